Background: an optimization exercise with open tools, aiming at small area. Do not read the settings as production practice.
RTL that was checked went through simulation tests only; none was proved equivalent to the original.
Order is by start time. A run may have started before the one above it ended, and the first run may already hold edits.
The series may have gaps, and a smaller design here may also do less where the tests do not look.
The RTL of runs 2 and 3 was laid out without a check of its function.
Power and IR drop assume default switching activity.

===== flow/config.mk =====
export PLATFORM = sky130hd
export DESIGN_NAME = mycpu
export DESIGN_NICKNAME = mycpu
export VERILOG_FILES = /design/flow/design.v
export SDC_FILE = /design/flow/constraint.sdc
export NUM_CORES = 8
export LEC_CHECK = 0
export CAP_MARGIN = 20
export CORE_MARGIN = 2
export CORE_UTILIZATION = 40
export PLACE_DENSITY = 0.55
export SETUP_SLACK_MARGIN = 0.3
export SLEW_MARGIN = 20

===== flow/constraint.sdc =====
create_clock -name core_clock -period 13.0 [get_ports {clk}]
set_input_delay 2.6000 -clock core_clock [delete_from_list [all_inputs] [get_ports {clk}]]
set_output_delay 2.6000 -clock core_clock [all_outputs]
set_load 0.01 [all_outputs]

===== flow/design.v =====
`timescale 1ns / 1ps
module pc(
    input           clk,
    input           rst,
    input           pc_jmp,
    input           pc_br,       
    input   [15:0]  pc_off,      
    input   [25:0]  pc_tgt,      
    output  [31:0]  pc_val       
    );
    reg [31:0] pc_reg;
    wire [31:0] pc_ds;   
    assign pc_ds = pc_reg + 32'h4;       
    always @(posedge clk or negedge rst) begin       
        if (!rst) pc_reg <= 32'hbfc00000;            
        else if (pc_jmp) pc_reg <= {pc_ds[31:28], pc_tgt[25:0], 2'b00};
        else if (pc_br) pc_reg <= pc_ds + (pc_off << 2);    
        else pc_reg <= pc_ds;
    end
    assign pc_val = pc_reg;
endmodule
`timescale 1ns / 1ps
module regfile(
    input  wire       clk,
    input  wire       rst,
    input  wire       reg_we,
    input  wire[4:0]  reg_ra1,
    input  wire[4:0]  reg_ra2,
    input  wire[4:0]  reg_wa,
    input  wire[31:0] reg_wd,
    output wire[31:0] reg_rd1,
    output wire[31:0] reg_rd2
    );
    (*mark_debug = "true"*)reg [31:0] regs[31:0];
   assign reg_rd1 = regs[reg_ra1];
    assign reg_rd2 = regs[reg_ra2];
    integer i;
    always @(posedge clk or negedge rst) begin
        if (!rst) begin
            for (i = 0; i <= 31; i = i + 1) regs[i] <= 32'b0;
        end
        else if (reg_we == 1'b1) regs[reg_wa] <= reg_wd;
    end
endmodule
`timescale 1ns / 1ps
module alu(
    input  wire [3:0]  alu_op,
    input  wire [31:0] alu_in1,
    input  wire [31:0] alu_in2,
    output wire [31:0] alu_out,
    output wire        alu_zero
    );
    reg err;
    reg zero;
    wire [31:0] in1   = alu_in1;
    wire [31:0] in2   = alu_in2;
    wire [31:0] in2_u = {16'b0, alu_in2[15:0]};
    wire [4:0]  sa    = alu_in1[10:6];
    wire [31:0] o_or  = in1 | in2_u;
    wire [31:0] o_lui = {alu_in2[15:0], 16'b0};
    wire [31:0] o_nor = ~(o_or);
    wire [32:0] in1_e = {alu_in1[31], alu_in1};
    wire [32:0] in2_e = {alu_in2[31], alu_in2};
    wire [32:0] o_add = in1_e + in2_e;
    wire [32:0] o_addiu = in1_e + in2_e;     
    wire [32:0] o_sub = in1_e - in2_e;
    assign alu_out = (alu_op == 0) ? o_add[31:0] :
                     (alu_op == 1) ? o_sub[31:0] :
                     (alu_op == 3 ) ? o_or  :
                     (alu_op == 6) ? o_lui : 
                     (alu_op == 9) ? o_addiu:
                     (alu_op == 8) ? o_nor : 32'b0;
    assign alu_zero = (alu_out == 32'b0) ? 1 : 0;
endmodule
`timescale 1ns / 1ps
module control(
    input   [5:0]   opcode,
    input   [5:0]   func,
    output          cu_c1,   
    output          cu_c2,   
    output          cu_c3,   
    output          cu_c4,   
    output  [3:0]   cu_cA,   
    output          cu_jmp,
    output          cu_br,
    output          d_we,    
    output          reg_we
    );
    wire [3:0] inst_id = get_inst_id(opcode, func);
    function [3:0] get_inst_id(input [5:0] opcode, input [5:0] func);
    begin
        case (opcode)
            6'b001111   : get_inst_id = 4;
            6'b001101   : get_inst_id = 5;
            6'b101011    : get_inst_id = 0;
            6'b100011    : get_inst_id = 1;
            6'b000100   : get_inst_id = 2;
            6'b000010     : get_inst_id = 3;
            6'b000101   : get_inst_id = 8;   
            6'b000000  : begin
                case (func)
                    6'b100000   : get_inst_id = 6;
                    default     : get_inst_id = 7;
                endcase
            end
            default     : get_inst_id = 7;
        endcase
    end
    endfunction
    wire [15:0] mask_c1 = 16'b0000000100110011;
    assign cu_c1  = mask_c1[inst_id];
    wire [15:0] mask_c2 = 16'b0000000001000000;
    assign cu_c2  = mask_c2[inst_id];
    assign cu_c3  = 1'b0;
    assign cu_c4  = (inst_id == 1 ) ? 1 : 0;
    assign cu_cA  = get_alu_op(inst_id);
    function [3:0] get_alu_op(input [3:0] inst_id);
    begin
        case (inst_id)
            0, 1, 6 : get_alu_op = 0;
            4                 : get_alu_op = 6;
            2                 : get_alu_op = 1;
            5                 : get_alu_op = 3;
            8                 : get_alu_op = 8;   
            default                 : get_alu_op = 7;
        endcase
    end
    endfunction
    assign cu_br  = (inst_id == 2) ? 1 : 0;
    assign cu_jmp = (inst_id == 3  ) ? 1 : 0;
    assign d_we   = (inst_id == 0 ) ? 1 : 0;
    wire [15:0] mask_regwe = 16'b0000000101110010;
    assign reg_we = mask_regwe[inst_id];
endmodule
`timescale 1ns / 1ps
module mycpu (
    input         rstn,
    input         clk,
    output [31:0] inst_rom_addr,     
    input  [31:0] inst_rom_rdata,    
    output [31:0] data_ram_addr,     
    output [31:0] data_ram_wdata,    
    output        data_ram_wen,      
    input  [31:0] data_ram_rdata     
    );
    wire        pc_jmp;      
    wire        pc_br;       
    wire [15:0] pc_off;      
    wire [25:0] pc_tgt;      
    wire [31:0] pc_val;      
    pc _pc(
        .clk(clk),
        .rst(rstn),
        .pc_jmp(pc_jmp),
        .pc_br(pc_br),
        .pc_off(pc_off),
        .pc_tgt(pc_tgt),
        .pc_val(pc_val)
    );
    wire        reg_we;      
    wire [4:0]  reg_ra1;     
    wire [4:0]  reg_ra2;     
    wire [4:0]  reg_wa;      
    wire [31:0] reg_wd;      
    wire [31:0] reg_rd1;     
    wire [31:0] reg_rd2;     
    regfile _regfile(
        .clk(clk),
        .rst(rstn),
        .reg_we(reg_we),
        .reg_ra1(reg_ra1),
        .reg_ra2(reg_ra2),
        .reg_wa(reg_wa),
        .reg_wd(reg_wd),
        .reg_rd1(reg_rd1),
        .reg_rd2(reg_rd2)
    );
    wire [3:0]  alu_op;      
    wire [31:0] alu_in1;     
    wire [31:0] alu_in2;     
    wire [31:0] alu_out;     
    wire        alu_zero;    
    alu _alu(
        .alu_op(alu_op),
        .alu_in1(alu_in1),
        .alu_in2(alu_in2),
        .alu_out(alu_out),
        .alu_zero(alu_zero)
    );
    wire [31:0] instr;       
    assign inst_rom_addr = pc_val;
    assign instr = inst_rom_rdata;
    wire        d_we;        
    wire [31:0] d_rdata;     
    assign data_ram_addr  = alu_out;
    assign data_ram_wdata = reg_rd2;
    assign data_ram_wen   = d_we;
    assign d_rdata        = data_ram_rdata;
    wire [5:0]  opcode;      
    wire [5:0]  func;        
    wire        cu_c1;       
    wire        cu_c2;       
    wire        cu_c3;       
    wire        cu_c4;       
    wire        cu_br;       
    control _cu(
        .opcode(opcode),
        .func(func),
        .cu_c1(cu_c1),
        .cu_c2(cu_c2),
        .cu_c3(cu_c3),
        .cu_c4(cu_c4),
        .cu_cA(alu_op),
        .cu_jmp(pc_jmp),
        .cu_br(cu_br),
        .d_we(d_we),
        .reg_we(reg_we)
    );
    wire [31:0] imm_e;       
    assign opcode   = instr[31:26];
    assign func     = instr[5:0];
    assign imm_e    = {{16{instr[15]}}, instr[15:0]};
    assign pc_tgt   = instr[25:0];
    assign pc_off   = instr[15:0];
    assign pc_br    = (cu_br == 1'b1) && (reg_rd1 == reg_rd2);
    assign reg_ra1  = instr[25:21];
    assign reg_ra2  = instr[20:16];
    assign reg_wa   = (cu_c2 == 1) ? instr[15:11] : instr[20:16];
    assign reg_wd   = (cu_c4 == 1) ? d_rdata : alu_out;      
    assign alu_in1  = (cu_c3 == 1) ? imm_e : reg_rd1;
    assign alu_in2  = (cu_c1 == 1) ? imm_e : reg_rd2;
endmodule

===== flow/run.sh =====
#!/bin/bash
# synth_recipe.tcl (not shown) runs the flow's synth.tcl, then flattens the netlist and writes it again
# the make line also repeats each setting of config.mk as NAME=value (left out here)
make -C /OpenROAD-flow-scripts/flow DESIGN_CONFIG=/design/flow/config.mk WORK_HOME=/design/flow/orfs CLKGATE_MAP_FILE= SYNTH_SCRIPT=/design/flow/synth_recipe.tcl finish

==> results of run 1 <==
==> final timing paths <==
kind                                    endpoint  cells past startpoint  slack, ns
max                            data_ram_addr[22]                     22       0.52
min                         _regfile.regs[6][28]                      2       0.50
max reg2reg                _regfile.regs[15][30]                     22       6.14
min reg2reg                 _regfile.regs[6][28]                      2       0.50
max in group asynchronous   _regfile.regs[2][19]                      3       8.55
min in group asynchronous          _pc.pc_reg[2]                      1       1.81
==> layout by cell type, fill, tap and decap left out, types with 59 or more instances in the layout <==
cell / count
clkbuf_16: 120
nor3_1: 59
and3_1: 174
a21oi_1: 207
buf_4: 355
nand2_1: 1163
clkdlybuf4s50_1: 148
nor2_1: 248
ha_1: 95
inv_1: 108
dfrtp_1: 1045
xnor2_1: 68
nor4_1: 65
nand4_1: 248
o21ai_0: 1042
nand3_1: 726
a22oi_1: 421
==> cell usage after synthesis (14+ instances only) <==
cell | count | area, sq um
nand2_1 | 1199 | 4500
nand2b_1 | 34 | 213
inv_1 | 108 | 405
and2_1 | 22 | 138
a211oi_1 | 21 | 158
dfrtp_1 | 1045 | 26200
nor2_1 | 291 | 1090
o21ai_0 | 1042 | 5220
a31oi_1 | 48 | 300
o22ai_1 | 14 | 87.6
a21oi_1 | 209 | 1050
nand3_1 | 726 | 3630
o21bai_1 | 21 | 158
a21o_1 | 20 | 150
and4_1 | 18 | 158
a2111oi_0 | 48 | 420
buf_1 | 42 | 158
or4_1 | 15 | 113
or3_1 | 19 | 119
nand4_1 | 248 | 1550
xor2_1 | 37 | 324
xnor2_1 | 68 | 596
and3_1 | 176 | 1100
a221o_1 | 25 | 250
buf_2 | 142 | 711
a22oi_1 | 421 | 3160
clkbuf_1 | 445 | 1670
a222oi_1 | 26 | 260
ha_1 | 95 | 1190
nor2b_1 | 22 | 138
a22o_1 | 42 | 368
buf_4 | 28 | 210
o221ai_1 | 15 | 131
nor4_1 | 66 | 413
nor3_1 | 60 | 300
mux2i_1 | 73 | 731
a221oi_1 | 21 | 184
==> timing repair <==
item	in CTS	in global routing
gates resized for setup	0	1
endpoints found under the setup margin	0	7
setup buffers	0	0
==> critical path, stage by stage <==
cell and delay [ns]:
buf_2 0.58, nor3b_2 1.10, buf_4 0.42, nand3_1 0.14, nand4_1 0.18, nor4_1 0.08
a31oi_1 0.85, inv_1 0.19, ha_1 0.32, fa_1 0.46, nand2b_1 0.16, a21oi_1 0.17
o21ai_0 0.14, a21oi_1 0.31, o21ai_1 0.15, a21oi_1 0.17, buf_4 0.15, nor4b_1 0.08
or2_2 0.33, a221o_1 0.32, a21oi_1 0.33, clkdlybuf4s50_1 0.62
==> kinds of logic after synthesis <==
logic type      share of synthesized area [%]
fa+ha+maj                                2.09
simple gates                             23.9
flops                                    44.1
other cells                           0.00627
mux                                      1.32
compound gates                           21.4
buf+inv                                  5.53
xor+xnor                                 1.54
==> final cells by class <==
cell class | count | area (sq um) | share of cell area, %
multi-input combinational | 5360 | 30800 | 44.8
sequential | 1054 | 26400 | 38.4
timing repair buffer | 534 | 4600 | 6.69
clock buffer | 166 | 3440 | 5.00
tap | 1930 | 2410 | 3.51
clock inverter | 52 | 687 | 0.999
inverter | 109 | 409 | 0.595
antenna | 16 | 40.0 | 0.0582
==> stage by stage <==
stage	hold slack [ns]	instance area (sq um)
global placement	0.473	64500
floorplan	0.455	59800
CTS	0.496	68700
global route	0.513	68700
finish	0.498	68800
detailed placement	0.483	64600
==> per-layer routing <==
metal / track usage [%] / up-vias / part of all wire [%]
met5: 0.797 / - / 0.10
li1: - / 26100 / -
met3: 16.5 / 1536 / 14
met2: 66.2 / 5209 / 40
met1: 60.3 / 31400 / 38
met4: 30.3 / 26 / 8.2
==> power by group through the flow <==
stage / clock, mW / combinational, mW / sequential (mW)
after floorplan: 0 / 0.592 / 3.49
after global placement: 0 / 1.13 / 3.52
after detailed placement: 0 / 1.14 / 3.52
after CTS: 3.65 / 1.14 / 3.46
after global routing: 3.77 / 1.24 / 3.47
final: 3.64 / 1.18 / 3.46
==> results.sh, run 1 <==
export IMPL_worst_pin_slew_ns=1.29
export IMPL_dp_hpwl_mm=239
export IMPL_period_needed_ns=12.48
export IMPL_place_inst=8986
export IMPL_die_h_microns=391
export IMPL_tritoncts="built"
export IMPL_cts_buffers=119
export IMPL_synth_ff_type="dfrtp_1"
export IMPL_mappedNetlistArea_sq_um=59800
export IMPL_tns_ns=0
export IMPL_start_util_pct=40.4
export IMPL_grt_overflow_total=0
export IMPL_ir_drop_uv=111
export IMPL_routed_via_density=6.96
export IMPL_postSynthCellCount=7192
export IMPL_yosysUniqueCellTypes=92
export IMPL_finalNetCount=7342
export IMPL_pwr_share_clk_pct=44.0
export IMPL_yosysWarningCount=4
export IMPL_h_tree_depth=3
export IMPL_startpoint="inst_rom_rdata[22]"
export IMPL_grt_pass1_wl_mm=499
export IMPL_worstPathRequired_ns=10.40
export IMPL_clock_fmax_mhz=80.1
export IMPL_min_from="_regfile.regs[6][28]"
export IMPL_pwr_share_seq_pct=41.8
export IMPL_drv_slew=0
export IMPL_io_pins=163
export IMPL_die_width_microns=391
export IMPL_cp_start_kind="input pin"
export IMPL_p_comb_share_pct=14.3
export IMPL_ctsLongestPathBuffers=3
export IMPL_syn_avg_cell_area_sq_um=8.31
export IMPL_worstPathMaxFanout=32
export IMPL_drt_pass1_iter_count=8
export IMPL_crit_type="in2out"
export IMPL_gp_congestion=1.02
export IMPL_critPathArrivalTime_ns=9.88
export IMPL_routed_wl_mm=364
export IMPL_max_cap_violations=0
export IMPL_setup_slack_ns=0.522
export IMPL_synth_seq_cells=1054
export IMPL_largest_reg_flops=1024
export IMPL_area_delta_synth_final_pct=15.0
export IMPL_outcome="finished clean"
export IMPL_final_setup_viol_count=0
export IMPL_ant_nets=0
export IMPL_yosysSeqAreaShare_pct=44.1
export IMPL_power_leakage_nw=29.8
export IMPL_post_route_util_pct=46.5
export IMPL_path_clk_slew_ns=0.06
export IMPL_hold_buffers=0
export IMPL_rsz0062_at_grt="no"
export IMPL_fillers=14500
export IMPL_p_sw_mw=2.45
export IMPL_wl_per_cell_microns=39.5
export IMPL_dp_slack_ns=0.556
export IMPL_clk_latency_ns=0.79
export IMPL_die_area_sq_um=153000
export IMPL_clock_skew_ns=0.0490
export IMPL_synth_edf_count=0
export IMPL_grt_max_degree=152
export IMPL_grt_pass1_vias=59300
export IMPL_power_total_mw=8.29
export IMPL_p_int_mw=5.84
export IMPL_core_area_sq_um=148000
export IMPL_final_cell_count_no_fill=9221
export IMPL_row_count=141
export IMPL_clockRootBuffer="clkbuf_16"
export IMPL_reg2reg_from="_regfile.regs[14][7]"
export IMPL_hold_viol_final=0
export IMPL_p_per_area_nw_per_um2=121
export IMPL_remaining_drc_errors=0
export IMPL_via_count=64200
export IMPL_async_flop_share_pct=100
export IMPL_swShare_pct=29.5
export IMPL_cts_sink_count=1054
export IMPL_antenna_found_initial=32
export IMPL_track_usage_pct=46.8
export IMPL_drive_gt1_share_pct=10.7
export IMPL_crit_path_end_kind="primary output"
export IMPL_port_buffers=160
export IMPL_finalCritPeriodShare_pct=96.0
export IMPL_hold_path_class="reg2reg"
export IMPL_drt_iter0_markers=10500
export IMPL_slew_headroom_pct=13.5
==> run 2: changes to the inputs <==
==> flow/design.v (replaced) <==
module rf_o22i(input wire a1, input wire a2, input wire b1, input wire b2, output wire y);
    assign y = ~((a1 | a2) & (b1 | b2));
endmodule
module rf_nor4(input wire a, input wire b, input wire c, input wire d, output wire y);
    assign y = ~(a | b | c | d);
endmodule
module rf_nand4(input wire a, input wire b, input wire c, input wire d, output wire y);
    assign y = ~(a & b & c & d);
endmodule
module rf_xnor2(input wire a, input wire b, output wire y);
    assign y = ~(a ^ b);
endmodule
module rf_word(
    input  wire        clk,
    input  wire        we,
    input  wire        wen,
    input  wire [31:0] x,
    output reg  [31:0] s
    );
    wire [31:0] d;
    genvar k;
    generate
        for (k = 0; k < 32; k = k + 1) begin : b
            rf_o22i u(.a1(we), .a2(s[k]), .b1(wen), .b2(x[k]), .y(d[k]));
        end
    endgenerate
    always @(posedge clk)
        s <= d;
endmodule
module rf_rbit(
    input  wire [31:0] seln,
    input  wire [31:0] d,
    input  wire        q,
    output wire        y
    );
    wire [15:0] t;
    wire [3:0]  w;
    wire        vn;
    genvar k;
    generate
        for (k = 0; k < 16; k = k + 1) begin : p
            rf_o22i u(.a1(seln[2*k]), .a2(d[2*k]), .b1(seln[2*k+1]), .b2(d[2*k+1]), .y(t[k]));
        end
        for (k = 0; k < 4; k = k + 1) begin : n
            rf_nor4 u(.a(t[4*k]), .b(t[4*k+1]), .c(t[4*k+2]), .d(t[4*k+3]), .y(w[k]));
        end
    endgenerate
    rf_nand4 un(.a(w[0]), .b(w[1]), .c(w[2]), .d(w[3]), .y(vn));
    rf_xnor2 ux(.a(vn), .b(q), .y(y));
endmodule
module regfile(
    input  wire        clk,
    input  wire        rstn,
    input  wire        we,
    input  wire [4:0]  wa,
    input  wire [31:0] wd,
    input  wire [4:0]  ra1,
    input  wire [4:0]  ra2,
    output wire [31:0] rd1,
    output wire [31:0] rd2
    );
    reg         phase;
    reg [31:0]  valid;
    wire [31:0] s [0:31];
    wire [31:0] wsel = we ? (32'b1 << wa) : 32'b0;
    wire [31:0] x    = wd ^ {32{phase}};
    always @(posedge clk or negedge rstn) begin
        if (!rstn) begin
            phase <= 1'b0;
            valid <= 32'b0;
        end else begin
            phase <= ~phase;
            valid <= valid | wsel;
        end
    end
    genvar g, k;
    generate
        for (g = 0; g < 32; g = g + 1) begin : w
            rf_word u(.clk(clk), .we(wsel[g]), .wen(~wsel[g]), .x(x), .s(s[g]));
        end
    endgenerate
    wire [31:0] sel1 = (32'b1 << ra1) & valid;
    wire [31:0] sel2 = (32'b1 << ra2) & valid;
    wire        q1   = phase | ~(|sel1);
    wire        q2   = phase | ~(|sel2);
    generate
        for (k = 0; k < 32; k = k + 1) begin : r
            wire [31:0] col;
            for (g = 0; g < 32; g = g + 1) begin : c
                assign col[g] = s[g][k];
            end
            rf_rbit u1(.seln(~sel1), .d(col), .q(q1), .y(rd1[k]));
            rf_rbit u2(.seln(~sel2), .d(col), .q(q2), .y(rd2[k]));
        end
    endgenerate
endmodule
module mycpu (
    input         rstn,
    input         clk,
    output [31:0] inst_rom_addr,
    input  [31:0] inst_rom_rdata,
    output [31:0] data_ram_addr,
    output [31:0] data_ram_wdata,
    output        data_ram_wen,
    input  [31:0] data_ram_rdata
    );
    wire [31:0] instr = inst_rom_rdata;
    wire [5:0]  op    = instr[31:26];
    wire [5:0]  func  = instr[5:0];
    wire [4:0]  rs    = instr[25:21];
    wire [4:0]  rt    = instr[20:16];
    wire [4:0]  rd    = instr[15:11];
    wire [15:0] imm   = instr[15:0];
    wire is_add = (op == 6'b000000) && (func == 6'b100000);
    wire is_lui = (op == 6'b001111);
    wire is_ori = (op == 6'b001101);
    wire is_nor = (op == 6'b000101);
    wire is_lw  = (op == 6'b100011);
    wire is_sw  = (op == 6'b101011);
    wire is_beq = (op == 6'b000100);
    wire is_j   = (op == 6'b000010);
    reg  [29:0] pc;
    assign inst_rom_addr = {pc, 2'b00};
    wire [31:0] a, b;
    wire [31:0] wd;
    regfile _regfile(
        .clk(clk), .rstn(rstn),
        .we(is_add | is_lui | is_ori | is_nor | is_lw),
        .wa(is_add ? rd : rt),
        .wd(wd),
        .ra1(rs), .ra2(rt),
        .rd1(a), .rd2(b)
    );
    wire [31:0] sum = a + ((is_lw | is_sw) ? {{16{imm[15]}}, imm} : b);
    wire [31:0] orv = a | {16'b0, imm};
    assign wd = is_lw  ? data_ram_rdata :
                is_add ? sum :
                is_lui ? {imm, 16'b0} :
                         (orv ^ {32{is_nor}});
    assign data_ram_addr  = sum;
    assign data_ram_wdata = b;
    assign data_ram_wen   = is_sw;
    wire        br   = is_beq && (a == b);
    wire [30:0] pcs  = {pc, 1'b1} + {14'b0, br ? imm : 16'b0, 1'b1};
    wire [29:0] pc1  = pcs[30:1];
    always @(posedge clk or negedge rstn) begin
        if (!rstn)     pc <= 30'h2FF00000;
        else if (is_j) pc <= {pc1[29:26], instr[25:0]};
        else           pc <= pc1;
    end
endmodule
--- a/flow/config.mk
+++ b/flow/config.mk
@@ -7,7 +7,8 @@
 export LEC_CHECK = 0
 export CAP_MARGIN = 20
 export CORE_MARGIN = 2
-export CORE_UTILIZATION = 40
-export PLACE_DENSITY = 0.55
+export CORE_UTILIZATION = 50
+export PLACE_DENSITY = 0.65
 export SETUP_SLACK_MARGIN = 0.3
 export SLEW_MARGIN = 20
+export SYNTH_HIERARCHICAL = 1
==> run 2 against run 1 <==
Still clean on timing, DRC and antenna. Routed wire length fell by 35%. Count of clock-buffer cells in the layout fell by 11. Global-route usage rose by 1.3 points. Combinational power rose by 17%. Critical path depth fell by 2. Total power rose by 3.1%. Design area fell by 18%. Register-to-register slack got worse by 0.84 ns.
==> results.sh, run 2 <==
export IMPL_outcome="finished clean"
export IMPL_synth_mux_area_share_pct=0.770
export IMPL_track_usage_pct=48.1
export IMPL_r2r_end="pc[26]"
export IMPL_layout_commonest_cell="o22ai_1"
export IMPL_synthTopCellsByArea="dfxtp_1 (44%), o22ai_1 (28%), nor4_2 (6.9%), dfrtp_1 (2.9%), xnor2_1 (2.3%)"
export IMPL_start_util_pct=50.4
export IMPL_post_dp_cell_area_sq_um=52300
export IMPL_synth_top_family_by_area="compound AO/OA/AOI/OAI gates"
export IMPL_ff2ff_path_depth=23
export IMPL_crit_type="in2out"
export IMPL_syn_avg_cell_area_sq_um=9.98
export IMPL_h_tree_depth=3
export IMPL_worstPathRequired_ns=10.40
export IMPL_hold_path_class="reg2reg"
export IMPL_clk_latency_ns=0.78
export IMPL_slew_headroom_pct=8.84
export IMPL_cp_start_kind="input pin"
export IMPL_yosysUniqueCellTypes=86
export IMPL_async_flop_share_pct=5.80
export IMPL_drive_gt1_share_pct=17.2
export IMPL_grt_max_degree=64
export IMPL_reg2reg_from="_regfile.valid[1]"
export IMPL_ctsLongestPathBuffers=3
export IMPL_ir_drop_uv=129
export IMPL_hold_viol_final=0
export IMPL_drt_iter0_markers=7557
export IMPL_post_cts_setup_buffers=0
export IMPL_final_area_sq_um=56100
export IMPL_critPathArrivalTime_ns=9.86
export IMPL_largest_reg_flops=1024
export IMPL_grt_overflow_total=0
export IMPL_grt_pass1_vias=45500
export IMPL_synthSimpleGateAreaFrac_pct=13.1
export IMPL_synth_compound_area_share_pct=31.7
export IMPL_synth_edf_count=0
export IMPL_finalNetCount=5309
export IMPL_port_buffers=160
export IMPL_yosysWarningCount=9
export IMPL_postSynthCellCount=4622
export IMPL_max_cap_violations=0
export IMPL_worstPathMaxFanout=15
export IMPL_clockRootBuffer="clkbuf_16"
export IMPL_p_per_area_nw_per_um2=152
export IMPL_mappedNetlistArea_sq_um=46100
export IMPL_clock_fmax_mhz=80.3
export IMPL_gp_congestion=1.10
export IMPL_largest_register="_regfile.w.u.s"
export IMPL_dp_slack_ns=0.877
export IMPL_drv_slew=0
export IMPL_regToRegSetupSlack_ns=5.30
export IMPL_via_count=49800
export IMPL_routed_wl_mm=237
export IMPL_tritoncts="built"
export IMPL_drt_pass1_iter_count=8
export IMPL_period_needed_ns=12.46
export IMPL_power_leakage_nw=21.5
export IMPL_path_clk_slew_ns=0.06
export IMPL_synth_top_area_cell="dfxtp_1"
export IMPL_die_width_microns=308
export IMPL_area_delta_synth_final_pct=21.6
export IMPL_antenna_found_initial=24
export IMPL_remaining_drc_errors=0
export IMPL_synth_ff_type="dfxtp_1"
export IMPL_cts_resized_gates=0
export IMPL_power_total_mw=8.55
export IMPL_row_count=111
export IMPL_final_cell_count_no_fill=6481
export IMPL_cts_buffers=110
export IMPL_crit_path_end_kind="primary output"
export IMPL_ant_nets=0
export IMPL_final_setup_viol_count=0
export IMPL_yosysSeqAreaShare_pct=47.9
export IMPL_routed_via_density=7.69
export IMPL_grt_pass1_wl_mm=332
export IMPL_clock_skew_ns=0.0400
export IMPL_rsz0062_at_grt="no"
export IMPL_synth_xor_area_share_pct=4.02
export IMPL_io_pins=163
export IMPL_synth_seq_cells=1087
export IMPL_hold_end="_regfile.w[25].u.s[4]"
export IMPL_place_inst=6266
export IMPL_setup_slack_ns=0.544
export IMPL_synth_adder_area_share_pct=1.36
export IMPL_cts_sink_count=1087
export IMPL_min_from="_regfile.w[25].u.s[4]"
export IMPL_wl_per_cell_microns=36.6
export IMPL_tns_ns=0
export IMPL_synth_common_cells="o22ai_1 (2052), dfxtp_1 (1024), nor4_2 (256)"
export IMPL_worst_pin_slew_ns=1.36
export IMPL_die_area_sq_um=94700
export IMPL_final_cell_mix="o22ai_1 (2052), dfxtp_1 (1024), buf_4 (355), nor4_2 (253), clkdlybuf4s50_1 (159)"
export IMPL_hold_buffers=0
export IMPL_finalCritPeriodShare_pct=95.8
export IMPL_dp_hpwl_mm=159
export IMPL_core_area_sq_um=91500
export IMPL_synth_most_common_cell="o22ai_1"
export IMPL_hold_depth=1
export IMPL_synth_top_cell_area_share_pct=44.4
export IMPL_die_h_microns=308
## run 2: worst max-delay path by stage
stage          slack [ns]                 to          startpoint  cells after the start
3_3_place_gp         0.88  data_ram_addr[29]  inst_rom_rdata[19]                     20
5_1_grt              0.55  data_ram_addr[29]  inst_rom_rdata[19]                     20
2_1_floorplan        2.71  data_ram_addr[30]  inst_rom_rdata[22]                     19
6_report             0.54  data_ram_addr[29]  inst_rom_rdata[19]                     20
3_5_place_dp         0.88  data_ram_addr[29]  inst_rom_rdata[19]                     20
4_1_cts              0.83  data_ram_addr[29]  inst_rom_rdata[19]                     20
## run 2: through the flow
| stage | hold WS, ns | utilization [%] |
|---|---|---|
| 2_1_floorplan | 0.456 | - |
| 3_3_place_gp | 0.465 | 57.2 |
| 3_5_place_dp | 0.472 | 57.2 |
| 4_1_cts | 0.482 | 61.2 |
| 5_1_grt | 0.491 | 61.3 |
| 6_report | 0.481 | 61.3 |
## run 2: routing by layer
metal | track usage, % | part of all wire [%]
met5 | 0.672 | 0.14
met4 | 35.4 | 9.4
met3 | 18.4 | 14
met2 | 68.7 | 40
met1 | 58.8 | 36
## run 2: worst max-delay path, stage by stage
cell and delay [ns]:
clkdlybuf4s50_1 0.85, and3_1 0.46, nand3_1 0.49, buf_4 0.41, o22ai_1 0.13, nor4_2 0.75
nand4_1 0.50, buf_4 0.29, xnor2_1 0.15, mux2_2 0.28, ha_1 0.43, nand2_1 0.15
a21oi_1 0.21, a21oi_1 0.10, a21boi_1 0.30, a21oi_1 0.20, o41ai_1 0.28, buf_4 0.19
xor2_1 0.41, clkdlybuf4s50_1 0.63
## run 2: per-module statistics from Yosys, one instance, submodules excluded, excerpt
module    cells  area (sq um)  flops+latches  copies in the design
rf_word      32           641             32                    32
rf_xnor2      1          8.76              0                    64
rf_o22i       1          6.26              0                  2048
mycpu       813          5880             30                     1
rf_nand4      1          6.26              0                    64
regfile     353          2790             33                     1
rf_nor4       1          12.5              0                   256
## run 2: where the power goes
group	switching [mW]	leakage (nW)	internal, mW
Clock	1.45	1.82	1.84
Sequential	0.242	10.0	3.64
Combinational	0.810	9.68	0.566
Total	2.50	21.5	6.05
## run 2: area by class of cell
type                            count  area (sq um)
Fill cell                        7848         35400
Multi-Input combinational cell   3421         24200
Sequential cell                  1087         22100
Timing Repair Buffer              520          4370
Clock buffer                      155          3140
Tap cell                         1186          1480
Clock inverter                     48           564
Inverter                           54           203
Antenna cell                       10          25.0
## run 2: logic make-up after synthesis
logic type / after synthesis
other: 1
multiplexers: 30
AO/OA/AOI/OAI: 2315
AND/OR/NAND/NOR: 813
flip-flops: 1087
adder cells (fa/ha/maj): 49
buffers and inverters: 115
XOR/XNOR: 212
==> run 3: changes to the inputs <==
--- a/flow/config.mk
+++ b/flow/config.mk
@@ -8,6 +8,7 @@
 export CAP_MARGIN = 20
 export CORE_MARGIN = 2
 export CORE_UTILIZATION = 50
+export CTS_BUF_LIST = sky130_fd_sc_hd__clkbuf_4
 export PLACE_DENSITY = 0.65
 export SETUP_SLACK_MARGIN = 0.3
 export SLEW_MARGIN = 20
==> run 3 against run 2 <==
Combinational power barely moved. Die area did not move. Worst hold slack improved by 0.00066 ns. Clock power fell by 11%. Synthesized cell count did not move. Critical endpoint unchanged. Flip-flop and latch count did not move. Largest cell class unchanged. Routed wire length rose by 0.40%. Design area fell by 0.50%. Global-route usage rose by 0.28 points. Maximum frequency fell by 1.7%. Register-to-register slack improved by 0.03 ns. Sequential share of layout area rose by 0.20 points. Still clean on timing, DRC and antenna.
==> results.sh, run 3 <==
export IMPL_p_per_area_nw_per_um2=147
export IMPL_row_count=111
export IMPL_multi_input_area_sq_um=24200
export IMPL_final_cell_mix="o22ai_1 (2052), dfxtp_1 (1024), clkbuf_4 (417), buf_4 (355), nor4_2 (253)"
export IMPL_synth_mux_area_share_pct=0.770
export IMPL_grt_overflow_total=0
export IMPL_grt_max_degree=64
export IMPL_crit_path_end_kind="primary output"
export IMPL_grt_pass1_wl_mm=334
export IMPL_cts_buffers=301
export IMPL_worst_pin_slew_ns=1.26
export IMPL_remaining_drc_errors=0
export IMPL_power_leakage_nw=21.8
export IMPL_mappedNetlistArea_sq_um=46100
export IMPL_ctsLongestPathBuffers=4
export IMPL_die_area_sq_um=94700
export IMPL_synth_ff_type="dfxtp_1"
export IMPL_io_pins=163
export IMPL_slew_headroom_pct=16.0
export IMPL_p_int_mw=5.71
export IMPL_pwr_share_clk_pct=35.9
export IMPL_synth_top_area_cell="dfxtp_1"
export IMPL_tritoncts="built"
export IMPL_core_area_sq_um=91500
export IMPL_hold_buffers=0
export IMPL_area_delta_synth_final_pct=21.0
export IMPL_hold_viol_final=0
export IMPL_final_setup_viol_count=0
export IMPL_via_count=51000
export IMPL_ff2ff_path_depth=23
export IMPL_synth_seq_cells=1087
export IMPL_die_h_microns=308
export IMPL_cp_start_kind="input pin"
export IMPL_post_cts_setup_buffers=0
export IMPL_drive_gt1_share_pct=20.8
export IMPL_finalCritPeriodShare_pct=97.5
export IMPL_crit_type="in2out"
export IMPL_start_util_pct=50.4
export IMPL_routed_via_density=7.55
export IMPL_p_sw_mw=2.49
export IMPL_period_needed_ns=12.68
export IMPL_drt_iter0_markers=7726
export IMPL_finalNetCount=5500
export IMPL_worstPathMaxFanout=15
export IMPL_antenna_found_initial=28
export IMPL_synth_xor_area_share_pct=4.02
export IMPL_synth_most_common_cell="o22ai_1"
export IMPL_drv_slew=0
export IMPL_synth_common_cells="o22ai_1 (2052), dfxtp_1 (1024), nor4_2 (256)"
export IMPL_ant_nets=0
export IMPL_swShare_pct=30.4
export IMPL_yosysSeqAreaShare_pct=47.9
export IMPL_post_dp_cell_area_sq_um=52300
export IMPL_cts_resized_gates=0
export IMPL_min_from="_regfile.w[25].u.s[4]"
export IMPL_path_clk_slew_ns=0.06
export IMPL_reg2reg_from="_regfile.valid[0]"
export IMPL_synth_adder_area_share_pct=1.36
export IMPL_die_width_microns=308
export IMPL_critPathArrivalTime_ns=10.08
export IMPL_outcome="finished clean"
export IMPL_final_area_sq_um=55800
export IMPL_worstPathRequired_ns=10.40
export IMPL_largest_register="_regfile.w.u.s"
export IMPL_cts_sink_count=1087
export IMPL_h_tree_depth=5
export IMPL_layout_commonest_cell="o22ai_1"
export IMPL_gp_congestion=1.10
export IMPL_synth_compound_area_share_pct=31.7
export IMPL_clockRootBuffer="clkbuf_4"
export IMPL_rsz0062_at_grt="no"
export IMPL_max_cap_violations=0
export IMPL_largest_reg_flops=1024
export IMPL_synth_edf_count=0
export IMPL_clock_fmax_mhz=78.9
export IMPL_track_usage_pct=48.4
export IMPL_grt_pass1_vias=46800
export IMPL_p_comb_share_pct=16.8
export IMPL_routed_wl_mm=238
export IMPL_synthTopCellsByArea="dfxtp_1 (44%), o22ai_1 (28%), nor4_2 (6.9%), dfrtp_1 (2.9%), xnor2_1 (2.3%)"
export IMPL_pwr_share_seq_pct=47.3
export IMPL_startpoint="inst_rom_rdata[19]"
export IMPL_dp_hpwl_mm=159
export IMPL_drt_pass1_iter_count=7
export IMPL_fillers=7974
export IMPL_postSynthCellCount=4622
export IMPL_ir_drop_uv=98.0
export IMPL_port_buffers=160
export IMPL_yosysWarningCount=9
export IMPL_clock_skew_ns=0.160
export IMPL_yosysUniqueCellTypes=86
export IMPL_clk_latency_ns=1.30
export IMPL_tns_ns=0
export IMPL_syn_avg_cell_area_sq_um=9.98
export IMPL_ff_latch_area_sq_um=22100
export IMPL_synthSimpleGateAreaFrac_pct=13.1
export IMPL_hold_path_class="reg2reg"
export IMPL_hold_depth=1
export IMPL_synth_top_family_by_area="compound AO/OA/AOI/OAI gates"
export IMPL_wl_per_cell_microns=35.3
export IMPL_async_flop_share_pct=5.80
export IMPL_synth_top_cell_area_share_pct=44.4
run 3: per-layer routing:
| layer | vias to the layer above | share of wire, % | wire (microns) | GRT usage (%) |
|---|---|---|---|---|
| li1 | 21300 | - | - | - |
| met1 | 24300 | 35 | 84200 | 58.2 |
| met2 | 4364 | 41 | 96900 | 69.1 |
| met3 | 1057 | 15 | 36000 | 20.5 |
| met4 | 30 | 8.8 | 20900 | 35.0 |
| met5 | - | 0.17 | 412 | 0.413 |
run 3: Yosys stat by module, one instance, submodules excluded, excerpt:
module    flops+latches  cells
mycpu                30    813
regfile              33    353
rf_nor4               0      1
rf_xnor2              0      1
rf_o22i               0      1
rf_nand4              0      1
run 3: area by class of cell:
class,count,area share (%)
Multi-Input combinational cell,3421,43.4
Timing Repair Buffer,520,7.83
Antenna cell,18,0.0807
Inverter,54,0.363
Clock inverter,57,0.498
Tap cell,1186,2.66
Clock buffer,417,5.61
Sequential cell,1087,39.6
run 3: power groups by stage:
| stage | clock, mW | combinational, mW | sequential [mW] |
|---|---|---|---|
| after global placement | 0 | 1.30 | 3.93 |
| after floorplan | 0 | 0.703 | 3.89 |
| final | 2.94 | 1.38 | 3.88 |
| after detailed placement | 0 | 1.31 | 3.94 |
| after global routing | 3.13 | 1.42 | 3.91 |
| after CTS | 2.93 | 1.32 | 3.87 |
run 3: cell families after synthesis:
group / count (synthesis)
adder cells (fa/ha/maj): 49
AO/OA/AOI/OAI: 2315
buffers and inverters: 115
other: 1
multiplexers: 30
flip-flops: 1087
XOR/XNOR: 212
AND/OR/NAND/NOR: 813
run 3: final timing paths:
kind	end	slack (ns)
setup / recovery	data_ram_addr[29]	0.32
hold / removal	_regfile.w[25].u.s[4]	0.48
setup reg to reg	pc[26]	5.33
hold reg to reg	_regfile.w[25].u.s[4]	0.48
max in group asynchronous	_regfile.phase	10.62
min in group asynchronous	pc[12]	1.54
run 3: worst max-delay path: stages:
cell and delay [ns]:
clkdlybuf4s50_1 0.84, and3_1 0.46, nand3_1 0.49, buf_4 0.41, o22ai_1 0.14, nor4_2 0.92, nand4_1 0.51, buf_4 0.29
xnor2_1 0.15, mux2_2 0.28, ha_1 0.43, nand2_1 0.15, a21oi_1 0.21, a21oi_1 0.10, a21boi_1 0.30, a21oi_1 0.20
o41ai_1 0.27, buf_4 0.18, xor2_1 0.44, clkdlybuf4s50_1 0.64
run 3: per-stage QoR:
stage                     power (mW)  util, %  hold WS (ns)  instances  setup WS [ns]
after global routing            8.46     61.0         0.491       6753          0.444
after CTS                       8.12     60.9         0.481       6740          0.770
after detailed placement        5.26     57.2         0.472       6266          0.877
after floorplan                 4.59        -         0.456       4623           2.71
final                           8.20     61.0         0.481       6760          0.323
after global placement          5.24     57.2         0.465       6266          0.877
==> run 4: changes to the inputs <==
--- a/flow/design.v
+++ b/flow/design.v
@@ -1,14 +1,56 @@
+module pc_next(
+    input  wire [29:0] pc,
+    input  wire [15:0] imm,
+    input  wire        br,
+    input  wire        j,
+    input  wire [25:0] tgt,
+    output wire [29:0] nx
+    );
+    wire [16:0] tc;
+    wire [15:0] t;
+    assign t[0]  = ~(pc[0] ^ imm[0]);
+    assign tc[1] = pc[0] | imm[0];
+    genvar i;
+    generate
+        for (i = 1; i < 16; i = i + 1) begin : f
+            add_fa u(.a(pc[i]), .b(imm[i]), .c(tc[i]), .s(t[i]), .co(tc[i+1]));
+        end
+    endgenerate
+    wire [29:0] p;
+    assign p[0] = 1'b1;
+    generate
+        for (i = 1; i < 30; i = i + 1) begin : a
+            if (i == 16) begin : z
+                assign p[i] = 1'b1;
+            end else begin : n
+                add_and2 u(.a(p[i-1]), .b(pc[i-1]), .y(p[i]));
+            end
+        end
+    endgenerate
+    wire ci = p[15] & pc[15];           
+    wire c  = br ? tc[16] : ci;
+    wire [15:0] lo = br ? t : (pc[15:0] ^ p[15:0]);
+    wire [13:0] hi = pc[29:16] ^ ({14{c}} & p[29:16]);
+    assign nx = {hi[13:10], j ? tgt : {hi[9:0], lo}};
+endmodule
 module rf_o22i(input wire a1, input wire a2, input wire b1, input wire b2, output wire y);
     assign y = ~((a1 | a2) & (b1 | b2));
 endmodule
-module rf_nor4(input wire a, input wire b, input wire c, input wire d, output wire y);
-    assign y = ~(a | b | c | d);
+module rf_a222i(input wire a1, input wire a2, input wire b1, input wire b2,
+                input wire c1, input wire c2, output wire y);
+    assign y = ~((a1 & a2) | (b1 & b2) | (c1 & c2));
 endmodule
 module rf_nand4(input wire a, input wire b, input wire c, input wire d, output wire y);
     assign y = ~(a & b & c & d);
 endmodule
-module rf_xnor2(input wire a, input wire b, output wire y);
-    assign y = ~(a ^ b);
+module rf_nand3(input wire a, input wire b, input wire c, output wire y);
+    assign y = ~(a & b & c);
+endmodule
+module rf_or3(input wire a, input wire b, input wire c, output wire y);
+    assign y = a | b | c;
+endmodule
+module rf_xor2(input wire a, input wire b, output wire y);
+    assign y = a ^ b;
 endmodule
 module rf_word(
     input  wire        clk,
@@ -28,25 +70,28 @@
         s <= d;
 endmodule
 module rf_rbit(
-    input  wire [31:0] seln,
+    input  wire [31:0] sel,
     input  wire [31:0] d,
-    input  wire        q,
+    input  wire        inv,
+    input  wire        phase,
     output wire        y
     );
-    wire [15:0] t;
-    wire [3:0]  w;
-    wire        vn;
+    wire [10:0] u;
+    wire [2:0]  p;
+    wire        v;
     genvar k;
     generate
-        for (k = 0; k < 16; k = k + 1) begin : p
-            rf_o22i u(.a1(seln[2*k]), .a2(d[2*k]), .b1(seln[2*k+1]), .b2(d[2*k+1]), .y(t[k]));
-        end
-        for (k = 0; k < 4; k = k + 1) begin : n
-            rf_nor4 u(.a(t[4*k]), .b(t[4*k+1]), .c(t[4*k+2]), .d(t[4*k+3]), .y(w[k]));
-        end
-    endgenerate
-    rf_nand4 un(.a(w[0]), .b(w[1]), .c(w[2]), .d(w[3]), .y(vn));
-    rf_xnor2 ux(.a(vn), .b(q), .y(y));
+        for (k = 0; k < 10; k = k + 1) begin : a
+            rf_a222i ua(.a1(sel[3*k]), .a2(d[3*k]), .b1(sel[3*k+1]), .b2(d[3*k+1]),
+                        .c1(sel[3*k+2]), .c2(d[3*k+2]), .y(u[k]));
+        end
+    endgenerate
+    rf_a222i ul(.a1(sel[30]), .a2(d[30]), .b1(sel[31]), .b2(d[31]), .c1(inv), .c2(phase), .y(u[10]));
+    rf_nand4 n0(.a(u[0]), .b(u[1]), .c(u[2]), .d(u[3]), .y(p[0]));
+    rf_nand4 n1(.a(u[4]), .b(u[5]), .c(u[6]), .d(u[7]), .y(p[1]));
+    rf_nand3 n2(.a(u[8]), .b(u[9]), .c(u[10]), .y(p[2]));
+    rf_or3   o (.a(p[0]), .b(p[1]), .c(p[2]), .y(v));
+    rf_xor2  x (.a(v), .b(phase), .y(y));
 endmodule
 module regfile(
     input  wire        clk,
@@ -81,18 +126,85 @@
     endgenerate
     wire [31:0] sel1 = (32'b1 << ra1) & valid;
     wire [31:0] sel2 = (32'b1 << ra2) & valid;
-    wire        q1   = phase | ~(|sel1);
-    wire        q2   = phase | ~(|sel2);
+    wire        inv1 = ~valid[ra1];
+    wire        inv2 = ~valid[ra2];
     generate
         for (k = 0; k < 32; k = k + 1) begin : r
             wire [31:0] col;
             for (g = 0; g < 32; g = g + 1) begin : c
                 assign col[g] = s[g][k];
             end
-            rf_rbit u1(.seln(~sel1), .d(col), .q(q1), .y(rd1[k]));
-            rf_rbit u2(.seln(~sel2), .d(col), .q(q2), .y(rd2[k]));
-        end
-    endgenerate
+            rf_rbit u1(.sel(sel1), .d(col), .inv(inv1), .phase(phase), .y(rd1[k]));
+            rf_rbit u2(.sel(sel2), .d(col), .inv(inv2), .phase(phase), .y(rd2[k]));
+        end
+    endgenerate
+endmodule
+module add_fa(input wire a, input wire b, input wire c, output wire s, output wire co);
+    assign {co, s} = a + b + c;
+endmodule
+module add_ha(input wire a, input wire b, output wire s, output wire co);
+    assign {co, s} = a + b;
+endmodule
+module add_and2(input wire a, input wire b, output wire y);
+    assign y = a & b;
+endmodule
+module add_a21o(input wire a1, input wire a2, input wire b, output wire y);
+    assign y = (a1 & a2) | b;
+endmodule
+module add_inc(input wire s, input wire c, input wire p, output wire y);
+    assign y = s ^ (c & p);
+endmodule
+module add_blk #(parameter N = 4) (
+    input  wire [N-1:0] a,
+    input  wire [N-1:0] b,
+    input  wire         cin,
+    output wire [N-1:0] y,
+    output wire         cout
+    );
+    wire [N:0]   c;
+    wire [N-1:0] s;
+    wire [N:0]   pre;
+    add_ha h0(.a(a[0]), .b(b[0]), .s(s[0]), .co(c[1]));
+    genvar i;
+    generate
+        for (i = 1; i < N; i = i + 1) begin : f
+            add_fa u(.a(a[i]), .b(b[i]), .c(c[i]), .s(s[i]), .co(c[i+1]));
+        end
+    endgenerate
+    assign pre[1] = s[0];
+    generate
+        for (i = 1; i < N; i = i + 1) begin : p
+            add_and2 u(.a(pre[i]), .b(s[i]), .y(pre[i+1]));
+        end
+    endgenerate
+    assign y[0] = s[0] ^ cin;
+    generate
+        for (i = 1; i < N; i = i + 1) begin : q
+            add_inc u(.s(s[i]), .c(cin), .p(pre[i]), .y(y[i]));
+        end
+    endgenerate
+    add_a21o uc(.a1(cin), .a2(pre[N]), .b(c[N]), .y(cout));
+endmodule
+module add32(
+    input  wire [31:0] a,
+    input  wire [31:0] b,
+    output wire [31:0] y
+    );
+    wire [4:0] rc;
+    wire [4:1] c;
+    add_ha h0(.a(a[0]), .b(b[0]), .s(y[0]), .co(rc[1]));
+    genvar i;
+    generate
+        for (i = 1; i < 4; i = i + 1) begin : r
+            add_fa u(.a(a[i]), .b(b[i]), .c(rc[i]), .s(y[i]), .co(rc[i+1]));
+        end
+    endgenerate
+    add_blk #(4) b1(.a(a[7:4]),   .b(b[7:4]),   .cin(rc[4]), .y(y[7:4]),   .cout(c[1]));
+    add_blk #(5) b2(.a(a[12:8]),  .b(b[12:8]),  .cin(c[1]),  .y(y[12:8]),  .cout(c[2]));
+    add_blk #(6) b3(.a(a[18:13]), .b(b[18:13]), .cin(c[2]),  .y(y[18:13]), .cout(c[3]));
+    add_blk #(6) b4(.a(a[24:19]), .b(b[24:19]), .cin(c[3]),  .y(y[24:19]), .cout(c[4]));
+    wire unused;
+    add_blk #(7) b5(.a(a[31:25]), .b(b[31:25]), .cin(c[4]),  .y(y[31:25]), .cout(unused));
 endmodule
 module mycpu (
     input         rstn,
@@ -131,7 +243,8 @@
         .ra1(rs), .ra2(rt),
         .rd1(a), .rd2(b)
     );
-    wire [31:0] sum = a + ((is_lw | is_sw) ? {{16{imm[15]}}, imm} : b);
+    wire [31:0] sum;
+    add32 _add(.a(a), .b((is_lw | is_sw) ? {{16{imm[15]}}, imm} : b), .y(sum));
     wire [31:0] orv = a | {16'b0, imm};
     assign wd = is_lw  ? data_ram_rdata :
                 is_add ? sum :
@@ -140,12 +253,11 @@
     assign data_ram_addr  = sum;
     assign data_ram_wdata = b;
     assign data_ram_wen   = is_sw;
-    wire        br   = is_beq && (a == b);
-    wire [30:0] pcs  = {pc, 1'b1} + {14'b0, br ? imm : 16'b0, 1'b1};
-    wire [29:0] pc1  = pcs[30:1];
+    wire [29:0] pc_nx;
+    pc_next _pcn(.pc(pc), .imm(imm), .br(is_beq && (a == b)), .j(is_j),
+                 .tgt(instr[25:0]), .nx(pc_nx));
     always @(posedge clk or negedge rstn) begin
-        if (!rstn)     pc <= 30'h2FF00000;
-        else if (is_j) pc <= {pc1[29:26], instr[25:0]};
-        else           pc <= pc1;
+        if (!rstn) pc <= 30'h2FF00000;
+        else       pc <= pc_nx;
     end
 endmodule
==> flow/config.mk (replaced) <==
export PLATFORM = sky130hd
export DESIGN_NAME = mycpu
export DESIGN_NICKNAME = mycpu
export VERILOG_FILES = /design/flow/design.v
export SDC_FILE = /design/flow/constraint.sdc
export NUM_CORES = 8
export LEC_CHECK = 0
export CAP_MARGIN = 5
export CORE_MARGIN = 2
export CORE_UTILIZATION = 60
export CTS_BUF_LIST = sky130_fd_sc_hd__clkbuf_4
export PLACE_DENSITY = 0.7
export SETUP_SLACK_MARGIN = 0.3
export SLEW_MARGIN = 5
export SYNTH_HIERARCHICAL = 1
==> run 4 against run 3 <==
Still clean. Total power decreased by 2.4%. Design area decreased by 5.7%. Clock power decreased by 3%. Largest cell class unchanged. Highest routed layer unchanged.
==> results.sh, run 4 <==
export IMPL_grt_max_degree=131
export IMPL_crit_type="in2out"
export IMPL_mappedNetlistArea_sq_um=44500
export IMPL_path_clk_slew_ns=0.06
export IMPL_use_met2_pct=69.4
export IMPL_grt_pass1_vias=46400
export IMPL_ir_drop_uv=126
export IMPL_tns_ns=0
export IMPL_die_width_microns=276
export IMPL_slew_headroom_pct=9.99
export IMPL_largest_reg_flops=1024
export IMPL_die_area_sq_um=76400
export IMPL_cts_sink_count=1087
export IMPL_gr_usage_met1_pct=66.8
export IMPL_worstPathRequired_ns=10.40
export IMPL_cp_start_kind="input pin"
export IMPL_tritoncts="built"
export IMPL_routed_via_density=8.37
export IMPL_core_area_sq_um=73200
export IMPL_gp_congestion=1.04
export IMPL_io_pins=163
export IMPL_largest_register="_regfile.w.u.s"
export IMPL_clk_latency_ns=1.19
export IMPL_final_area_sq_um=52600
export IMPL_clock_fmax_mhz=79.7
export IMPL_dp_hpwl_mm=135
export IMPL_antenna_found_initial=7
export IMPL_drt_iter0_markers=14000
export IMPL_finalNetCount=4949
export IMPL_multi_input_area_sq_um=22200
export IMPL_final_setup_viol_count=0
export IMPL_drv_slew=0
export IMPL_grt_pass1_wl_mm=302
export IMPL_ff_latch_area_sq_um=22100
export IMPL_postSynthCellCount=4189
export IMPL_die_h_microns=276
export IMPL_yosysWarningCount=9
export IMPL_max_cap_violations=0
export IMPL_worstPathMaxFanout=21
export IMPL_finalCritPeriodShare_pct=96.6
export IMPL_ctsLongestPathBuffers=4
export IMPL_critPathArrivalTime_ns=9.95
export IMPL_port_buffers=160
export IMPL_clock_skew_ns=0.149
export IMPL_via_count=49900
export IMPL_outcome="finished clean"
export IMPL_worst_pin_slew_ns=1.35
export IMPL_area_delta_synth_final_pct=18.3
export IMPL_fillers=5578
export IMPL_row_count=99
export IMPL_cts_buffers=289
export IMPL_rsz0062_at_grt="no"
export IMPL_ant_nets=0
export IMPL_track_usage_pct=52.1
export IMPL_final_cell_mix="o22ai_1 (1024), dfxtp_1 (1024), a222oi_1 (704), clkbuf_4 (399), buf_4 (254)"
export IMPL_hold_path_class="reg2reg"
export IMPL_drive_gt1_share_pct=14.9
export IMPL_wl_per_cell_microns=35.1
export IMPL_p_per_area_nw_per_um2=152
export IMPL_drt_pass1_iter_count=15
export IMPL_crit_path_end_kind="primary output"
export IMPL_start_util_pct=60.8
export IMPL_remaining_drc_errors=0
export IMPL_period_needed_ns=12.55
export IMPL_syn_avg_cell_area_sq_um=10.6
export IMPL_post_dp_cell_area_sq_um=49300
export IMPL_grt_overflow_total=0
export IMPL_routed_wl_mm=209
export IMPL_hold_viol_final=0
export IMPL_power_leakage_nw=19.9
export IMPL_use_met3_pct=21.3
export IMPL_grt_busiest_layer="met2"
export IMPL_power_total_mw=8.01
export IMPL_clockRootBuffer="clkbuf_4"
export IMPL_hold_buffers=0
export IMPL_h_tree_depth=5
==> run 4: changes by cell type in the layout (fill, tap and decap cells not counted), moves of 48 or more <==
cell / before / now
xor2_1: 58 / 111
xnor2_1: 122 / 32
a222oi_1: 0 / 704
buf_4: 355 / 254
nor4_2: 253 / 1
o22ai_1: 2052 / 1024
or3_1: 2 / 82
nor2_1: 120 / 72
nand4_1: 89 / 146
and3_1: 11 / 71
==> run 4: stage by stage <==
| stage | util, % | hold slack (ns) | setup slack, ns | cells |
|---|---|---|---|---|
| 3_5_place_dp | 67.3 | 0.471 | 0.628 | 5498 |
| 3_3_place_gp | 67.3 | 0.463 | 0.640 | 5498 |
| 6_report | 71.9 | 0.480 | 0.447 | 5970 |
| 5_1_grt | 71.9 | 0.493 | 0.303 | 5970 |
| 4_1_cts | 71.8 | 0.481 | 0.578 | 5961 |
| 2_1_floorplan | - | 0.455 | 1.23 | 4191 |
==> run 4: per-layer routing <==
layer  routed length [microns]  part of all wire [%]  vias up
li1                          -                     -    20000
met5                       207                 0.099        -
met2                     79500                    38     5400
met1                     70500                    34    23300
met4                     20200                   9.6       10
met3                     38900                    19     1299
==> run 4: final cells by class <==
class	instances	share of cell area (%)
flip-flops and latches	1087	42.0
multi-input cells	2976	42.2
clock inverters	64	0.539
clock buffers	399	5.69
inverters	62	0.442
repair buffers	418	6.82
well taps	959	2.28
diodes	5	0.0238
==> run 4: power by group <==
group	internal (mW)	switching, mW
registers	3.64	0.264
clock network	1.43	1.43
logic	0.551	0.697
==> run 4: worst paths after layout <==
path                                   startpoint                endpoint  slack (ns)  cells past startpoint
min                        _regfile.w[10].u.s[30]  _regfile.w[10].u.s[30]        0.48                      1
max in group asynchronous                    rstn          _regfile.phase       10.63                      2
min reg2reg                _regfile.w[10].u.s[30]  _regfile.w[10].u.s[30]        0.48                      1
min in group asynchronous                    rstn      _regfile.valid[17]        1.63                      2
max                            inst_rom_rdata[17]       data_ram_addr[21]        0.45                     21
max reg2reg                    _regfile.valid[19]  _regfile.w[25].u.s[30]        5.22                     26
==> run 4: what timing repair did <==
item	in CTS	in global routing
setup buffers	0	3
hold endpoints to repair	0	0
gates resized for setup	0	10
setup endpoints to repair	0	12
==> run 4: worst max-delay path, cell delays in order <==
cell and delay (ns):
clkdlybuf4s50_1 0.78, nor2b_1 0.67, and3_1 0.75, buf_4 0.47, a222oi_1 0.19, nand4_1 0.21
or3_1 0.16, xor2_1 0.08, nand2_1 0.10, nand2_1 0.07, ha_1 0.19, fa_1 0.38
fa_1 0.39, fa_1 0.52, and2_1 0.13, a21o_1 0.25, a21o_1 0.40, a21o_1 0.31
nand2_1 0.10, xnor2_1 0.53, clkdlybuf4s50_1 0.67
==> run 5: changes to the inputs <==
==> flow/flow/run.sh (new file) <==
#!/bin/bash
# Standard ORFS layout (standard.sh, unchanged synthesis, floorplan,
# power grid and tap cells), with two layout settings changed:
#  - port buffers use sky130_fd_sc_hd__buf_1 instead of the default pick;
#  - clock tree: clkbuf_4 buffers, clusters of at most 8 sinks within 40 um,
#    no dummy loads.
# All tool output goes to standard.log in the work folder (and ORFS's own
# per-step logs under orfs/logs).
set -euo pipefail
cd "$(dirname "$0")/.."
bash standard.sh \
  "BUFFER_PORTS_ARGS=-buffer_cell sky130_fd_sc_hd__buf_1" \
  "CTS_ARGS=-sink_clustering_enable -repair_clock_nets -dont_use_dummy_load -buf_list sky130_fd_sc_hd__clkbuf_4 -sink_clustering_size 8 -sink_clustering_max_diameter 40" \
  finish > standard.log 2>&1
==> flow/standard.sh (new file) <==
#!/bin/bash
# synth_recipe.tcl (not shown) runs the flow's synth.tcl, then flattens the netlist and writes it again
# the make line also repeats each setting of config.mk as NAME=value (left out here)
make -C /OpenROAD-flow-scripts/flow DESIGN_CONFIG=/design/flow/config.mk WORK_HOME=/design/flow/orfs CLKGATE_MAP_FILE= SYNTH_SCRIPT=/design/flow/synth_recipe.tcl "${@:-finish}"
removed: flow/run.sh
==> run 5 against run 4 <==
Utilization decreased by 4.9 points. Sequential share of layout area up 3.0 points. Non-clock buffer count shrank 62. Global-route usage fell by 0.80 points. Total power is 16% lower. Synthesized cell count is the same. Critical endpoint is now data_ram_addr[29]. Cell count down 6.0%. Combinational power fell by about 10%. Sequential power about the same. Largest cell class unchanged. Clock skew down 0.018 ns. Highest routed layer unchanged. Register-to-register slack lost 0.28 ns. Flip-flop and latch count is the same.
==> results.sh, run 5 <==
export IMPL_outcome="finished clean"
export IMPL_track_usage_pct=51.3
export IMPL_row_count=99
export IMPL_grt_overflow_total=0
export IMPL_remaining_drc_errors=0
export IMPL_syn_avg_cell_area_sq_um=10.6
export IMPL_tns_ns=0
export IMPL_postSynthCellCount=4189
export IMPL_crit_chain="buf_1 -> nor2b_1 -> and3_1 -> buf_4 -> a222oi_1 -> nand4_1 -> or3_1 -> xor2_1 -> nand2_1 -> nand2_1 -> ha_1 -> fa_1 -> fa_1 -> fa_1 -> and2_1 -> a21o_1 -> a21o_1 -> a21o_1 -> a21o_1 -> nand2_1 -> xnor2_1 -> buf_1"
export IMPL_worstPathRequired_ns=10.40
export IMPL_cts_resized_gates=0
export IMPL_setup_slack_ns=0.944
export IMPL_mappedNetlistArea_sq_um=44500
export IMPL_multi_input_area_sq_um=22200
export IMPL_start_util_pct=60.8
export IMPL_drive_gt1_share_pct=9.45
export IMPL_pwr_share_clk_pct=25.6
export IMPL_core_area_sq_um=73200
export IMPL_die_h_microns=276
export IMPL_period_needed_ns=12.06
export IMPL_wl_per_cell_microns=36.6
export IMPL_swShare_pct=31.0
export IMPL_fillers=6039
export IMPL_p_int_mw=4.66
export IMPL_largest_reg_flops=1024
export IMPL_clk_latency_ns=1.15
export IMPL_largest_register="_regfile.w.u.s"
export IMPL_path_clk_slew_ns=0.05
export IMPL_cpPeakStageDelay_ns=0.96
export IMPL_crit_top_cell="a21o_1"
export IMPL_gp_congestion=1.06
export IMPL_ir_drop_uv=104
export IMPL_ff_latch_area_sq_um=22100
export IMPL_final_setup_viol_count=0
export IMPL_via_count=48300
export IMPL_p_comb_share_pct=16.6
export IMPL_max_cap_violations=0
export IMPL_grt_pass1_wl_mm=296
export IMPL_clock_skew_ns=0.131
export IMPL_antenna_found_initial=9
export IMPL_crit_path_end_kind="primary output"
export IMPL_post_cts_setup_buffers=0
export IMPL_finalNetCount=4762
export IMPL_grt_pass1_vias=44100
export IMPL_critPathBufInv=3
export IMPL_finalCritPeriodShare_pct=92.7
export IMPL_hold_buffers=0
export IMPL_pwr_share_seq_pct=57.9
export IMPL_p_sw_mw=2.09
export IMPL_drt_iter0_markers=13600
export IMPL_hold_viol_final=0
export IMPL_routed_wl_mm=205
export IMPL_power_leakage_nw=17.8
export IMPL_routed_via_density=8.61
export IMPL_critPathArrivalTime_ns=9.46
export IMPL_grt_max_degree=102
export IMPL_cts_buffers=165
export IMPL_dp_hpwl_mm=128
export IMPL_drt_pass1_iter_count=19
export IMPL_final_cell_mix="o22ai_1 (1024), dfxtp_1 (1024), a222oi_1 (704), buf_4 (195), clkbuf_4 (165)"
export IMPL_slew_headroom_pct=10.9
export IMPL_die_width_microns=276
export IMPL_ant_nets=0
export IMPL_worstPathMaxFanout=17
export IMPL_area_delta_synth_final_pct=10.3
export IMPL_port_buffers=160
export IMPL_h_tree_depth=4
export IMPL_slowest_stage="and3_1"
export IMPL_clockRootBuffer="clkbuf_4"
export IMPL_crit_type="in2out"
export IMPL_yosysWarningCount=9
export IMPL_clock_fmax_mhz=82.9
export IMPL_worst_pin_slew_ns=1.34
export IMPL_hold_path_class="reg2reg"
export IMPL_cts_sink_count=1087
export IMPL_p_per_area_nw_per_um2=137
export IMPL_tritoncts="built"
export IMPL_drv_slew=0
export IMPL_ctsLongestPathBuffers=3
export IMPL_die_area_sq_um=76400
export IMPL_rsz0062_at_grt="no"
export IMPL_cp_start_kind="input pin"
export IMPL_cp_top_family="simple AND/OR/NAND/NOR gates"
export IMPL_dp_slack_ns=1.34
export IMPL_io_pins=163
-- run 5: worst reg2reg max path: cells and delay by family (launching register included) --
kind	cells	cell delay (ns)
adders and majority gates	6	2.54
AOI/OAI and AO/OA	7	1.66
DFF	1	0.48
muxes	1	0.13
xor gates and xnor gates	3	0.52
and+or+nand+nor	8	1.85
buffers and inverters	2	0.69
-- run 5: power groups by stage --
stage	Clock, mW	Combinational, mW	Sequential [mW]
floorplan	0	0.679	3.90
global placement	0	1.04	3.95
detailed placement	0	1.06	3.96
CTS	1.70	1.06	3.89
global route	1.84	1.18	3.94
finish	1.72	1.12	3.90
-- run 5: cell type report --
type / instances / area share (%)
clock buffers: 165 / 2.52
repair buffers: 356 / 4.25
diodes: 8 / 0.0408
well taps: 959 / 2.44
inverters: 62 / 0.474
flip-flops and latches: 1087 / 45.0
multi-input cells: 2975 / 45.3
-- run 5: metal layers --
metal	part of all wire [%]	wire, microns	vias to the layer above	global-route usage, %
met3	18	37300	1192	21.0
met2	38	77800	5039	68.0
li1	-	-	19400	-
met4	9.5	19600	16	37.9
met1	34	70600	22700	66.6
met5	0.10	209	-	0.813
-- run 5: through the flow --
step	std cells	hold WS [ns]	cell area [sq um]	util, %	power (mW)
floorplan	4191	0.455	44500	-	4.58
global placement	5439	0.462	47800	65.3	4.99
detailed placement	5439	0.471	47800	65.3	5.02
CTS	5604	0.483	49100	67.0	6.65
global route	5606	0.494	49100	67.0	6.95
finish	5612	0.484	49100	67.1	6.74
-- run 5: final timing paths --
check / startpoint / depth (start not counted) / slack [ns] / to
hold reg to reg: _regfile.w[31].u.s[21] / 1 / 0.48 / _regfile.w[31].u.s[21]
setup reg to reg: _regfile.valid[3] / 27 / 4.94 / _regfile.w[25].u.s[21]
hold / removal: _regfile.w[31].u.s[21] / 1 / 0.48 / _regfile.w[31].u.s[21]
min in group asynchronous: rstn / 2 / 1.68 / pc[28]
setup / recovery: inst_rom_rdata[17] / 22 / 0.94 / data_ram_addr[29]
max in group asynchronous: rstn / 2 / 10.58 / _regfile.phase
==> run 6: changes to the inputs <==
--- a/flow/design.v
+++ b/flow/design.v
@@ -46,9 +46,21 @@
 module rf_nand3(input wire a, input wire b, input wire c, output wire y);
     assign y = ~(a & b & c);
 endmodule
+module rf_nand2(input wire a, input wire b, output wire y);
+    assign y = ~(a & b);
+endmodule
+module rf_nor2(input wire a, input wire b, output wire y);
+    assign y = ~(a | b);
+endmodule
+module rf_and3(input wire a, input wire b, input wire c, output wire y);
+    assign y = a & b & c;
+endmodule
 module rf_or3(input wire a, input wire b, input wire c, output wire y);
     assign y = a | b | c;
 endmodule
+module rf_or2(input wire a, input wire b, output wire y);
+    assign y = a | b;
+endmodule
 module rf_xor2(input wire a, input wire b, output wire y);
     assign y = a ^ b;
 endmodule
@@ -93,41 +105,63 @@
     rf_or3   o (.a(p[0]), .b(p[1]), .c(p[2]), .y(v));
     rf_xor2  x (.a(v), .b(phase), .y(y));
 endmodule
+module rf_rdec(
+    input  wire [4:0]  ra,
+    input  wire [31:0] valid,
+    output wire [31:0] sel,
+    output wire        inv
+    );
+    wire [3:0] lo = 4'b1 << ra[1:0];
+    wire [7:0] hi = 8'b1 << ra[4:2];
+    genvar i;
+    generate
+        for (i = 0; i < 32; i = i + 1) begin : s
+            rf_and3 u(.a(valid[i]), .b(lo[i % 4]), .c(hi[i / 4]), .y(sel[i]));
+        end
+    endgenerate
+    assign inv = ~valid[ra];
+endmodule
 module regfile(
     input  wire        clk,
     input  wire        rstn,
     input  wire        we,
     input  wire [4:0]  wa,
-    input  wire [31:0] wd,
+    input  wire [31:0] x,        
     input  wire [4:0]  ra1,
     input  wire [4:0]  ra2,
     output wire [31:0] rd1,
-    output wire [31:0] rd2
+    output wire [31:0] rd2,
+    output reg         phase
     );
-    reg         phase;
-    reg [31:0]  valid;
+    reg  [31:0] valid;
     wire [31:0] s [0:31];
-    wire [31:0] wsel = we ? (32'b1 << wa) : 32'b0;
-    wire [31:0] x    = wd ^ {32{phase}};
+    wire [3:0]  wl  = 4'b1 << wa[1:0];
+    wire [7:0]  wh  = we ? (8'b1 << wa[4:2]) : 8'b0;
+    wire [3:0]  wln = ~wl;
+    wire [7:0]  whn = ~wh;
+    wire [31:0] wsel, wseln, vnext;
     always @(posedge clk or negedge rstn) begin
         if (!rstn) begin
             phase <= 1'b0;
             valid <= 32'b0;
         end else begin
             phase <= ~phase;
-            valid <= valid | wsel;
+            valid <= vnext;
         end
     end
     genvar g, k;
     generate
         for (g = 0; g < 32; g = g + 1) begin : w
-            rf_word u(.clk(clk), .we(wsel[g]), .wen(~wsel[g]), .x(x), .s(s[g]));
+            rf_nor2  un(.a(whn[g / 4]), .b(wln[g % 4]), .y(wsel[g]));
+            rf_nand2 ua(.a(wh[g / 4]),  .b(wl[g % 4]),  .y(wseln[g]));
+            rf_or2   uv(.a(valid[g]), .b(wsel[g]), .y(vnext[g]));
+            rf_word  u(.clk(clk), .we(wsel[g]), .wen(wseln[g]), .x(x), .s(s[g]));
         end
     endgenerate
-    wire [31:0] sel1 = (32'b1 << ra1) & valid;
-    wire [31:0] sel2 = (32'b1 << ra2) & valid;
-    wire        inv1 = ~valid[ra1];
-    wire        inv2 = ~valid[ra2];
+    wire [31:0] sel1, sel2;
+    wire        inv1, inv2;
+    rf_rdec d1(.ra(ra1), .valid(valid), .sel(sel1), .inv(inv1));
+    rf_rdec d2(.ra(ra2), .valid(valid), .sel(sel2), .inv(inv2));
     generate
         for (k = 0; k < 32; k = k + 1) begin : r
             wire [31:0] col;
@@ -231,25 +265,50 @@
     wire is_sw  = (op == 6'b101011);
     wire is_beq = (op == 6'b000100);
     wire is_j   = (op == 6'b000010);
+    wire is_orn = is_ori | is_nor;
+    wire is_mem = is_lw | is_sw;
     reg  [29:0] pc;
     assign inst_rom_addr = {pc, 2'b00};
     wire [31:0] a, b;
-    wire [31:0] wd;
+    wire [31:0] x;
+    wire        phase;
     regfile _regfile(
         .clk(clk), .rstn(rstn),
-        .we(is_add | is_lui | is_ori | is_nor | is_lw),
+        .we(is_add | is_lui | is_orn | is_lw),
         .wa(is_add ? rd : rt),
-        .wd(wd),
+        .x(x),
         .ra1(rs), .ra2(rt),
-        .rd1(a), .rd2(b)
+        .rd1(a), .rd2(b),
+        .phase(phase)
     );
     wire [31:0] sum;
-    add32 _add(.a(a), .b((is_lw | is_sw) ? {{16{imm[15]}}, imm} : b), .y(sum));
-    wire [31:0] orv = a | {16'b0, imm};
-    assign wd = is_lw  ? data_ram_rdata :
-                is_add ? sum :
-                is_lui ? {imm, 16'b0} :
-                         (orv ^ {32{is_nor}});
+    wire [31:0] imx = {{16{imm[15]}}, imm};
+    wire [31:0] bsel;
+    genvar i;
+    generate
+        for (i = 0; i < 32; i = i + 1) begin : bm
+            cpu_o22a u(.a1(is_mem), .a2(b[i]), .b1(~is_mem), .b2(imx[i]), .y(bsel[i]));
+        end
+    endgenerate
+    add32 _add(.a(a), .b(bsel), .y(sum));
+    wire q = phase ^ is_nor;
+    generate
+        for (i = 0; i < 16; i = i + 1) begin : wl
+            wire t, pn;
+            cpu_or2   uo(.a(a[i]), .b(imm[i]), .y(t));
+            cpu_a222i ua(.a1(is_lw), .a2(data_ram_rdata[i]), .b1(is_add), .b2(sum[i]),
+                         .c1(is_orn), .c2(t), .y(pn));
+            cpu_xnor2 ux(.a(pn), .b(q), .y(x[i]));
+        end
+        for (i = 16; i < 32; i = i + 1) begin : wh
+            wire u, w, p;
+            cpu_a222i ua(.a1(is_lw), .a2(data_ram_rdata[i]), .b1(is_add), .b2(sum[i]),
+                         .c1(is_lui), .c2(imm[i-16]), .y(u));
+            cpu_nand2 un(.a(is_orn), .b(a[i]), .y(w));
+            cpu_nand2 up(.a(u), .b(w), .y(p));
+            cpu_xor2  ux(.a(p), .b(q), .y(x[i]));
+        end
+    endgenerate
     assign data_ram_addr  = sum;
     assign data_ram_wdata = b;
     assign data_ram_wen   = is_sw;
@@ -261,3 +320,22 @@
         else       pc <= pc_nx;
     end
 endmodule
+module cpu_o22a(input wire a1, input wire a2, input wire b1, input wire b2, output wire y);
+    assign y = (a1 | a2) & (b1 | b2);
+endmodule
+module cpu_or2(input wire a, input wire b, output wire y);
+    assign y = a | b;
+endmodule
+module cpu_nand2(input wire a, input wire b, output wire y);
+    assign y = ~(a & b);
+endmodule
+module cpu_xor2(input wire a, input wire b, output wire y);
+    assign y = a ^ b;
+endmodule
+module cpu_a222i(input wire a1, input wire a2, input wire b1, input wire b2,
+                 input wire c1, input wire c2, output wire y);
+    assign y = ~((a1 & a2) | (b1 & b2) | (c1 & c2));
+endmodule
+module cpu_xnor2(input wire a, input wire b, output wire y);
+    assign y = ~(a ^ b);
+endmodule
==> run 6 against run 5 <==
Die area shrank 1.9%. First-iteration DRC count grew 4.8%. Design area decreased by 0.73%. Non-clock buffer count grew 12. Register-to-register slack got worse by 0.65 ns. Utilization is 0.88 points higher. Combinational power decreased by about 20%. Global-route usage grew 4.3 points. Clock power about the same. Area after synthesis decreased by 1.9%. Sequential share of layout area grew 0.33 points.
==> results.sh, run 6 <==
export IMPL_tritoncts="built"
export IMPL_finalCritPeriodShare_pct=94.3
export IMPL_antenna_found_initial=32
export IMPL_die_h_microns=274
export IMPL_clockRootBuffer="clkbuf_4"
export IMPL_routed_via_density=8.97
export IMPL_drt_pass1_iter_count=23
export IMPL_remaining_drc_errors=0
export IMPL_start_util_pct=60.9
export IMPL_final_cell_mix="o22ai_1 (1026), dfxtp_1 (1024), a222oi_1 (736), buf_4 (207), clkbuf_4 (167)"
export IMPL_path_clk_slew_ns=0.09
export IMPL_drt_iter0_markers=14200
export IMPL_postSynthCellCount=3917
export IMPL_critPathArrivalTime_ns=9.66
export IMPL_hold_depth=1
export IMPL_grt_max_degree=64
export IMPL_wl_met2_mm=80.8
export IMPL_max_cap_violations=0
export IMPL_grt_pass1_wl_mm=304
export IMPL_cts_buffers=167
export IMPL_fillers=5769
export IMPL_period_needed_ns=12.26
export IMPL_crit_path_end_kind="primary output"
export IMPL_place_inst=5210
export IMPL_grt_overflow_total=0
export IMPL_area_delta_synth_final_pct=11.6
export IMPL_core_area_sq_um=71700
export IMPL_yosysWarningCount=9
export IMPL_min_from="_regfile.w[7].u.s[4]"
export IMPL_p_per_area_nw_per_um2=135
export IMPL_ff2ff_path_depth=25
export IMPL_cp_start_kind="input pin"
export IMPL_wl_met1_mm=70.8
export IMPL_worstPathMaxFanout=14
export IMPL_h_tree_depth=4
export IMPL_final_cell_count_no_fill=5412
export IMPL_grt_pass1_vias=44200
export IMPL_track_usage_pct=55.7
export IMPL_outcome="finished clean"
export IMPL_cts_sink_count=1087
export IMPL_hold_buffers=0
export IMPL_routed_wl_mm=216
export IMPL_drv_slew=0
export IMPL_r2r_end="_regfile.w[27].u.s[28]"
export IMPL_worstPathRequired_ns=10.40
export IMPL_ir_drop_uv=104
export IMPL_slew_headroom_pct=5.90
export IMPL_ctsLongestPathBuffers=3
export IMPL_dp_hpwl_mm=134
export IMPL_reg2reg_from="_regfile.valid[29]"
export IMPL_highest_layer="met5"
export IMPL_hold_viol_final=0
export IMPL_die_area_sq_um=74900
export IMPL_power_leakage_nw=17.2
export IMPL_tns_ns=0
export IMPL_clock_fmax_mhz=81.5
export IMPL_rsz0062_at_grt="no"
export IMPL_clock_skew_ns=0.140
export IMPL_clk_latency_ns=1.13
export IMPL_wl_per_cell_microns=39.9
export IMPL_ant_nets=0
export IMPL_die_width_microns=274
export IMPL_syn_avg_cell_area_sq_um=11.1
export IMPL_regToRegSetupSlack_ns=4.29
export IMPL_largest_reg_flops=1024
export IMPL_mappedNetlistArea_sq_um=43700
export IMPL_finalNetCount=4544
export IMPL_drive_gt1_share_pct=11.2
export IMPL_row_count=98
export IMPL_gp_congestion=1.03
export IMPL_port_buffers=160
export IMPL_io_pins=163
export IMPL_wl_met3_mm=42.2
export IMPL_hold_end="_regfile.w[7].u.s[4]"
export IMPL_worst_pin_slew_ns=1.40
export IMPL_final_setup_viol_count=0
export IMPL_via_count=48600
export IMPL_hold_path_class="reg2reg"
export IMPL_largest_register="_regfile.w.u.s"
export IMPL_crit_type="in2out"
export IMPL_layout_commonest_cell="o22ai_1"
run 6: per-stage QoR:
| step | hold slack, ns | power (mW) | setup slack (ns) | util, % | instance area (sq um) |
|---|---|---|---|---|---|
| detailed placement | 0.471 | 4.83 | 0.843 | 66.1 | 47400 |
| global route | 0.496 | 6.74 | 0.607 | 67.8 | 48700 |
| floorplan | 0.455 | 4.48 | 1.64 | - | 43700 |
| CTS | 0.483 | 6.47 | 0.842 | 67.8 | 48600 |
| global placement | 0.463 | 4.79 | 0.938 | 66.1 | 47400 |
| finish | 0.487 | 6.57 | 0.737 | 67.9 | 48700 |
run 6: final cells by class:
type | instances | area (sq um) | share of cell area (%)
Multi-Input combinational cell | 2789 | 21900 | 44.9
Antenna cell | 35 | 87.6 | 0.180
Sequential cell | 1087 | 22100 | 45.3
Clock buffer | 167 | 1250 | 2.57
Inverter | 16 | 60.1 | 0.123
Timing Repair Buffer | 368 | 2180 | 4.47
Tap cell | 950 | 1190 | 2.44
run 6: worst max path at each step:
| stage | startpoint | slack (ns) | endpoint |
|---|---|---|---|
| floorplan | inst_rom_rdata[18] | 1.64 | data_ram_addr[26] |
| global placement | inst_rom_rdata[16] | 0.94 | data_ram_addr[28] |
| detailed placement | inst_rom_rdata[16] | 0.84 | data_ram_addr[28] |
| CTS | inst_rom_rdata[16] | 0.84 | data_ram_addr[28] |
| global route | inst_rom_rdata[18] | 0.61 | data_ram_addr[27] |
| finish | inst_rom_rdata[20] | 0.74 | data_ram_addr[28] |
run 6: timing repair:
item,in CTS,in global routing
setup buffers,0,0
setup endpoints to repair,0,6
resized for setup,0,2
run 6: critical path: stages:
cell      delay [ns]
buf_1           0.41
inv_1           0.21
nor3b_1         0.52
and3_1          0.97
buf_4           0.39
a222oi_1        0.10
nand4_1         0.32
or3_1           0.19
xor2_1          0.12
o22a_1          0.29
fa_1            0.44
fa_1            0.40
fa_1            0.39
fa_1            0.39
fa_1            0.53
and2_1          0.13
a21o_1          0.33
a21o_1          0.39
nand2_1         0.12
xnor2_1         0.22
buf_1           0.18
run 6: metal layers:
layer	track usage [%]	vias to the layer above
li1	-	18800
met1	67.4	22800
met5	3.59	-
met2	72.1	5467
met3	30.4	1514
met4	43.5	14
run 6: where the power goes:
part / switching (mW) / internal (mW)
combinational: 0.513 / 0.382
clock: 1.16 / 0.587
sequential: 0.270 / 3.65
==> run 7: changes to the inputs <==
--- a/flow/design.v
+++ b/flow/design.v
@@ -58,8 +58,8 @@
 module rf_or3(input wire a, input wire b, input wire c, output wire y);
     assign y = a | b | c;
 endmodule
-module rf_or2(input wire a, input wire b, output wire y);
-    assign y = a | b;
+module rf_o21a(input wire a, input wire b, input wire c, output wire y);
+    assign y = (a | b) & c;
 endmodule
 module rf_xor2(input wire a, input wire b, output wire y);
     assign y = a ^ b;
@@ -141,20 +141,17 @@
     wire [7:0]  whn = ~wh;
     wire [31:0] wsel, wseln, vnext;
     always @(posedge clk or negedge rstn) begin
-        if (!rstn) begin
-            phase <= 1'b0;
-            valid <= 32'b0;
-        end else begin
-            phase <= ~phase;
-            valid <= vnext;
-        end
+        if (!rstn) phase <= 1'b0;
+        else       phase <= ~phase;
     end
+    always @(posedge clk)
+        valid <= vnext;              
     genvar g, k;
     generate
         for (g = 0; g < 32; g = g + 1) begin : w
             rf_nor2  un(.a(whn[g / 4]), .b(wln[g % 4]), .y(wsel[g]));
             rf_nand2 ua(.a(wh[g / 4]),  .b(wl[g % 4]),  .y(wseln[g]));
-            rf_or2   uv(.a(valid[g]), .b(wsel[g]), .y(vnext[g]));
+            rf_o21a  uv(.a(valid[g]), .b(wsel[g]), .c(rstn), .y(vnext[g]));
             rf_word  u(.clk(clk), .we(wsel[g]), .wen(wseln[g]), .x(x), .s(s[g]));
         end
     endgenerate
==> flow/flow/run.sh (replaced) <==
#!/bin/bash
# Standard ORFS layout (standard.sh: unchanged synthesis, floorplan,
# power grid and tap cells), with these layout settings changed:
#  - port buffers use sky130_fd_sc_hd__buf_1 instead of the default pick;
#  - clock tree: clkbuf_4 buffers, clusters of at most 8 sinks within 40 um,
#    no dummy loads;
#  - RECOVER_POWER=100: after global routing, downsize gates on paths with
#    positive slack.
# All tool output goes to standard.log in the work folder (and ORFS's own
# per-step logs under orfs/logs).
set -euo pipefail
cd "$(dirname "$0")/.."
bash standard.sh \
  "BUFFER_PORTS_ARGS=-buffer_cell sky130_fd_sc_hd__buf_1" \
  "CTS_ARGS=-sink_clustering_enable -repair_clock_nets -dont_use_dummy_load -buf_list sky130_fd_sc_hd__clkbuf_4 -sink_clustering_size 8 -sink_clustering_max_diameter 40" \
  RECOVER_POWER=100 \
  finish > standard.log 2>&1
==> run 7 against run 6 <==
Now fails the layout checks on capacitance limit, slew limit. Synthesized cell count unchanged. Utilization down 0.88 points. Setup slack got worse by 0.11 ns. Clock power barely moved. Flip-flop and latch count unchanged. Via count decreased by 1.1%.
==> results.sh, run 7 <==
export IMPL_grt_overflow_total=0
export IMPL_outcome="finished with violations"
export IMPL_mappedNetlistArea_sq_um=43500
export IMPL_antenna_found_initial=29
export IMPL_finalNetCount=4520
export IMPL_clockRootBuffer="clkbuf_4"
export IMPL_max_cap_violations=62
export IMPL_tritoncts="built"
export IMPL_largest_reg_flops=1024
export IMPL_cts_resized_gates=0
export IMPL_setup_slack_ns=0.623
export IMPL_routed_via_density=8.90
export IMPL_crit_chain="clkbuf_1 -> nand2b_1 -> nor2_1 -> and3_1 -> clkbuf_1 -> a222oi_1 -> nand4_1 -> or3_1 -> xor2_1 -> o22a_1 -> fa_1 -> fa_1 -> fa_1 -> a21o_1 -> a21o_1 -> a21o_1 -> a21o_1 -> nand2_1 -> xnor2_1 -> buf_1"
export IMPL_use_met2_pct=73.5
export IMPL_layout_commonest_cell="dfxtp_1"
export IMPL_rsz0062_at_grt="no"
export IMPL_drt_iter0_markers=13200
export IMPL_so_faults="capacitance limit, slew limit"
export IMPL_power_leakage_nw=16.6
export IMPL_cts_buffers=162
export IMPL_cp_start_kind="input pin"
export IMPL_slowest_stage="or3_1"
export IMPL_crit_type="in2out"
export IMPL_clock_fmax_mhz=80.8
export IMPL_grt_pass1_vias=44000
export IMPL_die_h_microns=273
export IMPL_hold_viol_final=0
export IMPL_clock_skew_ns=0.150
export IMPL_remaining_drc_errors=0
export IMPL_use_met3_pct=30.2
export IMPL_die_width_microns=273
export IMPL_post_cts_setup_buffers=0
export IMPL_gr_usage_met1_pct=66.7
export IMPL_io_pins=163
export IMPL_start_util_pct=60.8
export IMPL_die_area_sq_um=74700
export IMPL_cts_sink_count=1087
export IMPL_finalCritPeriodShare_pct=95.2
export IMPL_h_tree_depth=4
export IMPL_dp_hpwl_mm=131
export IMPL_drt_pass1_iter_count=23
export IMPL_grt_max_degree=68
export IMPL_largest_register="_regfile.w.u.s"
export IMPL_hold_path_class="reg2reg"
export IMPL_grt_busiest_layer="met2"
export IMPL_row_count=98
export IMPL_yosysWarningCount=9
export IMPL_area_delta_synth_final_pct=10.3
export IMPL_wl_per_cell_microns=39.9
export IMPL_cpPeakStageDelay_ns=0.62
export IMPL_routed_wl_mm=215
export IMPL_crit_path_end_kind="primary output"
export IMPL_grt_pass1_wl_mm=302
export IMPL_via_count=48100
export IMPL_worstPathRequired_ns=10.40
export IMPL_port_buffers=160
export IMPL_worstPathMaxFanout=17
export IMPL_drive_gt1_share_pct=8.49
export IMPL_tns_ns=0
export IMPL_syn_avg_cell_area_sq_um=11.1
export IMPL_worst_pin_slew_ns=4.33
export IMPL_slew_headroom_pct=-189
export IMPL_path_clk_slew_ns=0.06
export IMPL_drv_slew=1993
export IMPL_track_usage_pct=55.2
export IMPL_core_area_sq_um=71600
export IMPL_dp_slack_ns=1.06
export IMPL_postSynthCellCount=3917
export IMPL_whs_ns=0.483
export IMPL_clk_latency_ns=1.15
export IMPL_ctsLongestPathBuffers=3
export IMPL_critPathArrivalTime_ns=9.78
export IMPL_ir_drop_uv=113
export IMPL_ant_nets=0
export IMPL_crit_top_cell="a21o_1"
export IMPL_final_cell_mix="dfxtp_1 (1056), o22ai_1 (1026), a222oi_1 (736), clkbuf_4 (162), buf_1 (150)"
export IMPL_final_setup_viol_count=0
export IMPL_hold_buffers=0
export IMPL_gp_congestion=1.04
export IMPL_p_per_area_nw_per_um2=133
export IMPL_period_needed_ns=12.38
## run 7: per-layer routing
metal / routed length [microns] / vias up
li1: - / 18700
met1: 70900 / 22700
met2: 81900 / 5174
met3: 41400 / 1466
met4: 20800 / 18
met5: 303 / -
## run 7: worst max-delay path: cells and delay by family
family	cells	cell delay, ns
compound gates	6	1.99
xor+xnor	2	0.35
fa+ha+maj	3	1.55
buf+inv	3	1.07
simple gates	6	2.20
## run 7: worst paths after layout
| kind | depth (start not counted) | from | end | slack, ns |
|---|---|---|---|---|
| max | 20 | inst_rom_rdata[18] | data_ram_addr[26] | 0.62 |
| min | 1 | _regfile.w[31].u.s[30] | _regfile.w[31].u.s[30] | 0.48 |
| max reg2reg | 25 | _regfile.valid[15] | _regfile.w[7].u.s[29] | 3.36 |
| min reg2reg | 1 | _regfile.w[31].u.s[30] | _regfile.w[31].u.s[30] | 0.48 |
| max in group asynchronous | 2 | rstn | _regfile.phase | 8.36 |
| min in group asynchronous | 2 | rstn | pc[28] | 2.70 |
## run 7: where the power goes
part | switching, mW | internal [mW] | total (mW)
sequential | 0.264 | 3.65 | 3.91
combinational | 0.424 | 0.335 | 0.759
clock | 1.15 | 0.570 | 1.72
## run 7: final cells by class
type / instances / area, sq um
fillers: 5884 / 23600
flip-flops and latches: 1087 / 21900
multi-input cells: 2789 / 21700
repair buffers: 349 / 1850
clock buffers: 162 / 1220
well taps: 950 / 1190
diodes: 43 / 108
inverters: 16 / 60.1
## run 7: per-stage QoR
step,cell area (sq um),total power [mW],instances,utilization [%]
final,48000,6.40,5396,67.1
after global routing,47900,6.56,5358,66.9
after CTS,48300,6.32,5353,67.5
after detailed placement,47100,4.70,5191,65.8
after global placement,47100,4.66,5191,65.8
after floorplan,43500,4.40,3919,-
==> run 8: changes to the inputs <==
--- a/flow/design.v
+++ b/flow/design.v
@@ -1,4 +1,5 @@
 module pc_next(
+    input  wire        rstn,
     input  wire [29:0] pc,
     input  wire [15:0] imm,
     input  wire        br,
@@ -31,7 +32,8 @@
     wire c  = br ? tc[16] : ci;
     wire [15:0] lo = br ? t : (pc[15:0] ^ p[15:0]);
     wire [13:0] hi = pc[29:16] ^ ({14{c}} & p[29:16]);
-    assign nx = {hi[13:10], j ? tgt : {hi[9:0], lo}};
+    wire [29:0] n = {hi[13:10], j ? tgt : {hi[9:0], lo}};
+    assign nx = rstn ? n : 30'h2FF00000;     
 endmodule
 module rf_o22i(input wire a1, input wire a2, input wire b1, input wire b2, output wire y);
     assign y = ~((a1 | a2) & (b1 | b2));
@@ -310,12 +312,10 @@
     assign data_ram_wdata = b;
     assign data_ram_wen   = is_sw;
     wire [29:0] pc_nx;
-    pc_next _pcn(.pc(pc), .imm(imm), .br(is_beq && (a == b)), .j(is_j),
+    pc_next _pcn(.rstn(rstn), .pc(pc), .imm(imm), .br(is_beq && (a == b)), .j(is_j),
                  .tgt(instr[25:0]), .nx(pc_nx));
-    always @(posedge clk or negedge rstn) begin
-        if (!rstn) pc <= 30'h2FF00000;
-        else       pc <= pc_nx;
-    end
+    always @(posedge clk)
+        pc <= pc_nx;
 endmodule
 module cpu_o22a(input wire a1, input wire a2, input wire b1, input wire b2, output wire y);
     assign y = (a1 | a2) & (b1 | b2);
==> flow/flow/run.sh (replaced) <==
#!/bin/bash
# Standard ORFS layout (standard.sh, unchanged synthesis, floorplan,
# power grid and tap cells), with two layout settings changed:
#  - port buffers use sky130_fd_sc_hd__buf_1 instead of the default pick;
#  - clock tree: clkbuf_4 buffers, clusters of at most 8 sinks within 40 um,
#    no dummy loads.
# All tool output goes to standard.log in the work folder (and ORFS's own
# per-step logs under orfs/logs).
set -euo pipefail
cd "$(dirname "$0")/.."
bash standard.sh \
  "BUFFER_PORTS_ARGS=-buffer_cell sky130_fd_sc_hd__buf_1" \
  "CTS_ARGS=-sink_clustering_enable -repair_clock_nets -dont_use_dummy_load -buf_list sky130_fd_sc_hd__clkbuf_4 -sink_clustering_size 8 -sink_clustering_max_diameter 40" \
  finish > standard.log 2>&1
--- a/flow/config.mk
+++ b/flow/config.mk
@@ -7,9 +7,9 @@
 export LEC_CHECK = 0
 export CAP_MARGIN = 5
 export CORE_MARGIN = 2
-export CORE_UTILIZATION = 60
+export CORE_UTILIZATION = 50
 export CTS_BUF_LIST = sky130_fd_sc_hd__clkbuf_4
-export PLACE_DENSITY = 0.7
+export PLACE_DENSITY = 0.6
 export SETUP_SLACK_MARGIN = 0.3
 export SLEW_MARGIN = 5
 export SYNTH_HIERARCHICAL = 1
==> run 8 against run 7 <==
Now clean on timing, DRC and antenna. Non-clock buffer count up 28. Utilization down 11 points. Worst hold slack better by 0.0010 ns. Setup slack better by 0.48 ns. Count of clock-buffer cells in the layout up 10. Clock skew down 0.026 ns. Combinational power down 14%. Critical path type unchanged. Critical endpoint unchanged.
==> results.sh, run 8 <==
export IMPL_clock_skew_ns=0.124
export IMPL_ant_nets=0
export IMPL_postSynthCellCount=3938
export IMPL_hold_path_class="reg2reg"
export IMPL_power_total_mw=6.30
export IMPL_grt_overflow_total=0
export IMPL_tns_ns=0
export IMPL_cpPeakStageDelay_ns=0.85
export IMPL_die_width_microns=299
export IMPL_worstPathRequired_ns=10.40
export IMPL_path_clk_slew_ns=0.07
export IMPL_finalNetCount=4577
export IMPL_multi_input_area_sq_um=22000
export IMPL_area_delta_synth_final_pct=12.4
export IMPL_cts_sink_count=1087
export IMPL_post_cts_setup_buffers=0
export IMPL_fillers=7894
export IMPL_outcome="finished clean"
export IMPL_antenna_found_initial=19
export IMPL_via_count=47000
export IMPL_ctsLongestPathBuffers=3
export IMPL_die_h_microns=299
export IMPL_drt_pass1_iter_count=14
export IMPL_slew_headroom_pct=6.90
export IMPL_period_needed_ns=11.90
export IMPL_grt_pass1_vias=43500
export IMPL_worstPathMaxFanout=19
export IMPL_finalCritPeriodShare_pct=91.5
export IMPL_dp_slack_ns=1.30
export IMPL_grt_pass1_wl_mm=310
export IMPL_port_buffers=160
export IMPL_grt_max_degree=50
export IMPL_largest_reg_flops=1024
export IMPL_io_pins=163
export IMPL_start_util_pct=50.2
export IMPL_crit_type="in2out"
export IMPL_routed_via_density=8.35
export IMPL_syn_avg_cell_area_sq_um=11.0
export IMPL_remaining_drc_errors=0
export IMPL_cp_start_kind="input pin"
export IMPL_power_leakage_nw=16.9
export IMPL_clk_latency_ns=1.18
export IMPL_hold_viol_final=0
export IMPL_drive_gt1_share_pct=11.3
export IMPL_critPathArrivalTime_ns=9.30
export IMPL_crit_path_end_kind="primary output"
export IMPL_setup_slack_ns=1.10
export IMPL_final_cell_mix="dfxtp_1 (1086), o22ai_1 (1026), a222oi_1 (736), buf_4 (216), clkbuf_4 (172)"
export IMPL_final_setup_viol_count=0
export IMPL_wl_per_cell_microns=39.1
export IMPL_max_cap_violations=0
export IMPL_crit_top_cell="fa_1"
export IMPL_core_area_sq_um=86500
export IMPL_tritoncts="built"
export IMPL_layout_commonest_cell="dfxtp_1"
export IMPL_post_route_util_pct=56.5
export IMPL_die_area_sq_um=89200
export IMPL_slowest_stage="nor2b_1"
export IMPL_p_per_area_nw_per_um2=129
export IMPL_clock_fmax_mhz=84.0
export IMPL_ff_latch_area_sq_um=21800
export IMPL_largest_register="_regfile.w.u.s"
export IMPL_mappedNetlistArea_sq_um=43400
export IMPL_dp_hpwl_mm=143
export IMPL_h_tree_depth=4
export IMPL_ir_drop_uv=87.5
export IMPL_cts_resized_gates=0
export IMPL_drv_slew=0
export IMPL_gp_congestion=1.05
export IMPL_cts_buffers=172
export IMPL_rsz0062_at_grt="no"
export IMPL_row_count=108
export IMPL_track_usage_pct=47.2
export IMPL_hold_buffers=0
export IMPL_crit_chain="buf_1 -> buf_4 -> nor2b_1 -> and3_1 -> buf_4 -> a222oi_1 -> nand4_1 -> or3_1 -> xor2_1 -> o22a_1 -> fa_1 -> fa_1 -> fa_1 -> fa_1 -> fa_1 -> and2_1 -> a21o_1 -> a21o_1 -> nand2_1 -> xnor2_1 -> buf_1"
export IMPL_yosysWarningCount=9
export IMPL_clockRootBuffer="clkbuf_4"
export IMPL_drt_iter0_markers=11300
export IMPL_worst_pin_slew_ns=1.39
export IMPL_routed_wl_mm=220
[run 8: changes by cell type in the layout (fill, tap and decap cells not counted), sizes merged, moves of 9 or more]
cell | previous run | this run
buf | 291 | 376
nor2 | 52 | 70
dfrtp | 22 | 1
dfxtp | 1056 | 1086
dfstp | 9 | 0
clkbuf | 220 | 173
diode | 43 | 15
mux2i | 19 | 5
o21ai | 19 | 36
[run 8: worst max-delay path, delay by kind of cell]
kind | cells | cell delay [ns]
AOI/OAI and AO/OA | 4 | 0.95
xor gates and xnor gates | 2 | 0.32
adders and majority gates | 5 | 2.27
buffers and inverters | 4 | 0.88
and+or+nand+nor | 6 | 2.23
[run 8: worst paths after layout]
kind / from / to / slack, ns / depth (start not counted)
worst max-delay path: inst_rom_rdata[17] / data_ram_addr[26] / 1.10 / 21
worst min-delay path: _regfile.w[1].u.s[18] / _regfile.w[1].u.s[18] / 0.48 / 1
worst max register to register: _regfile.valid[13] / _regfile.w[30].u.s[27] / 4.72 / 25
worst min register to register: _regfile.w[1].u.s[18] / _regfile.w[1].u.s[18] / 0.48 / 1
max in group asynchronous: rstn / _regfile.phase / 10.94 / 2
min in group asynchronous: rstn / _regfile.phase / 1.63 / 2
[run 8: layout make-up]
cell class	instances	share of cell area (%)
timing repair buffer	377	4.59
antenna	15	0.0769
sequential	1087	44.6
tap	1155	2.96
inverter	15	0.115
clock buffer	172	2.64
multi-input combinational	2809	45.0
[run 8: through the flow]
stage	instance area [sq um]	hold WS [ns]	instances
2_1_floorplan	43400	0.455	3940
3_3_place_gp	47500	0.463	5443
3_5_place_dp	47500	0.471	5443
4_1_cts	48800	0.483	5615
5_1_grt	48800	0.494	5618
6_report	48800	0.484	5630
[run 8: layer usage]
metal  up-vias  wire, microns  track usage (%)
met5         -             63                0
met4        10          16400             30.1
met3       904          36900             18.5
met2      4378          87400             65.7
met1     22800          79400             60.9
li1      18900              -                -
[run 8: where the power goes]
group | internal [mW] | switching [mW]
Combinational | 0.286 | 0.363
Sequential | 3.62 | 0.232
Clock | 0.603 | 1.19
Total | 4.51 | 1.78
==> run 9: changes to the inputs <==
--- a/flow/design.v
+++ b/flow/design.v
@@ -63,6 +63,9 @@
 module rf_o21a(input wire a, input wire b, input wire c, output wire y);
     assign y = (a | b) & c;
 endmodule
+module rf_or4(input wire a, input wire b, input wire c, input wire d, output wire y);
+    assign y = a | b | c | d;
+endmodule
 module rf_xor2(input wire a, input wire b, output wire y);
     assign y = a ^ b;
 endmodule
@@ -121,7 +124,17 @@
             rf_and3 u(.a(valid[i]), .b(lo[i % 4]), .c(hi[i / 4]), .y(sel[i]));
         end
     endgenerate
-    assign inv = ~valid[ra];
+    wire [7:0] o;
+    wire [1:0] h;
+    generate
+        for (i = 0; i < 8; i = i + 1) begin : r
+            rf_or4 u(.a(sel[4*i]), .b(sel[4*i+1]), .c(sel[4*i+2]), .d(sel[4*i+3]), .y(o[i]));
+        end
+        for (i = 0; i < 2; i = i + 1) begin : q
+            rf_or4 u(.a(o[4*i]), .b(o[4*i+1]), .c(o[4*i+2]), .d(o[4*i+3]), .y(h[i]));
+        end
+    endgenerate
+    rf_nor2 un(.a(h[0]), .b(h[1]), .y(inv));
 endmodule
 module regfile(
     input  wire        clk,
==> flow/flow/run.sh (replaced) <==
#!/bin/bash
# Standard ORFS layout (standard.sh, unchanged synthesis, floorplan,
# power grid and tap cells), with two layout settings changed:
#  - port buffers use sky130_fd_sc_hd__buf_1 instead of the default pick;
#  - clock tree: clkbuf_4 buffers, clusters of at most 9 sinks within 45 um,
#    no dummy loads.
# All tool output goes to standard.log in the work folder (and ORFS's own
# per-step logs under orfs/logs).
set -euo pipefail
cd "$(dirname "$0")/.."
bash standard.sh \
  "BUFFER_PORTS_ARGS=-buffer_cell sky130_fd_sc_hd__buf_1" \
  "CTS_ARGS=-sink_clustering_enable -repair_clock_nets -dont_use_dummy_load -buf_list sky130_fd_sc_hd__clkbuf_4 -sink_clustering_size 9 -sink_clustering_max_diameter 45" \
  finish > standard.log 2>&1
==> run 9 against run 8 <==
The layout now fails its checks (capacitance limit, slew limit). Setup slack worse by 0.43 ns. Worst hold slack better by 0.0022 ns. Clock skew is 0.0019 ns higher. Total power is 6.0% lower. Non-clock buffer count is 32 lower. Sequential power hardly changed. Design area is 1.5% lower. Cell count is 1.7% lower. Utilization hardly changed. Sequential share of layout area is 0.67 points higher.
==> results.sh, run 9 <==
export IMPL_p_sw_mw=1.57
export IMPL_post_dp_cell_area_sq_um=46900
export IMPL_grt_overflow_total=0
export IMPL_p_per_area_nw_per_um2=123
export IMPL_clock_skew_ns=0.126
export IMPL_die_area_sq_um=88200
export IMPL_hold_viol_final=0
export IMPL_mappedNetlistArea_sq_um=42900
export IMPL_final_cell_count_no_fill=5535
export IMPL_via_count=47600
export IMPL_period_needed_ns=12.33
export IMPL_crit_chain="buf_1 -> and3b_2 -> and3_2 -> or4_1 -> or4_1 -> nor2_4 -> buf_4 -> buf_4 -> a222oi_1 -> nand3_1 -> or3_1 -> xor2_1 -> o22a_1 -> fa_1 -> fa_1 -> fa_1 -> and2_1 -> a21o_1 -> a21o_1 -> a21o_1 -> nand2_1 -> xnor2_1 -> buf_1"
export IMPL_crit_path_end_kind="primary output"
export IMPL_wl_per_cell_microns=42.0
export IMPL_routed_via_density=8.60
export IMPL_tritoncts="built"
export IMPL_post_cts_setup_buffers=0
export IMPL_reg2reg_from="_regfile.valid[21]"
export IMPL_drt_pass1_iter_count=17
export IMPL_finalNetCount=4496
export IMPL_path_clk_slew_ns=0.10
export IMPL_swShare_pct=26.5
export IMPL_hold_buffers=0
export IMPL_slowest_stage="or4_1"
export IMPL_cts_resized_gates=0
export IMPL_worst_pin_slew_ns=1.53
export IMPL_hold_depth=1
export IMPL_track_usage_pct=50.0
export IMPL_regToRegSetupSlack_ns=3.69
export IMPL_io_pins=163
export IMPL_final_area_sq_um=48100
export IMPL_clk_latency_ns=1.16
export IMPL_cts_sink_count=1087
export IMPL_drv_slew=6
export IMPL_postSynthCellCount=3900
export IMPL_grt_pass1_wl_mm=321
export IMPL_finalCritPeriodShare_pct=94.8
export IMPL_die_width_microns=297
export IMPL_max_cap_violations=1
export IMPL_final_cell_mix="dfxtp_1 (1086), o22ai_1 (1024), a222oi_1 (736), buf_4 (184), buf_1 (159)"
export IMPL_worstPathRequired_ns=10.40
export IMPL_gp_congestion=1.05
export IMPL_final_setup_viol_count=0
export IMPL_row_count=107
export IMPL_core_area_sq_um=85100
export IMPL_syn_avg_cell_area_sq_um=11.0
export IMPL_ctsLongestPathBuffers=3
export IMPL_outcome="finished with violations"
export IMPL_drt_iter0_markers=12100
export IMPL_cp_top_family="simple AND/OR/NAND/NOR gates"
export IMPL_ir_drop_uv=91.8
export IMPL_cp_start_kind="input pin"
export IMPL_p_int_mw=4.35
export IMPL_dp_hpwl_mm=132
export IMPL_whs_ns=0.486
export IMPL_cpPeakStageDelay_ns=0.58
export IMPL_largest_reg_flops=1024
export IMPL_hold_end="_regfile.w[4].u.s[16]"
export IMPL_pwr_share_clk_pct=28.9
export IMPL_slew_headroom_pct=-2.27
export IMPL_grt_pass1_vias=44000
export IMPL_routed_wl_mm=233
export IMPL_critPathBufInv=4
export IMPL_grt_max_degree=101
export IMPL_remaining_drc_errors=0
export IMPL_critPathArrivalTime_ns=9.73
export IMPL_yosysWarningCount=9
export IMPL_clock_fmax_mhz=81.1
export IMPL_pwr_share_seq_pct=65.0
export IMPL_place_inst=5372
export IMPL_largest_register="_regfile.w.u.s"
export IMPL_clockRootBuffer="clkbuf_4"
export IMPL_rsz0062_at_grt="no"
export IMPL_ant_nets=0
export IMPL_so_faults="capacitance limit, slew limit"
export IMPL_p_comb_share_pct=6.1
export IMPL_min_from="_regfile.w[4].u.s[16]"
export IMPL_antenna_found_initial=26
export IMPL_drive_gt1_share_pct=10.7
export IMPL_ff2ff_path_depth=24
export IMPL_r2r_end="_regfile.w[7].u.s[27]"
export IMPL_worstPathMaxFanout=19
export IMPL_power_leakage_nw=16.6
export IMPL_port_buffers=160
export IMPL_layout_commonest_cell="dfxtp_1"
export IMPL_crit_type="in2out"
export IMPL_h_tree_depth=4
export IMPL_cts_buffers=151
export IMPL_tns_ns=0
export IMPL_area_delta_synth_final_pct=12.0
export IMPL_hold_path_class="reg2reg"
export IMPL_start_util_pct=50.4
export IMPL_die_h_microns=297
run 9: cell types whose count changed in the layout (fill, tap and decap cells not counted), sizes merged, moves of 8 or more:
cell | before | now
nor2 | 70 | 60
clkbuf | 173 | 152
mux4 | 12 | 0
buf | 376 | 344
or4 | 1 | 21
mux2 | 15 | 7
run 9: stage by stage:
step / total power, mW / utilization [%] / worst slack [ns]
floorplan: 4.12 / - / 0.846
global placement: 4.24 / 55.1 / 0.997
detailed placement: 4.26 / 55.1 / 0.828
CTS: 5.87 / 56.5 / 0.833
global route: 6.09 / 56.5 / 0.474
finish: 5.92 / 56.5 / 0.675
run 9: worst register-to-register path: stages (launching register included):
cell and delay (ns):
dfxtp_1 0.34, and3_2 0.20, or4_1 0.52, or4_1 0.58, nor2_4 0.18, buf_4 0.40, buf_4 0.36, a222oi_1 0.15
nand3_1 0.25, or3_1 0.16, xor2_1 0.17, o22a_1 0.30, fa_1 0.43, fa_1 0.40, fa_1 0.53, and2_1 0.13
a21o_1 0.29, a21o_1 0.34, a21o_1 0.44, nand2_1 0.13, xnor2_1 0.21, a222oi_1 1.04, nand2_1 0.33, xor2_4 0.97
o22ai_1 0.25
run 9: layout make-up:
cell class	instances	area, sq um
diodes	12	30.0
clock buffers	151	1130
fillers	7793	37000
inverters	13	48.8
multi-input cells	2783	21700
flip-flops and latches	1087	21800
well taps	1144	1430
repair buffers	345	2000
run 9: power by group through the flow:
stage | clock, mW | sequential, mW | combinational [mW]
after floorplan | 0 | 3.86 | 0.254
after global placement | 0 | 3.90 | 0.339
after detailed placement | 0 | 3.91 | 0.354
after CTS | 1.69 | 3.83 | 0.352
after global routing | 1.82 | 3.88 | 0.388
final | 1.71 | 3.85 | 0.363
run 9: routing by layer:
metal	part of all wire [%]	routed length [microns]	vias to the layer above	global-route usage [%]
met1	34	78400	22700	60.9
met4	9.6	22400	22	38.7
met3	19	43500	1308	25.3
met2	38	88000	4871	66.2
li1	-	-	18700	-
met5	0.14	324	-	1.62
run 9: worst max-delay path by stage:
stage | startpoint | to | slack (ns) | cells past startpoint
final | inst_rom_rdata[19] | data_ram_addr[27] | 0.67 | 23
after global routing | inst_rom_rdata[19] | data_ram_addr[27] | 0.47 | 23
after CTS | inst_rom_rdata[19] | data_ram_addr[27] | 0.83 | 24
after detailed placement | inst_rom_rdata[19] | data_ram_addr[27] | 0.83 | 24
after global placement | inst_rom_rdata[19] | data_ram_addr[27] | 1.0 | 23
after floorplan | inst_rom_rdata[18] | data_ram_addr[26] | 0.85 | 21
==> run 10: changes to the inputs <==
==> flow/flow/run.sh (replaced) <==
#!/bin/bash
# Standard ORFS layout (standard.sh, unchanged synthesis, floorplan,
# power grid and tap cells), with two layout settings changed:
#  - port buffers use sky130_fd_sc_hd__buf_1 instead of the default pick;
#  - clock tree: clkbuf_4 buffers, clusters of at most 8 sinks within 40 um,
#    no dummy loads.
# All tool output goes to standard.log in the work folder (and ORFS's own
# per-step logs under orfs/logs).
set -euo pipefail
cd "$(dirname "$0")/.."
bash standard.sh \
  "BUFFER_PORTS_ARGS=-buffer_cell sky130_fd_sc_hd__buf_1" \
  "CTS_ARGS=-sink_clustering_enable -repair_clock_nets -dont_use_dummy_load -buf_list sky130_fd_sc_hd__clkbuf_4 -sink_clustering_size 8 -sink_clustering_max_diameter 40" \
  finish > standard.log 2>&1
==> run 10 against run 9 <==
The run now finishes clean. Total power rose by 1.3%. Sequential share of layout area fell by 0.14 points. Area after synthesis did not move. Critical endpoint unchanged. Maximum frequency fell by 0.98%. Combinational power barely moved. First-iteration DRC count rose by 0.71%. Global-route usage rose by 0.11 points. Via count rose by 0.51%. Worst hold slack got worse by 0.0057 ns.
==> results.sh, run 10 <==
export IMPL_cpPeakStageDelay_ns=0.58
export IMPL_track_usage_pct=50.1
export IMPL_routed_via_density=8.61
export IMPL_gp_congestion=1.05
export IMPL_max_cap_violations=0
export IMPL_h_tree_depth=4
export IMPL_slew_headroom_pct=1.79
export IMPL_hold_depth=1
export IMPL_final_setup_viol_count=0
export IMPL_ff_latch_area_sq_um=21800
export IMPL_cp_start_kind="input pin"
export IMPL_die_area_sq_um=88200
export IMPL_worstPathMaxFanout=19
export IMPL_grt_overflow_total=0
export IMPL_use_met2_pct=66.0
export IMPL_pwr_share_clk_pct=29.8
export IMPL_crit_type="in2out"
export IMPL_cp_top_family="simple AND/OR/NAND/NOR gates"
export IMPL_path_clk_slew_ns=0.06
export IMPL_post_dp_cell_area_sq_um=46900
export IMPL_critPathBufInv=4
export IMPL_drive_gt1_share_pct=11.1
export IMPL_drt_iter0_markers=12200
export IMPL_die_h_microns=297
export IMPL_antenna_found_initial=23
export IMPL_p_sw_mw=1.58
export IMPL_drv_slew=0
export IMPL_pwr_share_seq_pct=64.2
export IMPL_mappedNetlistArea_sq_um=42900
export IMPL_ant_nets=0
export IMPL_largest_reg_flops=1024
export IMPL_drt_pass1_iter_count=17
export IMPL_port_buffers=160
export IMPL_worst_pin_slew_ns=1.47
export IMPL_core_area_sq_um=85100
export IMPL_largest_register="_regfile.w.u.s"
export IMPL_reg2reg_from="_regfile.valid[21]"
export IMPL_finalNetCount=4515
export IMPL_cts_resized_gates=0
export IMPL_postSynthCellCount=3900
export IMPL_power_leakage_nw=16.7
export IMPL_clock_skew_ns=0.151
export IMPL_wl_per_cell_microns=41.9
export IMPL_grt_pass1_vias=44200
export IMPL_io_pins=163
export IMPL_place_inst=5372
export IMPL_outcome="finished clean"
export IMPL_hold_path_class="reg2reg"
export IMPL_clock_fmax_mhz=80.3
export IMPL_row_count=107
export IMPL_tns_ns=0
export IMPL_crit_path_end_kind="primary output"
export IMPL_area_delta_synth_final_pct=12.4
export IMPL_ff2ff_path_depth=24
export IMPL_layout_commonest_cell="dfxtp_1"
export IMPL_post_cts_setup_buffers=0
export IMPL_p_int_mw=4.41
export IMPL_tritoncts="built"
export IMPL_via_count=47900
export IMPL_critPathArrivalTime_ns=9.85
export IMPL_hold_buffers=0
export IMPL_cts_sink_count=1087
export IMPL_r2r_end="_regfile.w[11].u.s[27]"
export IMPL_min_from="_regfile.w[4].u.s[16]"
export IMPL_gr_usage_met1_pct=60.8
export IMPL_clk_latency_ns=1.18
export IMPL_swShare_pct=26.4
export IMPL_start_util_pct=50.4
export IMPL_p_comb_share_pct=6.1
export IMPL_final_cell_count_no_fill=5556
export IMPL_p_per_area_nw_per_um2=124
export IMPL_ir_drop_uv=89.5
export IMPL_rsz0062_at_grt="no"
export IMPL_ctsLongestPathBuffers=3
export IMPL_hold_viol_final=0
export IMPL_period_needed_ns=12.45
export IMPL_finalCritPeriodShare_pct=95.7
export IMPL_use_met3_pct=25.5
export IMPL_yosysWarningCount=9
export IMPL_clockRootBuffer="clkbuf_4"
export IMPL_dp_hpwl_mm=132
export IMPL_regToRegSetupSlack_ns=3.56
export IMPL_final_cell_mix="dfxtp_1 (1086), o22ai_1 (1024), a222oi_1 (736), buf_4 (184), clkbuf_4 (170)"
export IMPL_grt_max_degree=101
export IMPL_slowest_stage="or4_1"
export IMPL_syn_avg_cell_area_sq_um=11.0
export IMPL_grt_busiest_layer="met2"
export IMPL_final_area_sq_um=48300
export IMPL_fillers=7764
export IMPL_remaining_drc_errors=0
export IMPL_grt_pass1_wl_mm=322
export IMPL_worstPathRequired_ns=10.40
export IMPL_crit_chain="buf_1 -> and3b_2 -> and3_2 -> or4_1 -> or4_1 -> nor2_4 -> buf_4 -> buf_4 -> a222oi_1 -> nand3_1 -> or3_1 -> xor2_1 -> o22a_1 -> fa_1 -> fa_1 -> fa_1 -> and2_1 -> a21o_1 -> a21o_1 -> a21o_1 -> nand2_1 -> xnor2_1 -> buf_1"
export IMPL_routed_wl_mm=233
export IMPL_hold_end="_regfile.w[4].u.s[16]"
export IMPL_post_route_util_pct=56.7
export IMPL_die_width_microns=297
export IMPL_multi_input_area_sq_um=21700
export IMPL_cts_buffers=170
-- run 10: cell count changes in the layout (fill, tap and decap cells not counted) --
cell / change
clkbuf_4: +19
diode_2: +2
-- run 10: power groups by stage --
stage                     Combinational, mW  Clock, mW  Sequential (mW)
after floorplan                       0.254          0             3.86
after global placement                0.339          0             3.90
after detailed placement              0.354          0             3.91
after CTS                             0.352       1.77             3.83
after global routing                  0.389       1.90             3.88
final                                 0.363       1.78             3.85
-- run 10: area by class of cell --
cell class | instances | area share (%)
inverters | 13 | 0.101
repair buffers | 345 | 4.15
diodes | 14 | 0.0726
well taps | 1144 | 2.97
flip-flops and latches | 1087 | 45.1
clock buffers | 170 | 2.64
multi-input cells | 2783 | 45.0
-- run 10: worst max-delay path by stage --
stage	from	end	slack, ns	cells past startpoint
2_1_floorplan	inst_rom_rdata[18]	data_ram_addr[26]	0.85	21
3_3_place_gp	inst_rom_rdata[19]	data_ram_addr[27]	1.0	23
3_5_place_dp	inst_rom_rdata[19]	data_ram_addr[27]	0.83	24
4_1_cts	inst_rom_rdata[19]	data_ram_addr[27]	0.83	24
5_1_grt	inst_rom_rdata[19]	data_ram_addr[27]	0.46	23
6_report	inst_rom_rdata[19]	data_ram_addr[27]	0.55	23
-- run 10: through the flow --
stage,setup WS (ns),power [mW],hold WS [ns]
2_1_floorplan,0.846,4.12,0.434
3_3_place_gp,0.997,4.24,0.462
3_5_place_dp,0.828,4.26,0.463
4_1_cts,0.833,5.95,0.481
5_1_grt,0.456,6.17,0.495
6_report,0.553,5.99,0.480
-- run 10: worst reg2reg max path, delay by kind of cell (launching register included) --
family	cells	cell delay, ns
AO/OA/AOI/OAI	7	2.85
AND/OR/NAND/NOR	9	2.53
XOR/XNOR	3	1.38
adder cells (fa/ha/maj)	3	1.38
buffers and inverters	2	0.75
flip-flops	1	0.34
-- run 10: per-layer routing --
metal  routed length, microns  vias to the layer above
li1                         -                    18700
met1                    79400                    23000
met2                    88600                     4815
met3                    42100                     1329
met4                    22600                       22
met5                      283                        -
==> run 11: changes to the inputs <==
--- a/flow/config.mk
+++ b/flow/config.mk
@@ -7,9 +7,9 @@
 export LEC_CHECK = 0
 export CAP_MARGIN = 5
 export CORE_MARGIN = 2
-export CORE_UTILIZATION = 50
+export CORE_UTILIZATION = 60
 export CTS_BUF_LIST = sky130_fd_sc_hd__clkbuf_4
-export PLACE_DENSITY = 0.6
+export PLACE_DENSITY = 0.75
 export SETUP_SLACK_MARGIN = 0.3
 export SLEW_MARGIN = 5
 export SYNTH_HIERARCHICAL = 1
==> run 11 against run 10 <==
Now fails the layout checks on capacitance limit, slew limit. Global-route usage is 7.2 points higher. Clock skew is 0.015 ns lower. Count of clock-buffer cells in the layout is 1 lower.
==> results.sh, run 11 <==
export IMPL_mappedNetlistArea_sq_um=42900
export IMPL_clock_fmax_mhz=79.0
export IMPL_hold_viol_final=0
export IMPL_start_util_pct=60.4
export IMPL_crit_type="in2out"
export IMPL_rsz0062_at_grt="no"
export IMPL_final_cell_mix="dfxtp_1 (1086), o22ai_1 (1024), a222oi_1 (736), buf_4 (186), clkbuf_4 (169)"
export IMPL_outcome="finished with violations"
export IMPL_crit_top_cell="fa_1"
export IMPL_grt_pass1_vias=44300
export IMPL_io_pins=163
export IMPL_clk_latency_ns=1.13
export IMPL_worst_pin_slew_ns=1.53
export IMPL_routed_wl_mm=222
export IMPL_yosysWarningCount=9
export IMPL_worstPathRequired_ns=10.40
export IMPL_tritoncts="built"
export IMPL_clock_skew_ns=0.135
export IMPL_period_needed_ns=12.66
export IMPL_cpPeakStageDelay_ns=0.71
export IMPL_via_count=48800
export IMPL_max_cap_violations=1
export IMPL_slew_headroom_pct=-2.19
export IMPL_die_width_microns=272
export IMPL_p_per_area_nw_per_um2=125
export IMPL_crit_chain="buf_1 -> and3b_2 -> and3_2 -> or4_1 -> or4_1 -> nor2_2 -> buf_4 -> a222oi_1 -> nand3_1 -> or3_1 -> xor2_1 -> o22a_1 -> ha_1 -> fa_1 -> fa_1 -> fa_1 -> fa_1 -> and2_1 -> a21o_1 -> a21o_1 -> a21o_1 -> nand2_1 -> xnor2_1 -> buf_1"
export IMPL_tns_ns=0
export IMPL_drt_pass1_iter_count=22
export IMPL_post_route_util_pct=67.3
export IMPL_remaining_drc_errors=0
export IMPL_ir_drop_uv=80.2
export IMPL_path_clk_slew_ns=0.05
export IMPL_row_count=98
export IMPL_worstPathMaxFanout=10
export IMPL_port_buffers=160
export IMPL_dp_hpwl_mm=127
export IMPL_area_delta_synth_final_pct=11.5
export IMPL_cp_start_kind="input pin"
export IMPL_cts_sink_count=1087
export IMPL_whs_ns=0.476
export IMPL_drive_gt1_share_pct=10.3
export IMPL_grt_max_degree=51
export IMPL_crit_path_end_kind="primary output"
export IMPL_antenna_found_initial=21
export IMPL_core_area_sq_um=71100
export IMPL_finalCritPeriodShare_pct=97.4
export IMPL_drv_slew=35
export IMPL_drt_iter0_markers=14400
export IMPL_clockRootBuffer="clkbuf_4"
export IMPL_slowest_stage="a21o_1"
export IMPL_hold_path_class="reg2reg"
export IMPL_cts_buffers=169
export IMPL_syn_avg_cell_area_sq_um=11.0
export IMPL_power_leakage_nw=16.7
export IMPL_die_h_microns=272
export IMPL_power_total_mw=5.98
export IMPL_postSynthCellCount=3900
export IMPL_track_usage_pct=57.4
export IMPL_routed_via_density=9.09
export IMPL_critPathArrivalTime_ns=10.06
export IMPL_die_area_sq_um=73700
export IMPL_ctsLongestPathBuffers=3
export IMPL_wl_per_cell_microns=41.3
export IMPL_finalNetCount=4515
export IMPL_h_tree_depth=4
export IMPL_gp_congestion=1.09
export IMPL_ant_nets=0
export IMPL_so_faults="capacitance limit, slew limit"
export IMPL_largest_reg_flops=1024
export IMPL_fillers=5901
export IMPL_grt_overflow_total=0
export IMPL_final_setup_viol_count=0
export IMPL_layout_commonest_cell="dfxtp_1"
export IMPL_grt_pass1_wl_mm=309
export IMPL_largest_register="_regfile.w.u.s"
-- run 11: layout make-up --
class / count / area [sq um] / area share [%]
antenna: 18 / 45.0 / 0.0941
clock buffer: 169 / 1270 / 2.65
inverter: 13 / 48.8 / 0.102
multi-input combinational: 2783 / 21600 / 45.0
sequential: 1087 / 21800 / 45.5
tap: 950 / 1190 / 2.48
timing repair buffer: 346 / 2000 / 4.17
-- run 11: what timing repair did --
item	in CTS	in global routing
setup endpoints to repair	0	5
resized for setup	0	1
setup buffers	0	0
hold buffers	0	0
-- run 11: worst paths after layout --
path	cells past startpoint	slack, ns	start	end
setup / recovery	24	0.34	inst_rom_rdata[20]	data_ram_addr[26]
hold / removal	1	0.48	_regfile.valid[13]	_regfile.valid[13]
setup reg to reg	23	3.53	_regfile.valid[19]	_regfile.w[23].u.s[25]
hold reg to reg	1	0.48	_regfile.valid[13]	_regfile.valid[13]
max in group asynchronous	1	10.53	rstn	_regfile.phase
min in group asynchronous	1	1.76	rstn	_regfile.phase
-- run 11: critical path: cells and delay by family --
kind,cells,cell delay [ns]
simple gates,9,2.50
xor+xnor,2,0.35
compound gates,5,1.83
fa+ha+maj,5,1.93
buf+inv,3,0.84
-- run 11: power breakdown --
group / internal [mW] / switching (mW) / total, mW / leakage, nW
clock network: 0.593 / 1.16 / 1.76 / 0.778
registers: 3.62 / 0.229 / 3.85 / 9.72
logic: 0.191 / 0.176 / 0.367 / 6.18
-- run 11: metal layers --
layer	vias up	track usage [%]	routed length [microns]
li1	18700	-	-
met4	18	43.1	23800
met1	22900	68.6	70600
met2	5564	73.7	81100
met3	1676	34.3	45600
met5	-	6.61	584
-- run 11: per-stage QoR --
step	std cells	setup WS, ns	area [sq um]
5_1_grt	5354	0.340	47800
4_1_cts	5348	0.696	47800
3_3_place_gp	5179	0.870	46600
3_5_place_dp	5179	0.732	46600
6_report	5366	0.341	47900
2_1_floorplan	3902	0.846	42900
==> run 12: changes to the inputs <==
==> flow/config.mk (replaced) <==
export PLATFORM = sky130hd
export DESIGN_NAME = mycpu
export DESIGN_NICKNAME = mycpu
export VERILOG_FILES = /design/flow/design.v
export SDC_FILE = /design/flow/constraint.sdc
export NUM_CORES = 8
export LEC_CHECK = 0
export CAP_MARGIN = 10
export CORE_MARGIN = 2
export CORE_UTILIZATION = 50
export CTS_BUF_LIST = sky130_fd_sc_hd__clkbuf_4
export PLACE_DENSITY = 0.8
export SETUP_SLACK_MARGIN = 0.3
export SLEW_MARGIN = 10
export SYNTH_HIERARCHICAL = 1
==> run 12 against run 11 <==
Non-clock buffer count shrank 16. Critical path depth shrank 1. Worst hold slack gained 0.0088 ns. Largest cell class unchanged. Via count shrank 3.1%. Largest power group unchanged. Cell count grew 3.1%. The run now finishes clean. First-iteration DRC count shrank 18%.
==> results.sh, run 12 <==
export IMPL_largest_register="_regfile.w.u.s"
export IMPL_grt_pass1_vias=44200
export IMPL_track_usage_pct=43.3
export IMPL_drt_pass1_iter_count=22
export IMPL_yosysWarningCount=9
export IMPL_remaining_drc_errors=0
export IMPL_post_cts_setup_buffers=0
export IMPL_mappedNetlistArea_sq_um=42900
export IMPL_max_cap_violations=0
export IMPL_ctsLongestPathBuffers=3
export IMPL_routed_via_density=8.54
export IMPL_clk_latency_ns=1.13
export IMPL_clock_fmax_mhz=78.7
export IMPL_worstPathMaxFanout=17
export IMPL_postSynthCellCount=3900
export IMPL_crit_path_end_kind="primary output"
export IMPL_ant_nets=0
export IMPL_h_tree_depth=4
export IMPL_startpoint="inst_rom_rdata[20]"
export IMPL_final_cell_mix="dfxtp_1 (1086), o22ai_1 (1024), a222oi_1 (736), buf_4 (169), clkbuf_4 (160)"
export IMPL_port_buffers=160
export IMPL_ff_latch_area_sq_um=21800
export IMPL_power_leakage_nw=16.6
export IMPL_crit_type="in2out"
export IMPL_drive_gt1_share_pct=9.81
export IMPL_path_clk_slew_ns=0.08
export IMPL_row_count=107
export IMPL_clockRootBuffer="clkbuf_4"
export IMPL_largest_reg_flops=1024
export IMPL_routed_wl_mm=204
export IMPL_outcome="finished clean"
export IMPL_hold_path_class="reg2reg"
export IMPL_syn_avg_cell_area_sq_um=11.0
export IMPL_cts_sink_count=1087
export IMPL_multi_input_area_sq_um=21600
export IMPL_dp_hpwl_mm=116
export IMPL_fillers=7474
export IMPL_die_area_sq_um=88200
export IMPL_p_per_area_nw_per_um2=124
export IMPL_ir_drop_uv=54.2
export IMPL_tritoncts="built"
export IMPL_cts_buffers=160
export IMPL_cts_resized_gates=0
export IMPL_slew_headroom_pct=7.80
export IMPL_antenna_found_initial=15
export IMPL_reg2reg_from="_regfile.valid[13]"
export IMPL_die_width_microns=297
export IMPL_gp_congestion=1.06
export IMPL_ff2ff_path_depth=25
export IMPL_wl_per_cell_microns=36.8
export IMPL_layout_commonest_cell="dfxtp_1"
export IMPL_cp_start_kind="input pin"
export IMPL_grt_max_degree=52
export IMPL_regToRegSetupSlack_ns=3.69
export IMPL_grt_overflow_total=0
export IMPL_worst_pin_slew_ns=1.38
export IMPL_period_needed_ns=12.70
export IMPL_grt_pass1_wl_mm=288
export IMPL_finalNetCount=4490
export IMPL_area_delta_synth_final_pct=11.6
export IMPL_whs_ns=0.485
export IMPL_clock_skew_ns=0.134
export IMPL_hold_viol_final=0
export IMPL_hold_buffers=0
export IMPL_critPathArrivalTime_ns=10.10
export IMPL_drv_slew=0
export IMPL_worstPathRequired_ns=10.40
export IMPL_via_count=47300
export IMPL_core_area_sq_um=85100
export IMPL_start_util_pct=50.4
export IMPL_tns_ns=0
export IMPL_r2r_end="_regfile.w[16].u.s[26]"
export IMPL_endpoint="data_ram_addr[14]"
export IMPL_rsz0062_at_grt="no"
export IMPL_post_route_util_pct=56.3
export IMPL_io_pins=163
export IMPL_finalCritPeriodShare_pct=97.7
export IMPL_final_setup_viol_count=0
export IMPL_die_h_microns=297
export IMPL_drt_iter0_markers=11900
-- run 12: cell count changes in the layout (fill, tap and decap cells not counted), moves of 3 or more --
cell,previous run,this run
buf_4,186,169
and3_2,6,3
clkbuf_4,169,160
diode_2,18,15
and3_1,64,67
-- run 12: cell type report --
class	instances	share of cell area, %
clock buffer	160	2.51
tap	1144	2.99
multi-input combinational	2783	45.0
antenna	15	0.0783
timing repair buffer	330	3.96
sequential	1087	45.4
inverter	13	0.102
-- run 12: worst min path at each step --
| stage | from | to | slack (ns) | cells past startpoint |
|---|---|---|---|---|
| after floorplan | _regfile.valid[0] | _regfile.valid[0] | 0.43 | 1 |
| after global placement | _regfile.w[6].u.s[10] | _regfile.w[6].u.s[10] | 0.46 | 1 |
| after detailed placement | _regfile.w[18].u.s[5] | _regfile.w[18].u.s[5] | 0.47 | 1 |
| after CTS | _regfile.w[25].u.s[8] | _regfile.w[25].u.s[8] | 0.48 | 1 |
| after global routing | _regfile.w[22].u.s[0] | _regfile.w[22].u.s[0] | 0.50 | 1 |
| final | _regfile.w[1].u.s[7] | _regfile.w[1].u.s[7] | 0.48 | 1 |
-- run 12: critical path: stages --
cell	delay, ns
buf_1	0.41
and3b_2	0.30
and3_1	0.20
or4_1	0.63
or4_1	0.57
nor2_2	0.31
buf_4	0.37
a222oi_1	0.14
nand3_1	0.13
or3_1	0.12
xor2_1	0.11
o22a_1	0.27
ha_1	0.19
fa_1	0.41
fa_1	0.40
fa_1	0.38
fa_1	0.52
and2_1	0.14
a21o_1	0.51
buf_4	0.30
nand2_1	0.09
xnor2_1	0.75
buf_1	0.23
-- run 12: per-stage QoR --
| stage | worst slack, ns | area, sq um | power (mW) | std cells |
|---|---|---|---|---|
| finish | 0.301 | 47900 | 5.94 | 5532 |
| detailed placement | 0.477 | 46700 | 4.27 | 5356 |
| floorplan | 0.846 | 42900 | 4.12 | 3902 |
| global placement | 0.553 | 46700 | 4.23 | 5356 |
| global route | 0.375 | 47900 | 6.09 | 5522 |
| CTS | 0.459 | 47900 | 5.87 | 5516 |
-- run 12: power by group --
part / switching, mW / internal [mW]
Clock: 1.15 / 0.564
Sequential: 0.224 / 3.62
Combinational: 0.182 / 0.192
-- run 12: routing by layer --
layer  track usage [%]  routed length [microns]  vias up
li1                  -                        -    18700
met1              53.2                    66900    22000
met2              56.2                    75900     5246
met3              23.2                    41700     1369
met4              32.0                    18700       17
met5              2.81                      379        -
==> run 13: changes to the inputs <==
--- a/flow/config.mk
+++ b/flow/config.mk
@@ -9,7 +9,7 @@
 export CORE_MARGIN = 2
 export CORE_UTILIZATION = 50
 export CTS_BUF_LIST = sky130_fd_sc_hd__clkbuf_4
-export PLACE_DENSITY = 0.8
+export PLACE_DENSITY = 0.7
 export SETUP_SLACK_MARGIN = 0.3
 export SLEW_MARGIN = 10
 export SYNTH_HIERARCHICAL = 1
==> run 13 against run 12 <==
Routed wire length grew 3.0%. Via count decreased by 0.28%. Utilization rose by 0.31 points. Total power rose by 0.43%. Design area up 0.55%. Worst hold slack worse by 0.0050 ns. Critical endpoint is now data_ram_addr[26]. Largest power group unchanged.
==> results.sh, run 13 <==
export IMPL_clock_skew_ns=0.111
export IMPL_start_util_pct=50.4
export IMPL_layout_commonest_cell="dfxtp_1"
export IMPL_crit_top_cell="fa_1"
export IMPL_critPathArrivalTime_ns=9.92
export IMPL_hold_path_class="reg2reg"
export IMPL_slowest_stage="or4_1"
export IMPL_final_cell_mix="dfxtp_1 (1086), o22ai_1 (1024), a222oi_1 (736), buf_4 (189), clkbuf_4 (166)"
export IMPL_clk_latency_ns=1.16
export IMPL_largest_reg_flops=1024
export IMPL_drive_gt1_share_pct=11.5
export IMPL_largest_register="_regfile.w.u.s"
export IMPL_syn_avg_cell_area_sq_um=11.0
export IMPL_period_needed_ns=12.52
export IMPL_grt_overflow_total=0
export IMPL_tns_ns=0
export IMPL_drv_slew=0
export IMPL_port_buffers=160
export IMPL_gp_congestion=1.03
export IMPL_drt_iter0_markers=12100
export IMPL_finalCritPeriodShare_pct=96.3
export IMPL_p_per_area_nw_per_um2=124
export IMPL_row_count=107
export IMPL_cpPeakStageDelay_ns=0.58
export IMPL_worst_pin_slew_ns=1.37
export IMPL_crit_chain="buf_1 -> and3b_2 -> and3_2 -> or4_1 -> or4_1 -> nor2_4 -> buf_4 -> a222oi_1 -> nand3_1 -> or3_1 -> xor2_1 -> o22a_1 -> fa_1 -> fa_1 -> fa_1 -> fa_1 -> and2_1 -> a21o_1 -> a21o_1 -> a21o_2 -> nand2_1 -> xnor2_1 -> buf_1"
export IMPL_routed_via_density=8.47
export IMPL_outcome="finished clean"
export IMPL_cts_resized_gates=0
export IMPL_wl_per_cell_microns=37.7
export IMPL_antenna_found_initial=15
export IMPL_cts_buffers=166
export IMPL_worstPathMaxFanout=14
export IMPL_ir_drop_uv=82.8
export IMPL_track_usage_pct=45.0
export IMPL_ant_nets=0
export IMPL_drt_pass1_iter_count=15
export IMPL_hold_viol_final=0
export IMPL_remaining_drc_errors=0
export IMPL_tritoncts="built"
export IMPL_power_leakage_nw=16.7
export IMPL_worstPathRequired_ns=10.40
export IMPL_die_area_sq_um=88200
export IMPL_path_clk_slew_ns=0.08
export IMPL_mappedNetlistArea_sq_um=42900
export IMPL_max_cap_violations=0
export IMPL_via_count=47100
export IMPL_finalNetCount=4516
export IMPL_die_h_microns=297
export IMPL_clockRootBuffer="clkbuf_4"
export IMPL_grt_pass1_vias=44000
export IMPL_die_width_microns=297
export IMPL_rsz0062_at_grt="no"
export IMPL_core_area_sq_um=85100
export IMPL_area_delta_synth_final_pct=12.2
export IMPL_yosysWarningCount=9
export IMPL_postSynthCellCount=3900
export IMPL_clock_fmax_mhz=79.9
export IMPL_ctsLongestPathBuffers=3
export IMPL_cts_sink_count=1087
export IMPL_hold_buffers=0
export IMPL_io_pins=163
export IMPL_startpoint="inst_rom_rdata[19]"
export IMPL_reg2reg_from="_regfile.valid[13]"
export IMPL_routed_wl_mm=210
export IMPL_crit_type="in2out"
export IMPL_final_area_sq_um=48200
export IMPL_post_cts_setup_buffers=0
export IMPL_min_from="_regfile.valid[11]"
export IMPL_grt_max_degree=60
export IMPL_grt_pass1_wl_mm=296
export IMPL_cp_start_kind="input pin"
export IMPL_h_tree_depth=4
export IMPL_crit_path_end_kind="primary output"
export IMPL_dp_hpwl_mm=120
export IMPL_final_setup_viol_count=0
export IMPL_slew_headroom_pct=8.20
export IMPL_post_dp_cell_area_sq_um=46900
## run 13: through the flow
step	worst slack [ns]	instances	hold slack (ns)	power, mW	util (%)
2_1_floorplan	0.846	3902	0.434	4.12	-
3_3_place_gp	0.616	5376	0.461	4.24	55.1
3_5_place_dp	0.553	5376	0.459	4.27	55.1
4_1_cts	0.527	5542	0.478	5.91	56.5
5_1_grt	0.389	5547	0.496	6.14	56.6
6_report	0.485	5562	0.480	5.96	56.6
## run 13: path summary, 6_finish.rpt
check	slack, ns	depth (start not counted)	end
worst min-delay path	0.48	1	_regfile.valid[11]
worst max-delay path	0.48	23	data_ram_addr[26]
worst min register to register	0.48	1	_regfile.valid[11]
max in group asynchronous	10.66	1	_regfile.phase
worst max register to register	4.22	25	_regfile.w[0].u.s[26]
min in group asynchronous	1.65	1	_regfile.phase
## run 13: area by class of cell
type                            count  area (sq um)
Sequential cell                  1087         21800
Antenna cell                       19          47.5
Timing Repair Buffer              350          2040
Multi-Input combinational cell   2783         21600
Inverter                           13          48.8
Clock buffer                      166          1250
Fill cell                        7656         36900
Tap cell                         1144          1430
## run 13: critical path, delay by kind of cell
| family | cells | cell delay (ns) |
|---|---|---|
| adder cells (fa/ha/maj) | 4 | 1.75 |
| XOR/XNOR | 2 | 0.37 |
| buffers and inverters | 3 | 0.96 |
| AO/OA/AOI/OAI | 5 | 1.75 |
| AND/OR/NAND/NOR | 9 | 2.46 |
## run 13: layer usage
metal,part of all wire [%],routed length (microns),GRT usage (%),vias up
li1,-,-,-,18700
met5,0.031,65,0,-
met2,38,79600,59.7,4930
met4,8.8,18400,32.7,10
met3,19,40800,21.7,1164
met1,34,70900,56.2,22300
## run 13: power by group
group | total (mW) | internal [mW] | switching (mW)
registers | 3.85 | 3.62 | 0.223
clock network | 1.74 | 0.584 | 1.16
logic | 0.372 | 0.193 | 0.178
==> run 14: changes to the inputs <==
==> flow/flow/run.sh (replaced) <==
#!/bin/bash
# Standard ORFS layout (standard.sh, unchanged synthesis, floorplan,
# power grid and tap cells), with two layout settings changed:
#  - port buffers use sky130_fd_sc_hd__buf_1 instead of the default pick;
#  - clock tree: clkbuf_4 buffers, clusters of at most 9 sinks within 45 um,
#    no dummy loads.
# All tool output goes to standard.log in the work folder (and ORFS's own
# per-step logs under orfs/logs).
set -euo pipefail
cd "$(dirname "$0")/.."
bash standard.sh \
  "BUFFER_PORTS_ARGS=-buffer_cell sky130_fd_sc_hd__buf_1" \
  "CTS_ARGS=-sink_clustering_enable -repair_clock_nets -dont_use_dummy_load -buf_list sky130_fd_sc_hd__clkbuf_4 -sink_clustering_size 9 -sink_clustering_max_diameter 45" \
  finish > standard.log 2>&1
==> run 14 against run 13 <==
Still clean on timing, DRC and antenna. Maximum frequency is essentially flat. Routed wire length shrank 0.19%. Clock skew shrank 0.023 ns. Critical path type unchanged. Critical endpoint unchanged. Largest power group unchanged. Highest routed layer unchanged.
==> results.sh, run 14 <==
export IMPL_largest_register="_regfile.w.u.s"
export IMPL_ant_nets=0
export IMPL_yosysWarningCount=9
export IMPL_cpPeakStageDelay_ns=0.58
export IMPL_regToRegSetupSlack_ns=4.16
export IMPL_core_area_sq_um=85100
export IMPL_routed_wl_mm=209
export IMPL_start_util_pct=50.4
export IMPL_post_cts_setup_buffers=0
export IMPL_finalCritPeriodShare_pct=96.3
export IMPL_multi_input_area_sq_um=21600
export IMPL_hold_depth=1
export IMPL_clockRootBuffer="clkbuf_4"
export IMPL_die_h_microns=297
export IMPL_die_area_sq_um=88200
export IMPL_crit_top_cell="fa_1"
export IMPL_clk_latency_ns=1.15
export IMPL_grt_pass1_vias=43900
export IMPL_cts_resized_gates=0
export IMPL_layout_commonest_cell="dfxtp_1"
export IMPL_p_comb_share_pct=6.3
export IMPL_io_pins=163
export IMPL_ff2ff_path_depth=25
export IMPL_clock_fmax_mhz=79.8
export IMPL_slowest_stage="or4_1"
export IMPL_dp_hpwl_mm=120
export IMPL_drive_gt1_share_pct=11.1
export IMPL_final_cell_mix="dfxtp_1 (1086), o22ai_1 (1024), a222oi_1 (736), buf_4 (188), buf_1 (159)"
export IMPL_ctsLongestPathBuffers=3
export IMPL_rsz0062_at_grt="no"
export IMPL_grt_max_degree=60
export IMPL_whs_ns=0.482
export IMPL_postSynthCellCount=3900
export IMPL_antenna_found_initial=18
export IMPL_largest_reg_flops=1024
export IMPL_worstPathMaxFanout=14
export IMPL_cts_sink_count=1087
export IMPL_finalNetCount=4499
export IMPL_hold_buffers=0
export IMPL_power_leakage_nw=16.6
export IMPL_critPathArrivalTime_ns=9.92
export IMPL_swShare_pct=26.2
export IMPL_p_per_area_nw_per_um2=122
export IMPL_mappedNetlistArea_sq_um=42900
export IMPL_track_usage_pct=45.0
export IMPL_pwr_share_seq_pct=65.3
export IMPL_worstPathRequired_ns=10.40
export IMPL_reg2reg_from="_regfile.valid[12]"
export IMPL_path_clk_slew_ns=0.10
export IMPL_drv_slew=0
export IMPL_gp_congestion=1.03
export IMPL_h_tree_depth=4
export IMPL_p_int_mw=4.34
export IMPL_min_from="_regfile.valid[11]"
export IMPL_clock_skew_ns=0.0881
export IMPL_hold_end="_regfile.valid[11]"
export IMPL_pwr_share_clk_pct=28.4
export IMPL_drt_iter0_markers=12100
export IMPL_wl_per_cell_microns=37.7
export IMPL_grt_pass1_wl_mm=295
export IMPL_port_buffers=160
export IMPL_crit_type="in2out"
export IMPL_crit_path_end_kind="primary output"
export IMPL_outcome="finished clean"
export IMPL_crit_chain="buf_1 -> and3b_2 -> and3_2 -> or4_1 -> or4_1 -> nor2_4 -> buf_4 -> a222oi_1 -> nand3_1 -> or3_1 -> xor2_1 -> o22a_1 -> fa_1 -> fa_1 -> fa_1 -> fa_1 -> and2_1 -> a21o_1 -> a21o_1 -> a21o_2 -> nand2_1 -> xnor2_1 -> buf_1"
export IMPL_die_width_microns=297
export IMPL_area_delta_synth_final_pct=12.0
export IMPL_drt_pass1_iter_count=14
export IMPL_grt_overflow_total=0
export IMPL_worst_pin_slew_ns=1.42
export IMPL_fillers=7658
export IMPL_final_setup_viol_count=0
export IMPL_cts_buffers=149
export IMPL_ff_latch_area_sq_um=21800
export IMPL_routed_via_density=8.43
export IMPL_r2r_end="_regfile.w[15].u.s[26]"
export IMPL_slew_headroom_pct=4.76
export IMPL_hold_path_class="reg2reg"
export IMPL_max_cap_violations=0
export IMPL_tns_ns=0
export IMPL_row_count=107
export IMPL_p_sw_mw=1.55
export IMPL_via_count=46800
export IMPL_syn_avg_cell_area_sq_um=11.0
export IMPL_hold_viol_final=0
export IMPL_remaining_drc_errors=0
export IMPL_cp_start_kind="input pin"
export IMPL_tritoncts="built"
export IMPL_ir_drop_uv=89.0
export IMPL_period_needed_ns=12.52
-- run 14: critical path, delay by kind of cell --
| kind | cells | cell delay (ns) |
|---|---|---|
| AO/OA/AOI/OAI | 5 | 1.74 |
| adder cells (fa/ha/maj) | 4 | 1.76 |
| XOR/XNOR | 2 | 0.37 |
| AND/OR/NAND/NOR | 9 | 2.49 |
| buffers and inverters | 3 | 0.95 |
-- run 14: power by group through the flow --
stage                     clock [mW]  sequential [mW]  combinational, mW
after floorplan                    0             3.86              0.254
after detailed placement           0             3.91              0.358
final                           1.67             3.85              0.371
after CTS                       1.65             3.83              0.357
after global placement             0             3.90              0.341
after global routing            1.79             3.88              0.395
-- run 14: worst max-delay path by stage --
stage	start	endpoint	cells past startpoint
2_1_floorplan	inst_rom_rdata[18]	data_ram_addr[26]	21
3_3_place_gp	inst_rom_rdata[19]	data_ram_addr[26]	23
3_5_place_dp	inst_rom_rdata[19]	data_ram_addr[26]	23
4_1_cts	inst_rom_rdata[20]	data_ram_addr[26]	23
5_1_grt	inst_rom_rdata[19]	data_ram_addr[26]	23
6_report	inst_rom_rdata[19]	data_ram_addr[26]	23
-- run 14: area by class of cell --
cell class	count	area share, %
inverter	13	0.101
multi-input combinational	2783	44.9
antenna	28	0.146
timing repair buffer	350	4.27
clock buffer	149	2.33
tap	1144	2.98
sequential	1087	45.2
-- run 14: routing by layer --
| metal | GRT usage, % | vias up | routed length, microns |
|---|---|---|---|
| met4 | 32.1 | 14 | 18400 |
| li1 | - | 18700 | - |
| met3 | 22.1 | 1152 | 40500 |
| met5 | 0 | - | 872 |
| met2 | 60.0 | 4991 | 79600 |
| met1 | 55.9 | 21900 | 70000 |
-- run 14: stage by stage --
step | utilization (%) | cells | cell area, sq um | setup slack (ns) | power, mW
3_3_place_gp | 55.1 | 5376 | 46900 | 0.616 | 4.24
4_1_cts | 56.4 | 5525 | 48000 | 0.527 | 5.84
3_5_place_dp | 55.1 | 5376 | 46900 | 0.553 | 4.27
6_report | 56.5 | 5554 | 48100 | 0.476 | 5.89
2_1_floorplan | - | 3902 | 42900 | 0.846 | 4.12
5_1_grt | 56.4 | 5530 | 48000 | 0.404 | 6.07

## port drivers added, routing unchanged
The results above use ideal ports. As a check the final layouts listed here were re-extracted and re-timed, cells and wires unchanged. Step 1: set_driving_cell puts a clkbuf_16 on clk and a buf_2 on each other input, an assumption about the parent block. Step 2 adds t to the input delays and takes it off the output delays; t is the mean of the earliest and latest rising clock arrival at the registers after step 1. Input paths then give back, and output paths get back, about the clock's delay inside the block. Three values: ideal, step 1, step 2; two values: the first two.
run	t, ns	slack for setup (ns)	worst setup path at the end
run 1	0.851	0.522 / 0.442 / 0.442	input to output
run 2	0.832	0.544 / 0.516 / 0.516	input to output
run 3	1.293	0.323 / 0.295 / 0.295	input to output
run 4	1.183	0.447 / 0.408 / 0.408	input to output
run 5	1.155	0.944 / 0.917 / 0.917	input to output
run 6	1.132	0.737 / 0.713 / 0.713	input to output
run 7	1.148	0.623 / 0.590 / 0.247	input to register
run 8	1.185	1.101 / 1.078 / 1.078	input to output
run 9	1.164	0.675 / 0.647 / 0.647	input to output
run 10	1.174	0.553 / 0.526 / 0.526	input to output
run 11	1.130	0.341 / 0.309 / 0.309	input to output
run 12	1.134	0.301 / 0.273 / 0.273	input to output
run 13	1.170	0.485 / 0.459 / 0.459	input to output
run 14	1.165	0.476 / 0.450 / 0.450	input to output
The setup slack of run 7, which loses most, moves by -0.033 ns with the drivers and by -0.376 ns with both steps.
